From an optimization exercise on the open Yosys and OpenROAD flow, aimed at small area; shortcuts taken in it are not production practice. RTL that was checked went through simulation tests only; none was proved equivalent to the original. The runs stand in the order in which they began. Some may have run side by side, so a run need not build on the results above it, and the first need not be the original design. Some runs may be left out. An edit can pass the tests and still lose a function that they never use. The RTL of runs 2 and 6 was laid out without a check of its function. The clock cells of runs 9 to 13 come from the design's own scripts or RTL, not from TritonCTS. No driver is modelled on the clock port, so clock power and skew are understated where the tree is cut down; a real chip needs a root buffer or a tree. Power figures rest on the tool's default switching activity, not on a simulated workload.

==> design/flow/design.v <==
`timescale 1ns / 1ps
module uart_tx 
  #(parameter CLKS_PER_BIT = 2000000)   
  (
   input       Clk,
   input       Reset,
   input       Tx_Start,
   input [7:0] Tx_Byte, 
   output      Tx_Active,
   output reg  Tx_Serial,
   output      Tx_Done
   );
  localparam IDLE  = 3'b000;
  localparam START = 3'b001;
  localparam DATA  = 3'b010;
  localparam STOP  = 3'b011;
  reg [2:0]    State;
  reg [31:0] r_Clk_Count;   
  reg [2:0]    r_Bit_Index;
  reg [7:0]    r_Tx_Data;
  reg          r_Tx_Done;
  reg [31:0]   r_Done_Count;   
  reg          r_Tx_Active;
  always @(posedge Clk)
    if (Reset)
    begin
      State        <= IDLE;
      r_Clk_Count  <= 0;
      r_Bit_Index  <= 0;
      r_Tx_Data    <= 0;
      r_Tx_Done    <= 0;
      r_Done_Count <= 0;
      r_Tx_Active  <= 0;
      Tx_Serial    <= 1'b1;
    end
    else
    begin
      case (State)
        IDLE :
          begin
            Tx_Serial   <= 1'b1;
            r_Clk_Count <= 0;
            r_Bit_Index <= 0;
            if (Tx_Start == 1'b1)
              begin
                r_Tx_Active <= 1'b1;
                r_Tx_Data   <= Tx_Byte;
                State       <= START;
              end
            else
              State <= IDLE;
          end
        START :
          begin
            Tx_Serial <= 1'b0;
            if (r_Clk_Count < CLKS_PER_BIT-1)
              begin
                r_Clk_Count <= r_Clk_Count + 1;
                State       <= START;
              end
            else
              begin
                r_Clk_Count <= 0;
                State       <= DATA;
              end
          end
        DATA :
          begin
            Tx_Serial <= r_Tx_Data[r_Bit_Index];
            if (r_Clk_Count < CLKS_PER_BIT-1)
              begin
                r_Clk_Count <= r_Clk_Count + 1;
                State       <= DATA;
              end
            else
              begin
                r_Clk_Count <= 0;
                if (r_Bit_Index < 7)
                  begin
                    r_Bit_Index <= r_Bit_Index + 1;
                    State     <= DATA;
                  end
                else
                  begin
                    r_Bit_Index <= 0;
                    State     <= STOP;
                  end
              end
          end
        STOP :
          begin
            Tx_Serial <= 1'b1;
            if (r_Clk_Count < CLKS_PER_BIT-1)
              begin
                r_Clk_Count <= r_Clk_Count + 1;
                State       <= STOP;
              end
            else
              begin
                r_Clk_Count <= 0;
                r_Bit_Index <= 0;
                r_Tx_Active <= 1'b0;
                State       <= IDLE;
                r_Tx_Done   <= 1'b1;   
                r_Done_Count <= 0;     
              end
          end
        default :
          State <= IDLE;
      endcase
      if (r_Tx_Done && r_Done_Count < CLKS_PER_BIT-1) begin
        r_Done_Count <= r_Done_Count + 1;   
      end
      else if (r_Tx_Done && r_Done_Count == CLKS_PER_BIT-1) begin
        r_Tx_Done <= 1'b0;   
      end
    end
  assign Tx_Active = r_Tx_Active;
  assign Tx_Done   = r_Tx_Done;
endmodule
`timescale 1ns / 1ps
module uart_rx 
  #(parameter CLKS_PER_BIT = 2000000)   
  (
   input        Clk,
   input        Reset,
   input        Rx_Serial,
   output       Data_Valid,
   output [7:0] Rx_Byte
   );
  localparam IDLE  = 3'b000;
  localparam START = 3'b001;
  localparam DATA  = 3'b010;
  localparam STOP  = 3'b011;
  reg           r_Rx_Data;
  reg [31:0] r_Clk_Count;   
  reg [2:0]     r_Bit_Index;
  reg [7:0]     r_Rx_Byte;
  reg           r_Data_Valid;
  reg [31:0]    r_DV_Count;   
  reg [2:0]     State;
  always @(posedge Clk)
    begin
      if (Reset)
        r_Rx_Data <= 1'b1;
      else
        r_Rx_Data <= Rx_Serial;
    end
  always @(posedge Clk)
    if (Reset)
    begin
      r_Clk_Count  <= 0;
      r_Bit_Index  <= 0;
      r_Rx_Byte    <= 0;
      r_Data_Valid <= 0;
      r_DV_Count   <= 0;
      State        <= IDLE;
    end
    else
    begin
      case (State)
        IDLE :
          begin
            r_Clk_Count <= 0;
            r_Bit_Index <= 0;
            if (r_Rx_Data == 1'b0)           
              State <= START;
            else
              State <= IDLE;
          end
        START :
          begin
            if (r_Clk_Count == (CLKS_PER_BIT-1)/2)   
              begin
                if (r_Rx_Data == 1'b0)
                  begin
                    State <= DATA;   
                    r_Clk_Count <= 0;   
                  end
                else
                  State <= IDLE;
              end
            else if (r_Clk_Count < CLKS_PER_BIT-1)   
              begin
                r_Clk_Count <= r_Clk_Count + 1;
                State     <= START;
              end
            else   
              begin
                r_Clk_Count <= 0;
                State     <= DATA;   
              end
          end
        DATA :
          begin
            if (r_Clk_Count < CLKS_PER_BIT-1)
              begin
                r_Clk_Count <= r_Clk_Count + 1;
                State     <= DATA;
              end
            else
              begin
                r_Clk_Count          <= 0;
                r_Rx_Byte[r_Bit_Index] <= r_Rx_Data;
                if (r_Bit_Index < 7)
                  begin
                    r_Bit_Index <= r_Bit_Index + 1;
                    State     <= DATA;
                  end
                else
                  begin
                    r_Bit_Index <= 0;
                    State     <= STOP;
                  end
              end
          end
        STOP :
          begin
            if (r_Clk_Count < CLKS_PER_BIT-1)
              begin
                r_Clk_Count <= r_Clk_Count + 1;
                State     <= STOP;
              end
            else
              begin
                r_Clk_Count   <= 0;
                r_Bit_Index   <= 0;
                r_Data_Valid  <= 1'b1;   
                r_DV_Count    <= 0;      
                State         <= IDLE;
              end
          end
        default :
          State <= IDLE;
      endcase
      if (r_Data_Valid && r_DV_Count < CLKS_PER_BIT-1) begin
        r_DV_Count <= r_DV_Count + 1;   
      end
      else if (r_Data_Valid && r_DV_Count == CLKS_PER_BIT-1) begin
        r_Data_Valid <= 1'b0;   
      end
    end   
  assign Data_Valid = r_Data_Valid;
  assign Rx_Byte    = r_Rx_Byte;
endmodule
`timescale 1ns / 1ps
module uart_top
  #(parameter CLKS_PER_BIT = 10417)   
  (
   input        Clk,
   input        Reset,
   input        Tx_Start,
   input [7:0]  Tx_Byte,
   input        Rx_Serial,
   output       Tx_Active,
   output       Tx_Done,
   output       Tx_Serial,
   output       Data_Valid,
   output [7:0] Rx_Byte
   );
   uart_tx
     #(.CLKS_PER_BIT(CLKS_PER_BIT))
     u_tx (
       .Clk(Clk),
       .Reset(Reset),
       .Tx_Start(Tx_Start),
       .Tx_Byte(Tx_Byte),
       .Tx_Active(Tx_Active),
       .Tx_Serial(Tx_Serial),
       .Tx_Done(Tx_Done)
     );
   uart_rx
     #(.CLKS_PER_BIT(CLKS_PER_BIT))
     u_rx (
       .Clk(Clk),
       .Reset(Reset),
       .Rx_Serial(Rx_Serial),
       .Data_Valid(Data_Valid),
       .Rx_Byte(Rx_Byte)
     );
endmodule
==> design/flow/run.sh <==
#!/bin/bash
# synth_recipe.tcl (not shown) runs the flow's synth.tcl, then flattens the netlist and writes it again
# the make line also repeats each setting of config.mk as NAME=value (left out here)
make -C /OpenROAD-flow-scripts/flow DESIGN_CONFIG=/design/flow/config.mk WORK_HOME=/design/flow/orfs CLKGATE_MAP_FILE= SYNTH_SCRIPT=/design/flow/synth_recipe.tcl finish
==> design/flow/config.mk <==
export PLATFORM = sky130hd
export DESIGN_NAME = uart_top
export DESIGN_NICKNAME = uart_top
export VERILOG_FILES = /design/flow/design.v
export SDC_FILE = /design/flow/constraint.sdc
export NUM_CORES = 4
export LEC_CHECK = 0
export CAP_MARGIN = 20
export CORE_MARGIN = 2
export CORE_UTILIZATION = 40
export SLEW_MARGIN = 20
==> design/flow/constraint.sdc <==
create_clock -name core_clock -period 10.0 [get_ports {Clk}]
set_input_delay 2.0000 -clock core_clock [delete_from_list [all_inputs] [get_ports {Clk}]]
set_output_delay 2.0000 -clock core_clock [all_outputs]
set_load 0.01 [all_outputs]
==> impl_metrics.json, run 1 <==
{
  "status": "no timing/DRC/antenna violations",
  "max_freq_mhz": 296.7,
  "yosysUniqueCellTypes": 67,
  "dp_hpwl_um": 8340,
  "avgRoutedWirePerCell_um": 12.90,
  "p_total_w": 0.001321,
  "synthTopCellsByCount": "dfxtp_1 (159), nor2_1 (69), nand2_1 (53)",
  "peakVddDrop_mv": 0.1929,
  "drtIter0Drc": 290,
  "grt_overflow_total": 0,
  "numCtsBuffers": 17,
  "worstSetupStartpointType": "register",
  "area_growth_pct": 16.04,
  "arrival_ns": 1.37,
  "fin_crit_ns": 3.370,
  "worst-path-buf-inv": 1,
  "rows": 46,
  "htreeDepth": 4,
  "antenna_found_initial": 0,
  "fin_nets": 776,
  "avgSynthCellArea_um2": 9.153,
  "required_ns": 8.00,
  "grt_max_degree": 70,
  "cp-end-kind": "output pin",
  "holdBufCountCts": 0,
  "clockRootBuffer": "clkbuf_16",
  "cts.reportedPaths.clkPinSlew_ns": 0.07,
  "slowest_stage": "clkdlybuf4s50_1",
  "drtAntennaViolNets": 0,
  "async_flop_share_pct": 0,
  "relSlewSlack_pct": 48.31,
  "syn_area_mm2": 0.006507,
  "p_leak_nw": 2.765,
  "cts_resized": 0,
  "yosys.area.top_type": "dfxtp_1",
  "ys_warn_count": 2,
  "path_class": "reg -> out",
  "die_height_um": 131.6,
  "hold_viol": 0,
  "syn_inst": 711,
  "place_ws_ns": 6.190,
  "synth_seq_area_share_pct": 48.91,
  "setup_viol": 0,
  "hold_class": "reg -> reg",
  "layout_setup_ws_ns": 6.630,
  "synthFlopType": "dfxtp_1",
  "vias": 5079,
  "clkLatencyLatePin_ns": 0.42,
  "synth_edf_count": 0,
  "cts_setup_buffers": 0,
  "netlist.area_leader.share_pct": 48.91,
  "cts.path.max_buffers": 2,
  "cts_tree": "done",
  "track_usage_pct": 15.02,
  "synth-seq-cells": 159,
  "fin_setup_tns_ns": 0,
  "clkSinkCount": 159,
  "gp_congestion": 0.8364,
  "core_mm2": 0.01589,
  "rsz0062_at_grt": "false",
  "dr.pass1.iters": 5,
  "viasPerCell": 5.204,
  "drive_above_1_share_pct": 6.974,
  "port_buffers": 23,
  "drcViolationCount": 0,
  "fillers": 1519,
  "tightest_slew_ns": 0.7739,
  "fin_util_pct": 47.53,
  "num_io_pins": 24,
  "worst_path_largest_cell_delay_ns": 0.56,
  "postRouteWirelength_um": 12590,
  "first_global_vias": 4843,
  "fin_crit_sh_pct": 33.70,
  "path_cells": "clkdlybuf4s50_1",
  "dieArea_mm2": 0.01731,
  "synth.most_common_cell": "dfxtp_1",
  "crit_family": "buffers and inverters",
  "synthTopCellsByArea": "dfxtp_1 (49%), and2_1 (4.2%), nor2_1 (4.0%)",
  "die_x_um": 131.6,
  "final_max_slew_viol_count": 0,
  "grt_pass1_wl_um": 21870,
  "p_per_area_mw_per_mm2": 175.0,
  "skew_ns": 0.008500,
  "critPathMaxFanout": 4,
  "antenna_cells": 0,
  "cap_viol_max_count": 0,
  "initial_core_util_pct": 40.97
}
==> cells in the final DEF (no fill, tap or decap), types with 19 or more instances in the layout <==
master             n
nand2_1           53
dfxtp_1          159
o21ai_0           19
nor4_1            21
and3_1            26
and2_1            44
clkdlybuf4s50_1   22
nand3_1           40
a21oi_1           46
nor2_1            69
==> registers in the layout (all words and copies together), names as in the netlist <==
signal and cells:
u_rx.State 2, u_tx.r_Done_Count 32, u_rx.r_Rx_Data 1, u_tx.r_Bit_Index 3, u_tx.r_Tx_Done 1, u_tx.r_Clk_Count 32, u_rx.r_DV_Count 32, u_tx.r_Tx_Data 8
u_rx.r_Data_Valid 1, u_rx.r_Bit_Index 3, u_tx.r_Tx_Active 1, u_rx.r_Rx_Byte 8, u_rx.r_Clk_Count 32, u_tx.State 2, u_tx.Tx_Serial 1
==> where the power goes <==
group	internal, W	leakage [nW]	switching [W]
combinational	0.0000179	1.20	0.0000319
sequential	0.000642	1.29	0.00000594
clock	0.000350	0.278	0.000274
==> logic make-up after synthesis <==
group | after synthesis | share of synthesized area (%)
compound gates | 129 | 13.56
xor+xnor | 21 | 2.826
fa+ha+maj | 17 | 3.269
buf+inv | 44 | 2.769
flops | 159 | 48.91
mux | 10 | 1.923
other cells | 1 | 0.05763
simple gates | 330 | 26.69
==> per-stage QoR <==
| stage | std cells | cell area (um^2) | hold WS [ns] |
|---|---|---|---|
| 5_1_grt | 976 | 7551 | 0.4833 |
| 6_report | 976 | 7551 | 0.4579 |
| 2_1_floorplan | 728 | 6571 | 0.4302 |
| 4_1_cts | 975 | 7543 | 0.4568 |
| 3_3_place_gp | 943 | 6969 | 0.4426 |
| 3_5_place_dp | 943 | 6969 | 0.4456 |
==> tightest hold or removal path: stages, from the launching register on <==
cell	delay, ns
dfxtp_1	0.31
nand2_1	0.05
a21oi_1	0.05
==> worst paths after layout <==
kind                             from             endpoint  slack (ns)  cells after the start
setup / recovery       u_tx.r_Tx_Done              Tx_Done        6.63                      1
hold / removal      u_tx.r_Tx_Data[3]    u_tx.r_Tx_Data[3]        0.46                      2
setup reg to reg  u_tx.r_Clk_Count[5]  u_tx.r_Clk_Count[6]        7.62                      5
hold reg to reg     u_tx.r_Tx_Data[3]    u_tx.r_Tx_Data[3]        0.46                      2
==> layout make-up <==
cell class              count  area (um^2)  area share (%)
clock inverters            15        148.9           1.972
flip-flops and latches    159         3183           42.15
well taps                 216        270.3           3.579
inverters                  18        67.56          0.8948
clock buffers              17        425.4           5.634
multi-input cells         525         3208           42.49
repair buffers             26        247.7           3.281
==> metal layers <==
| metal | part of all wire (%) | GRT usage (%) | vias up |
|---|---|---|---|
| met5 | 0 | 0 | - |
| li1 | - | - | 2610 |
| met2 | 47 | 25.16 | 84 |
| met4 | 1.2 | 5.133 | 0 |
| met1 | 48 | 19.09 | 2375 |
| met3 | 3.2 | 3.356 | 10 |
==> run 2, diff against run 1 <==
==> design/flow/design.v (replaced) <==
module uart_tx
  #(parameter CLKS_PER_BIT = 10417)
  (
   input       Clk,
   input       Reset,
   input       Tx_Start,
   input [7:0] Tx_Byte,
   output      Tx_Active,
   output reg  Tx_Serial,
   output      Tx_Done
   );
  localparam [13:0] TERM = 14'h0e53;
  localparam [13:0] MASK = 14'h3d7f;
  reg        r_Active;
  reg [9:0]  r_Shift;
  reg [13:0] r_Count;
  reg        r_Done;
  reg [13:0] r_Done_Count;
  wire w_Tick      = ((r_Count & MASK) == (TERM & MASK));
  wire w_Last      = (r_Shift[9:1] == 9'd0);
  wire w_Done_Tick = ((r_Done_Count & MASK) == (TERM & MASK));
  always @(posedge Clk)
    begin
      if (!r_Active || w_Tick)
        r_Count <= 14'd0;
      else
        r_Count <= {r_Count[12:0], ~(r_Count[13] ^ r_Count[12])};
      if (!r_Active)
        r_Shift <= {1'b1, Tx_Byte, 1'b0};
      else if (w_Tick)
        r_Shift <= {1'b0, r_Shift[9:1]};
      Tx_Serial <= Reset | ~r_Active | r_Shift[0];
      if (Reset)
        r_Active <= 1'b0;
      else if (!r_Active)
        r_Active <= Tx_Start;
      else if (w_Tick && w_Last)
        r_Active <= 1'b0;
      if (Reset)
        r_Done <= 1'b0;
      else if (r_Done)
        r_Done <= ~w_Done_Tick;
      else
        r_Done <= r_Active & w_Tick & w_Last;
      r_Done_Count <= {r_Done_Count[12:0],
                       r_Done & ~(r_Done_Count[13] ^ r_Done_Count[12])};
    end
  assign Tx_Active = r_Active;
  assign Tx_Done   = r_Done;
endmodule
module uart_rx
  #(parameter CLKS_PER_BIT = 10417)
  (
   input        Clk,
   input        Reset,
   input        Rx_Serial,
   output       Data_Valid,
   output [7:0] Rx_Byte
   );
  localparam [13:0] TERM = 14'h0e53;    
  localparam [13:0] MASK = 14'h3d7f;
  localparam [13:0] HALF = 14'h3a31;    
  localparam [3:0] IDLE  = 4'b0000;
  localparam [3:0] START = 4'b0001;
  localparam [3:0] STOP  = 4'b0010;
  reg        r_Rx_Data;
  reg [3:0]  r_State;
  reg [13:0] r_Count;
  reg [7:0]  r_Rx_Byte;
  reg        r_Data_Valid;
  reg [13:0] r_DV_Count;
  wire w_Tick    = ((r_Count & MASK) == (TERM & MASK));
  wire w_DV_Tick = ((r_DV_Count & MASK) == (TERM & MASK));
  wire [13:0] w_Next = {r_Count[12:0], ~(r_Count[13] ^ r_Count[12])};
  always @(posedge Clk)
    begin
      r_Rx_Data <= Reset | Rx_Serial;
      if (Reset)
        r_State <= IDLE;
      else if (r_State == IDLE)
        begin
          if (!r_Rx_Data)
            r_State <= START;
        end
      else if (w_Tick)
        begin
          if (r_State == START)
            r_State <= r_Rx_Data ? IDLE : 4'b1000;
          else if (r_State == STOP)
            r_State <= IDLE;
          else if (r_State == 4'b1111)
            r_State <= STOP;
          else
            r_State <= r_State + 4'd1;
        end
      if (r_State == IDLE)
        r_Count <= HALF;
      else if (w_Tick)
        r_Count <= 14'd0;
      else
        r_Count <= w_Next;
      if (r_State[3] && w_Tick)
        r_Rx_Byte <= {r_Rx_Data, r_Rx_Byte[7:1]};
      if (Reset)
        r_Data_Valid <= 1'b0;
      else if (r_Data_Valid)
        r_Data_Valid <= ~w_DV_Tick;
      else
        r_Data_Valid <= (r_State == STOP) & w_Tick;
      r_DV_Count <= {r_DV_Count[12:0],
                     r_Data_Valid & ~(r_DV_Count[13] ^ r_DV_Count[12])};
    end
  assign Data_Valid = r_Data_Valid;
  assign Rx_Byte    = r_Rx_Byte;
endmodule
`timescale 1ns / 1ps
module uart_top
  #(parameter CLKS_PER_BIT = 10417)   
  (
   input        Clk,
   input        Reset,
   input        Tx_Start,
   input [7:0]  Tx_Byte,
   input        Rx_Serial,
   output       Tx_Active,
   output       Tx_Done,
   output       Tx_Serial,
   output       Data_Valid,
   output [7:0] Rx_Byte
   );
   uart_tx
     #(.CLKS_PER_BIT(CLKS_PER_BIT))
     u_tx (
       .Clk(Clk),
       .Reset(Reset),
       .Tx_Start(Tx_Start),
       .Tx_Byte(Tx_Byte),
       .Tx_Active(Tx_Active),
       .Tx_Serial(Tx_Serial),
       .Tx_Done(Tx_Done)
     );
   uart_rx
     #(.CLKS_PER_BIT(CLKS_PER_BIT))
     u_rx (
       .Clk(Clk),
       .Reset(Reset),
       .Rx_Serial(Rx_Serial),
       .Data_Valid(Data_Valid),
       .Rx_Byte(Rx_Byte)
     );
endmodule
==> impl_metrics.json, run 2 <==
{
  "tightest_slew_ns": 0.7202,
  "drive_above_1_share_pct": 10.20,
  "avgRoutedWirePerCell_um": 13.11,
  "viasPerCell": 4.929,
  "required_ns": 8.00,
  "cts.path.max_buffers": 2,
  "max_freq_mhz": 295.9,
  "final_cell_mix": "dfxtp_1 (67), clkdlybuf4s50_1 (23), edfxtp_1 (16)",
  "die_height_um": 85.70,
  "fin_nets": 260,
  "critPathMaxFanout": 8,
  "dp_hpwl_um": 2843,
  "track_usage_pct": 12.56,
  "yosysUniqueCellTypes": 43,
  "clockRootBuffer": "clkbuf_8",
  "cts_resized": 0,
  "p_per_area_mw_per_mm2": 197.0,
  "grt_pass1_wl_um": 7127,
  "fillers": 595,
  "fin_setup_tns_ns": 0,
  "syn_area_mm2": 0.002670,
  "grt_overflow_total": 0,
  "fin_crit_ns": 3.380,
  "netlist.area_leader.share_pct": 50.23,
  "antenna_found_initial": 0,
  "setup_viol": 0,
  "switchingPower_w": 0.0001269,
  "avgSynthCellArea_um2": 12.54,
  "dieArea_mm2": 0.007344,
  "p_leak_nw": 1.205,
  "ys_warn_count": 2,
  "holdBufCountCts": 0,
  "rows": 29,
  "p_sw_share_pct": 20.26,
  "synth_edf_count": 16,
  "synthTopCellsByCount": "dfxtp_1 (67), edfxtp_1 (16), and2_1 (14), inv_1 (14), nor2_1 (10)",
  "cts.reportedPaths.clkPinSlew_ns": 0.07,
  "relSlewSlack_pct": 51.77,
  "drtAntennaViolNets": 0,
  "arrival_ns": 1.38,
  "numCtsBuffers": 9,
  "regArea_mm2": 0.001822,
  "initial_core_util_pct": 41.81,
  "rsz0062_at_grt": "false",
  "crit_family": "buffers and inverters",
  "hold_viol": 0,
  "die_x_um": 85.70,
  "path_class": "reg -> out",
  "slowest_stage": "clkdlybuf4s50_1",
  "core_mm2": 0.006386,
  "skew_ns": 0.01065,
  "postRouteWirelength_um": 4221,
  "mostFrequentLayoutCell": "dfxtp_1",
  "path_cells": "clkdlybuf4s50_1",
  "worst-path-buf-inv": 1,
  "hold_class": "reg -> reg",
  "gp_congestion": 0.7689,
  "synth_seq_area_share_pct": 68.23,
  "num_io_pins": 24,
  "p_int_w": 0.0004994,
  "antenna_cells": 0,
  "power_frac_clock_pct": 40.5,
  "worstSetupStartpointType": "register",
  "clkLatencyLatePin_ns": 0.35,
  "clkSinkCount": 83,
  "vias": 1587,
  "multi_input_area_um2": 768.2,
  "dr.pass1.iters": 4,
  "worst_path_largest_cell_delay_ns": 0.58,
  "synth.most_common_cell": "dfxtp_1",
  "area_growth_pct": 19.07,
  "synthFlopType": "dfxtp_1",
  "post-place-cells": 306,
  "port_buffers": 23,
  "cap_viol_max_count": 0,
  "first_global_vias": 1542,
  "cts_tree": "done",
  "synth-seq-cells": 83,
  "place_area_mm2": 0.002969,
  "yosys.area.top_type": "dfxtp_1",
  "htreeDepth": 3,
  "drcViolationCount": 0,
  "synthTopCellsByArea": "dfxtp_1 (50%), edfxtp_1 (18%), ha_1 (3.7%)",
  "peakVddDrop_mv": 0.1375,
  "drtIter0Drc": 152,
  "cts_setup_buffers": 0,
  "design_area_mm2": 0.003179,
  "syn_inst": 213,
  "async_flop_share_pct": 0,
  "fin_crit_sh_pct": 33.80,
  "power_frac_seq_pct": 56.2,
  "final_max_slew_viol_count": 0,
  "grt_max_degree": 19,
  "cp-end-kind": "output pin",
  "p_total_w": 0.0006263,
  "final_cells": 322,
  "power_frac_comb_pct": 3.3,
  "status": "no timing/DRC/antenna violations"
}
-- run 2: changes by cell type after synthesis, sizes merged, moves of 18 or more --
cell	change
nor4	-20
nand3	-36
nor2	-59
dfxtp	-92
and2	-30
a21oi	-45
and3	-20
o21ai	-18
nand2	-45
-- run 2: cell type report --
type	instances	share of cell area, %
multi-input cells	109	24.16
clock inverters	4	2.361
inverters	14	1.653
repair buffers	23	7.241
well taps	77	3.030
clock buffers	12	4.250
flip-flops and latches	83	57.30
-- run 2: path summary, 6_finish.rpt --
check                           to  slack [ns]                  from  depth (start not counted)
min reg2reg  u_tx.r_Done_Count[10]        0.33  u_tx.r_Done_Count[9]                          0
max reg2reg      u_rx.r_Rx_Byte[4]        7.68      u_rx.r_Count[12]                          5
min          u_tx.r_Done_Count[10]        0.33  u_tx.r_Done_Count[9]                          0
max                      Tx_Active        6.62         u_tx.r_Active                          1
-- run 2: through the flow --
stage	utilization, %	hold WS [ns]	setup WS, ns
after floorplan	-	0.3096	7.344
after global placement	46.49	0.3116	6.834
after detailed placement	46.49	0.3147	6.783
after CTS	49.78	0.3317	6.599
after global routing	49.78	0.3361	6.531
final	49.78	0.3287	6.620
-- run 2: cells by family after synthesis --
logic type	share of synthesized area, %
adders and majority gates	3.749
and+or+nand+nor	16.40
AOI/OAI and AO/OA	8.623
buffers and inverters	2.999
DFF	68.23
-- run 2: power groups by stage --
stage	logic [W]	clock network, W	registers, W
floorplan	0.0000127	0	0.000359
global placement	0.0000208	0	0.000360
detailed placement	0.0000211	0	0.000360
CTS	0.0000212	0.000261	0.000352
global route	0.0000232	0.000274	0.000353
finish	0.0000209	0.000253	0.000352
-- run 2: metal layers --
| metal | share of wire [%] | track usage [%] | wire length [um] |
|---|---|---|---|
| met4 | 0.76 | 6.061 | 32 |
| met5 | 0 | 0 | 0 |
| met1 | 51 | 16.66 | 2151 |
| met3 | 5.3 | 5.005 | 222 |
| met2 | 43 | 17.90 | 1815 |
==> run 3, diff against run 2 <==
--- a/design/flow/design.v
+++ b/design/flow/design.v
@@ -20,2 +20,3 @@
   wire w_Last      = (r_Shift[9:1] == 9'd0);
+  wire w_Run       = r_Active & ~w_Tick;
   wire w_Done_Tick = ((r_Done_Count & MASK) == (TERM & MASK));
@@ -23,6 +24,5 @@
     begin
-      if (!r_Active || w_Tick)
-        r_Count <= 14'd0;
-      else
-        r_Count <= {r_Count[12:0], ~(r_Count[13] ^ r_Count[12])};
+      r_Count[13:1] <= r_Count[12:0] & {13{w_Run}};
+      r_Count[0]    <= (w_Run & r_Count[13] & r_Count[12]) |
+                       (w_Run & ~r_Count[13] & ~r_Count[12]);
       if (!r_Active)
@@ -45,3 +45,4 @@
       r_Done_Count <= {r_Done_Count[12:0],
-                       r_Done & ~(r_Done_Count[13] ^ r_Done_Count[12])};
+                       (r_Done & r_Done_Count[13] & r_Done_Count[12]) |
+                       (r_Done & ~r_Done_Count[13] & ~r_Done_Count[12])};
     end
@@ -73,3 +74,2 @@
   wire w_DV_Tick = ((r_DV_Count & MASK) == (TERM & MASK));
-  wire [13:0] w_Next = {r_Count[12:0], ~(r_Count[13] ^ r_Count[12])};
   always @(posedge Clk)
@@ -93,10 +93,21 @@
           else
-            r_State <= r_State + 4'd1;
+            case (r_State[2:0])
+              3'd0: r_State <= 4'b1001;
+              3'd1: r_State <= 4'b1010;
+              3'd2: r_State <= 4'b1011;
+              3'd3: r_State <= 4'b1100;
+              3'd4: r_State <= 4'b1101;
+              3'd5: r_State <= 4'b1110;
+              default: r_State <= 4'b1111;
+            endcase
         end
       if (r_State == IDLE)
-        r_Count <= HALF;
+        r_Count[13:1] <= HALF[13:1];
       else if (w_Tick)
-        r_Count <= 14'd0;
+        r_Count[13:1] <= 13'd0;
       else
-        r_Count <= w_Next;
+        r_Count[13:1] <= r_Count[12:0];
+      r_Count[0] <= (r_State == IDLE) |
+                    (~w_Tick & r_Count[13] & r_Count[12]) |
+                    (~w_Tick & ~r_Count[13] & ~r_Count[12]);
       if (r_State[3] && w_Tick)
@@ -110,3 +121,4 @@
       r_DV_Count <= {r_DV_Count[12:0],
-                     r_Data_Valid & ~(r_DV_Count[13] ^ r_DV_Count[12])};
+                     (r_Data_Valid & r_DV_Count[13] & r_DV_Count[12]) |
+                     (r_Data_Valid & ~r_DV_Count[13] & ~r_DV_Count[12])};
     end
--- a/design/flow/config.mk
+++ b/design/flow/config.mk
@@ -10,2 +10,4 @@
 export CORE_UTILIZATION = 40
+export CTS_CLUSTER_DIAMETER = 500
+export CTS_CLUSTER_SIZE = 100
 export SLEW_MARGIN = 20
==> impl_metrics.json, run 3 <==
{
  "place_area_mm2": 0.002844,
  "regArea_mm2": 0.001822,
  "yosysUniqueCellTypes": 40,
  "clkLatencyLatePin_ns": 0.34,
  "dieArea_mm2": 0.006990,
  "dr_wl_met3_um": 218,
  "relSlewSlack_pct": 52.25,
  "synthFlopType": "dfxtp_1",
  "hold_viol": 0,
  "peakVddDrop_mv": 0.1418,
  "antenna_cells": 0,
  "clockRootBuffer": "clkbuf_8",
  "ys_warn_count": 2,
  "drcViolationCount": 0,
  "initial_core_util_pct": 40.62,
  "fin_crit_ns": 3.413,
  "cts_resized": 0,
  "postRouteWirelength_um": 3992,
  "gp_congestion": 0.7246,
  "avgSynthCellArea_um2": 13.07,
  "cts.path.max_buffers": 2,
  "port_buffers": 23,
  "mostFrequentLayoutCell": "dfxtp_1",
  "drtIter0Drc": 107,
  "min_path_cells": 0,
  "grt_max_degree": 15,
  "syn_area_mm2": 0.002535,
  "final_max_slew_viol_count": 0,
  "wl_met1_um": 1986,
  "cts.reportedPaths.clkPinSlew_ns": 0.08,
  "worst-path-buf-inv": 1,
  "slowest_stage": "clkdlybuf4s50_1",
  "skew_ns": 0.008513,
  "hold_class": "reg -> reg",
  "viasPerCell": 4.787,
  "htreeDepth": 3,
  "num_io_pins": 24,
  "synthTopCellsByArea": "dfxtp_1 (53%), edfxtp_1 (19%), and2_1 (5.2%)",
  "critPathMaxFanout": 9,
  "rsz0062_at_grt": "false",
  "fin_setup_tns_ns": 0,
  "vias": 1460,
  "cp-end-kind": "output pin",
  "async_flop_share_pct": 0,
  "numCtsBuffers": 9,
  "core_mm2": 0.006241,
  "cts_setup_buffers": 0,
  "multi_input_area_um2": 669.4,
  "tightest_slew_ns": 0.7129,
  "drive_above_1_share_pct": 10.09,
  "drtAntennaViolNets": 0,
  "dr_wl_met2_um": 1757,
  "syn_inst": 194,
  "worstSetupStartpointType": "register",
  "path_cells": "clkdlybuf4s50_1",
  "synth-seq-cells": 83,
  "grt_pass1_wl_um": 6713,
  "design_area_mm2": 0.003050,
  "yosys.area.top_type": "dfxtp_1",
  "path_depth": 1,
  "synth.most_common_cell": "dfxtp_1",
  "p_per_area_mw_per_mm2": 199.5,
  "die_height_um": 83.61,
  "required_ns": 8.00,
  "netlist.area_leader.share_pct": 52.91,
  "rr_worst_depth": 3,
  "p_leak_nw": 1.114,
  "synth_edf_count": 16,
  "arrival_ns": 1.41,
  "synthTopCellsByCount": "dfxtp_1 (67), and2_1 (21), edfxtp_1 (16)",
  "status": "no timing/DRC/antenna violations",
  "die_x_um": 83.61,
  "dr.max_layer_used": "met4",
  "clkSinkCount": 83,
  "dr.pass1.iters": 4,
  "post-place-cells": 289,
  "final_cells": 305,
  "holdBufCountCts": 0,
  "worst_path_largest_cell_delay_ns": 0.59,
  "cts_tree": "done",
  "rows": 29,
  "fin_crit_sh_pct": 34.13,
  "avgRoutedWirePerCell_um": 13.09,
  "crit_family": "buffers and inverters",
  "path_class": "reg -> out",
  "first_global_vias": 1467,
  "area_growth_pct": 20.34,
  "track_usage_pct": 12.43,
  "grt_overflow_total": 0,
  "max_freq_mhz": 293.0,
  "setup_viol": 0,
  "fin_util_pct": 48.88,
  "dp_hpwl_um": 2604,
  "synth_seq_area_share_pct": 71.87,
  "cap_viol_max_count": 0,
  "fin_nets": 235,
  "antenna_found_initial": 0,
  "fillers": 576,
  "final_cell_mix": "dfxtp_1 (67), clkdlybuf4s50_1 (23), and2_1 (21)"
}
## run 3: cells by family after synthesis
| logic type | Yosys count | synth area share (%) |
|---|---|---|
| compound gates | 29 | 8.736 |
| xor+xnor | 3 | 1.037 |
| buf+inv | 11 | 1.727 |
| flops | 83 | 71.87 |
| simple gates | 68 | 16.63 |
## run 3: layout make-up
type	instances	area share [%]
Inverter	5	0.6153
Multi-Input combinational cell	100	21.94
Sequential cell	83	59.72
Clock buffer	12	5.824
Timing Repair Buffer	24	7.793
Clock inverter	4	0.9434
Tap cell	77	3.158
## run 3: path summary, 6_finish.rpt
path                 startpoint                  to  slack [ns]
max               u_tx.r_Active           Tx_Active        6.59
min reg2reg  u_rx.r_DV_Count[7]  u_rx.r_DV_Count[8]        0.33
max reg2reg    u_rx.r_Count[12]   u_rx.r_Rx_Byte[0]        8.00
min          u_rx.r_DV_Count[7]  u_rx.r_DV_Count[8]        0.33
## run 3: where the power goes
group	total, W	switching [W]	internal (W)	leakage, nW
combinational	0.0000188	0.00000826	0.0000105	0.315
clock	0.000237	0.000116	0.000121	0.101
sequential	0.000353	0.00000490	0.000348	0.698
total	0.000609	0.000129	0.000480	1.11
## run 3: metal layers
metal	vias up	global-route usage [%]
met3	2	5.539
li1	743	-
met2	26	17.53
met1	689	16.20
met4	0	6.158
met5	-	0
## run 3: per-stage QoR
stage	hold slack (ns)	setup slack, ns	total power [W]
global placement	0.3119	6.877	0.0003793
CTS	0.3293	6.563	0.0006158
detailed placement	0.3121	6.853	0.0003795
finish	0.3285	6.587	0.0006086
global route	0.3256	6.488	0.0006315
floorplan	0.3096	7.335	0.0003701
==> run 4, diff against run 3 <==
--- a/design/flow/config.mk
+++ b/design/flow/config.mk
@@ -10,2 +10,3 @@
 export CORE_UTILIZATION = 40
+export CTS_BUF_LIST = sky130_fd_sc_hd__clkbuf_16
 export CTS_CLUSTER_DIAMETER = 500
==> impl_metrics.json, run 4 <==
{
  "synth.most_common_cell": "dfxtp_1",
  "worstSetupStartpointType": "register",
  "fin_crit_sh_pct": 33.99,
  "cts_setup_buffers": 0,
  "avgSynthCellArea_um2": 13.07,
  "min_path_cells": 0,
  "area_growth_pct": 24.33,
  "mostFrequentLayoutCell": "dfxtp_1",
  "drcViolationCount": 0,
  "drtAntennaViolNets": 0,
  "clkLatencyLatePin_ns": 0.33,
  "whs_ns": 0.3268,
  "ys_warn_count": 2,
  "die_x_um": 83.61,
  "syn_area_mm2": 0.002535,
  "grt_overflow_total": 0,
  "cp-end-kind": "output pin",
  "synth_top_family_by_area": "simple AND/OR/NAND/NOR gates",
  "rr_worst_depth": 3,
  "synth_xor_area_share_pct": 1.037,
  "r2r_start": "u_rx.r_Count[12]",
  "avgRoutedWirePerCell_um": 13.16,
  "synthTopCellsByArea": "dfxtp_1 (53%), edfxtp_1 (19%), and2_1 (5.2%)",
  "r2r_end": "u_rx.r_Rx_Byte[0]",
  "gp_congestion": 0.7246,
  "fin_util_pct": 50.50,
  "final_max_slew_viol_count": 0,
  "cts_tree": "done",
  "final_cell_mix": "dfxtp_1 (67), clkdlybuf4s50_1 (23), and2_1 (21)",
  "critPathMaxFanout": 9,
  "dr.pass1.iters": 4,
  "yosys.area.top_type": "dfxtp_1",
  "synth-seq-cells": 83,
  "syn_inst": 194,
  "initial_core_util_pct": 40.62,
  "synthTopCellsByCount": "dfxtp_1 (67), and2_1 (21), edfxtp_1 (16)",
  "clockRootBuffer": "clkbuf_16",
  "tightest_slew_ns": 0.6847,
  "cap_viol_max_count": 0,
  "setup_viol": 0,
  "port_buffers": 23,
  "synth_compound_area_share_pct": 8.736,
  "fin_nets": 235,
  "skew_ns": 0.005263,
  "vias": 1468,
  "grt_pass1_wl_um": 6817,
  "drive_above_1_share_pct": 10.09,
  "status": "no timing/DRC/antenna violations",
  "fin_setup_tns_ns": 0,
  "required_ns": 8.00,
  "cts.path.max_buffers": 2,
  "relSlewSlack_pct": 54.14,
  "viasPerCell": 4.813,
  "worst-path-buf-inv": 1,
  "hold_path_end": "u_tx.r_Done_Count[8]",
  "synth_seq_area_share_pct": 71.87,
  "yosysUniqueCellTypes": 40,
  "dp_hpwl_um": 2604,
  "first_global_vias": 1495,
  "synthMuxAreaShare_pct": 0,
  "track_usage_pct": 12.85,
  "p_leak_nw": 1.164,
  "async_flop_share_pct": 0,
  "num_io_pins": 24,
  "core_mm2": 0.006241,
  "synth_edf_count": 16,
  "yosys.area_share.simple_pct": 16.63,
  "reg2reg_setup_slack_ns": 8.01,
  "antenna_cells": 0,
  "hold_class": "reg -> reg",
  "die_height_um": 83.61,
  "path_cells": "clkdlybuf4s50_1",
  "synthFlopType": "dfxtp_1",
  "peakVddDrop_mv": 0.1773,
  "slowest_stage": "clkdlybuf4s50_1",
  "worst_path_largest_cell_delay_ns": 0.60,
  "dieArea_mm2": 0.006990,
  "crit_family": "buffers and inverters",
  "holdBufCountCts": 0,
  "rows": 29,
  "max_freq_mhz": 294.2,
  "fin_crit_ns": 3.399,
  "path_class": "reg -> out",
  "hold_viol": 0,
  "arrival_ns": 1.40,
  "netlist.area_leader.share_pct": 52.91,
  "rsz0062_at_grt": "false",
  "grt_max_degree": 15,
  "antenna_found_initial": 0,
  "postRouteWirelength_um": 4015,
  "numCtsBuffers": 9,
  "cts.reportedPaths.clkPinSlew_ns": 0.06,
  "p_per_area_mw_per_mm2": 220.6,
  "clkSinkCount": 83,
  "synthAdderAreaFrac_pct": 0,
  "cts_resized": 0,
  "drtIter0Drc": 104,
  "htreeDepth": 3,
  "hold_start": "u_tx.r_Done_Count[7]"
}
-- run 4: changes by cell type in the layout (fill, tap and decap cells not counted), sizes merged --
cell,before,now
inv,6,7
clkbuf,12,11
-- run 4: layout make-up --
| class | instances | area (um^2) |
|---|---|---|
| Fill cell | 564 | 3089 |
| Timing Repair Buffer | 24 | 237.7 |
| Multi-Input combinational cell | 100 | 669.4 |
| Clock inverter | 5 | 32.53 |
| Sequential cell | 83 | 1822 |
| Inverter | 5 | 18.77 |
| Clock buffer | 11 | 275.3 |
| Tap cell | 77 | 96.34 |
-- run 4: how the worst max path moves through the flow --
stage                              from               to  slack (ns)  cells past startpoint
after global placement            Reset  u_rx.r_State[0]        6.88                      3
final                     u_tx.r_Active        Tx_Active        6.60                      1
after floorplan                   Reset  u_rx.r_State[0]        7.33                      3
after global routing      u_tx.r_Active        Tx_Active        6.52                      1
after detailed placement          Reset  u_rx.r_State[0]        6.85                      3
after CTS                 u_tx.r_Active        Tx_Active        6.59                      1
-- run 4: where the power goes --
group	leakage (nW)	total, W	internal [W]	switching (W)
registers	0.698	0.000354	0.000349	0.00000491
logic	0.315	0.0000187	0.0000105	0.00000820
clock network	0.151	0.000323	0.000198	0.000125
total	1.16	0.000695	0.000557	0.000138
-- run 4: per-stage QoR --
step	worst slack [ns]	power (W)	instance area [um^2]	std cells
6_report	6.601	0.0006953	3152	305
5_1_grt	6.519	0.0007220	3152	305
4_1_cts	6.590	0.0007058	3152	305
3_5_place_dp	6.853	0.0003795	2844	289
3_3_place_gp	6.877	0.0003793	2844	289
2_1_floorplan	7.335	0.0003701	2535	194
-- run 4: metal layers --
| metal | share of wire, % | up-vias | GRT usage (%) |
|---|---|---|---|
| met1 | 50 | 696 | 16.27 |
| met5 | 0 | - | 0 |
| li1 | - | 742 | - |
| met3 | 4.7 | 7 | 6.133 |
| met4 | 2.0 | 0 | 7.038 |
| met2 | 43 | 23 | 18.04 |
-- run 4: logic make-up (layout without fill, tap and decap cells) --
kind of cell | count (synthesis) | in the layout
flip-flops | 83 | 83
AO/OA/AOI/OAI | 29 | 29
buffers and inverters | 11 | 45
XOR/XNOR | 3 | 3
AND/OR/NAND/NOR | 68 | 68
==> run 5, diff against run 4 <==
--- a/design/flow/config.mk
+++ b/design/flow/config.mk
@@ -10,3 +10,3 @@
 export CORE_UTILIZATION = 40
-export CTS_BUF_LIST = sky130_fd_sc_hd__clkbuf_16
+export CTS_BUF_LIST = sky130_fd_sc_hd__clkbuf_8
 export CTS_CLUSTER_DIAMETER = 500
==> impl_metrics.json, run 5 <==
{
  "avgSynthCellArea_um2": 13.07,
  "cts.reportedPaths.clkPinSlew_ns": 0.08,
  "gp_congestion": 0.7246,
  "r2r_end": "u_rx.r_Rx_Byte[0]",
  "synthTopCellsByArea": "dfxtp_1 (53%), edfxtp_1 (19%), and2_1 (5.2%)",
  "worst_path_largest_cell_delay_ns": 0.60,
  "first_global_vias": 1468,
  "cts.path.max_buffers": 2,
  "final_cell_mix": "dfxtp_1 (67), clkdlybuf4s50_1 (23), and2_1 (21)",
  "antenna_found_initial": 0,
  "htreeDepth": 3,
  "setup_viol": 0,
  "drtAntennaViolNets": 0,
  "port_buffers": 23,
  "grt_pass1_wl_um": 6686,
  "setup.worst_path.start": "u_tx.r_Active",
  "antenna_cells": 0,
  "dr_wl_met3_um": 211,
  "status": "no timing/DRC/antenna violations",
  "power_frac_clock_pct": 40.7,
  "synthFlopType": "dfxtp_1",
  "netlist.area_leader.share_pct": 52.91,
  "dp_hpwl_um": 2604,
  "drive_above_1_share_pct": 10.09,
  "p_sw_share_pct": 20.36,
  "rows": 29,
  "hold_viol": 0,
  "core_mm2": 0.006241,
  "worst-path-buf-inv": 1,
  "reg2reg_setup_slack_ns": 8.00,
  "r2r_start": "u_rx.r_Count[12]",
  "initial_core_util_pct": 40.62,
  "mostFrequentLayoutCell": "dfxtp_1",
  "relSlewSlack_pct": 52.61,
  "dr.pass1.iters": 4,
  "worstSetupStartpointType": "register",
  "drtIter0Drc": 86,
  "skew_ns": 0.008478,
  "whs_ns": 0.3295,
  "synth.most_common_cell": "dfxtp_1",
  "crit_end": "Tx_Active",
  "clkLatencyLatePin_ns": 0.34,
  "arrival_ns": 1.42,
  "die_height_um": 83.61,
  "dieArea_mm2": 0.006990,
  "synthTopCellsByCount": "dfxtp_1 (67), and2_1 (21), edfxtp_1 (16)",
  "die_x_um": 83.61,
  "cts_tree": "done",
  "fin_crit_ns": 3.417,
  "crit_family": "buffers and inverters",
  "cp-end-kind": "output pin",
  "switchingPower_w": 0.0001276,
  "num_io_pins": 24,
  "path_class": "reg -> out",
  "max_freq_mhz": 292.7,
  "p_int_w": 0.0004989,
  "clockRootBuffer": "clkbuf_8",
  "path_depth": 1,
  "power_frac_comb_pct": 3.0,
  "fin_crit_sh_pct": 34.17,
  "p_leak_nw": 1.122,
  "syn_inst": 194,
  "yosys.area.top_type": "dfxtp_1",
  "fin_nets": 235,
  "cap_viol_max_count": 0,
  "viasPerCell": 4.754,
  "area_growth_pct": 20.73,
  "postRouteWirelength_um": 3972,
  "fin_setup_tns_ns": 0,
  "tightest_slew_ns": 0.7076,
  "peakVddDrop_mv": 0.1260,
  "clkSinkCount": 83,
  "avgRoutedWirePerCell_um": 13.02,
  "required_ns": 8.00,
  "slowest_stage": "clkdlybuf4s50_1",
  "numCtsBuffers": 9,
  "drcViolationCount": 0,
  "synth-seq-cells": 83,
  "cts_setup_buffers": 0,
  "dr_wl_met2_um": 1776,
  "async_flop_share_pct": 0,
  "cts_resized": 0,
  "power_frac_seq_pct": 56.4,
  "grt_overflow_total": 0,
  "synth_edf_count": 16,
  "rsz0062_at_grt": "false",
  "grt_max_degree": 15,
  "path_cells": "clkdlybuf4s50_1",
  "final_max_slew_viol_count": 0,
  "rr_worst_depth": 3,
  "p_per_area_mw_per_mm2": 204.7,
  "wl_met1_um": 1954,
  "syn_area_mm2": 0.002535,
  "yosysUniqueCellTypes": 40,
  "track_usage_pct": 12.39,
  "hold_class": "reg -> reg",
  "ys_warn_count": 2,
  "critPathMaxFanout": 9,
  "dr.max_layer_used": "met4",
  "holdBufCountCts": 0,
  "vias": 1450,
  "synth_seq_area_share_pct": 71.87
}
## run 5: cell counts after synthesis
No cell type changed its count.
## run 5: power by group through the flow
stage          registers (W)  logic (W)  clock network [W]
2_1_floorplan       0.000359  0.0000113                  0
3_5_place_dp        0.000361  0.0000187                  0
4_1_cts             0.000353  0.0000189           0.000263
6_report            0.000353  0.0000187           0.000255
3_3_place_gp        0.000361  0.0000186                  0
5_1_grt             0.000354  0.0000208           0.000275
## run 5: metrics by stage
| stage | total power (W) | cells | utilization (%) | cell area (um^2) | setup WS, ns |
|---|---|---|---|---|---|
| 2_1_floorplan | 0.0003701 | 194 | - | 2535 | 7.335 |
| 3_3_place_gp | 0.0003793 | 289 | 45.57 | 2844 | 6.877 |
| 3_5_place_dp | 0.0003795 | 289 | 45.57 | 2844 | 6.853 |
| 4_1_cts | 0.0006347 | 305 | 49.04 | 3060 | 6.565 |
| 5_1_grt | 0.0006499 | 305 | 49.04 | 3060 | 6.490 |
| 6_report | 0.0006265 | 305 | 49.04 | 3060 | 6.583 |
## run 5: cell type report
class	count	area [um^2]
Clock buffer	9	123.9
Clock inverter	7	92.59
Fill cell	574	3181
Inverter	5	18.77
Multi-Input combinational cell	100	669.4
Sequential cell	83	1822
Tap cell	77	96.34
Timing Repair Buffer	24	237.7
## run 5: routing by layer
layer / up-vias / GRT usage (%)
met3: 2 / 5.539
met1: 679 / 16.19
met5: - / 0
met4: 0 / 6.158
li1: 743 / -
met2: 26 / 17.38
## run 5: worst min-delay path by stage
stage          slack (ns)  depth (start not counted)                   to          startpoint
2_1_floorplan        0.31                          0  u_rx.r_DV_Count[10]  u_rx.r_DV_Count[9]
3_3_place_gp         0.31                          0  u_rx.r_DV_Count[10]  u_rx.r_DV_Count[9]
3_5_place_dp         0.31                          0   u_rx.r_DV_Count[8]  u_rx.r_DV_Count[7]
4_1_cts              0.33                          0   u_rx.r_DV_Count[8]  u_rx.r_DV_Count[7]
5_1_grt              0.33                          0   u_rx.r_DV_Count[8]  u_rx.r_DV_Count[7]
6_report             0.33                          0   u_rx.r_DV_Count[8]  u_rx.r_DV_Count[7]
## run 5: kinds of logic after synthesis
logic type / after synthesis / share of synthesized area (%)
XOR/XNOR: 3 / 1.037
flip-flops: 83 / 71.87
buffers and inverters: 11 / 1.727
AO/OA/AOI/OAI: 29 / 8.736
AND/OR/NAND/NOR: 68 / 16.63
==> run 6, diff against run 5 <==
--- a/design/flow/design.v
+++ b/design/flow/design.v
@@ -13,8 +13,10 @@
   localparam [13:0] MASK = 14'h3d7f;
+  localparam [13:0] POL  = 14'h2aaa;
   reg        r_Active;
   reg [9:0]  r_Shift;
-  reg [13:0] r_Count;
+  reg [13:0] r_Count;       
   reg        r_Done;
-  reg [13:0] r_Done_Count;
-  wire w_Tick      = ((r_Count & MASK) == (TERM & MASK));
+  reg [13:0] r_Done_Count;  
+  wire [13:0] w_Count = r_Count ^ POL;
+  wire w_Tick      = ((w_Count & MASK) == (TERM & MASK));
   wire w_Last      = (r_Shift[9:1] == 9'd0);
@@ -22,7 +24,9 @@
   wire w_Done_Tick = ((r_Done_Count & MASK) == (TERM & MASK));
+  wire [13:0] w_Count_Next;
+  assign w_Count_Next[13:1] = w_Count[12:0] & {13{w_Run}};
+  assign w_Count_Next[0]    = (w_Run & w_Count[13] & w_Count[12]) |
+                              (w_Run & ~w_Count[13] & ~w_Count[12]);
   always @(posedge Clk)
     begin
-      r_Count[13:1] <= r_Count[12:0] & {13{w_Run}};
-      r_Count[0]    <= (w_Run & r_Count[13] & r_Count[12]) |
-                       (w_Run & ~r_Count[13] & ~r_Count[12]);
+      r_Count <= w_Count_Next ^ POL;
       if (!r_Active)
@@ -63,2 +67,3 @@
   localparam [13:0] HALF = 14'h3a31;    
+  localparam [13:0] POL  = 14'h2aaa;
   localparam [3:0] IDLE  = 4'b0000;
@@ -68,8 +73,16 @@
   reg [3:0]  r_State;
-  reg [13:0] r_Count;
+  reg [13:0] r_Count;       
   reg [7:0]  r_Rx_Byte;
   reg        r_Data_Valid;
-  reg [13:0] r_DV_Count;
-  wire w_Tick    = ((r_Count & MASK) == (TERM & MASK));
+  reg [13:0] r_DV_Count;    
+  wire [13:0] w_Count = r_Count ^ POL;
+  wire w_Idle    = (r_State == IDLE);
+  wire w_Tick    = ((w_Count & MASK) == (TERM & MASK));
   wire w_DV_Tick = ((r_DV_Count & MASK) == (TERM & MASK));
+  wire [13:0] w_Count_Next;
+  assign w_Count_Next[13:1] = w_Idle ? HALF[13:1] :
+                              (w_Count[12:0] & {13{~w_Tick}});
+  assign w_Count_Next[0] = w_Idle |
+                           (~w_Tick & w_Count[13] & w_Count[12]) |
+                           (~w_Tick & ~w_Count[13] & ~w_Count[12]);
   always @(posedge Clk)
@@ -79,3 +92,3 @@
         r_State <= IDLE;
-      else if (r_State == IDLE)
+      else if (w_Idle)
         begin
@@ -103,11 +116,3 @@
         end
-      if (r_State == IDLE)
-        r_Count[13:1] <= HALF[13:1];
-      else if (w_Tick)
-        r_Count[13:1] <= 13'd0;
-      else
-        r_Count[13:1] <= r_Count[12:0];
-      r_Count[0] <= (r_State == IDLE) |
-                    (~w_Tick & r_Count[13] & r_Count[12]) |
-                    (~w_Tick & ~r_Count[13] & ~r_Count[12]);
+      r_Count <= w_Count_Next ^ POL;
       if (r_State[3] && w_Tick)
--- a/design/flow/config.mk
+++ b/design/flow/config.mk
@@ -10,5 +10,2 @@
 export CORE_UTILIZATION = 40
-export CTS_BUF_LIST = sky130_fd_sc_hd__clkbuf_8
-export CTS_CLUSTER_DIAMETER = 500
-export CTS_CLUSTER_SIZE = 100
 export SLEW_MARGIN = 20
==> impl_metrics.json, run 6 <==
{
  "syn_inst": 203,
  "status": "no timing/DRC/antenna violations",
  "synth_edf_count": 16,
  "port_buffers": 23,
  "multi_input_area_um2": 689.4,
  "skew_ns": 0.01301,
  "rsz0062_at_grt": "false",
  "arrival_ns": 1.39,
  "slowest_stage": "clkdlybuf4s50_1",
  "avgRoutedWirePerCell_um": 12.55,
  "path_cells": "clkdlybuf4s50_1",
  "p_per_area_mw_per_mm2": 211.4,
  "die_height_um": 84.22,
  "path_class": "reg -> out",
  "clockRootBuffer": "clkbuf_8",
  "synth.most_common_cell": "dfxtp_1",
  "fillers": 564,
  "yosys.area.top_type": "dfxtp_1",
  "fin_nets": 241,
  "dieArea_mm2": 0.007092,
  "cts_tree": "done",
  "htreeDepth": 3,
  "postRouteWirelength_um": 3903,
  "drtAntennaViolNets": 0,
  "antenna_cells": 0,
  "drtIter0Drc": 93,
  "worst-path-buf-inv": 1,
  "crit_family": "buffers and inverters",
  "worst_path_largest_cell_delay_ns": 0.59,
  "numCtsBuffers": 9,
  "die_x_um": 84.22,
  "avgSynthCellArea_um2": 12.68,
  "async_flop_share_pct": 0,
  "setup_viol": 0,
  "hold_class": "reg -> reg",
  "synthTopCellsByArea": "dfxtp_1 (52%), edfxtp_1 (19%), nor2_1 (3.4%)",
  "fin_setup_tns_ns": 0,
  "cp-end-kind": "output pin",
  "clkLatencyLatePin_ns": 0.35,
  "synth_seq_area_share_pct": 70.78,
  "num_io_pins": 24,
  "place_ws_ns": 6.840,
  "dr.pass1.iters": 4,
  "gp_congestion": 0.7451,
  "tightest_slew_ns": 0.6939,
  "core_mm2": 0.006277,
  "ys_warn_count": 2,
  "netlist.area_leader.share_pct": 52.11,
  "vias": 1523,
  "grt_pass1_wl_um": 6713,
  "critPathMaxFanout": 7,
  "cts_resized": 0,
  "hold_viol": 0,
  "place_area_mm2": 0.002843,
  "final_cell_mix": "dfxtp_1 (67), nor2_1 (23), clkdlybuf4s50_1 (23)",
  "clkSinkCount": 83,
  "wl_met1_um": 1947,
  "synth-seq-cells": 83,
  "drcViolationCount": 0,
  "cap_viol_max_count": 0,
  "cts.reportedPaths.clkPinSlew_ns": 0.07,
  "dr_wl_met2_um": 1686,
  "track_usage_pct": 12.25,
  "relSlewSlack_pct": 53.35,
  "grt_overflow_total": 0,
  "holdBufCountCts": 0,
  "max_freq_mhz": 295.2,
  "cts.path.max_buffers": 2,
  "antenna_found_initial": 0,
  "grt_max_degree": 17,
  "p_total_w": 0.0006533,
  "area_growth_pct": 20.08,
  "final_max_slew_viol_count": 0,
  "p_leak_nw": 1.138,
  "required_ns": 8.00,
  "synthTopCellsByCount": "dfxtp_1 (67), nor2_1 (23), nand2_1 (18)",
  "regArea_mm2": 0.001822,
  "mostFrequentLayoutCell": "dfxtp_1",
  "design_area_mm2": 0.003090,
  "dr_wl_met3_um": 174,
  "dp_hpwl_um": 2494,
  "dr.max_layer_used": "met4",
  "drive_above_1_share_pct": 9.829,
  "viasPerCell": 4.897,
  "synthFlopType": "dfxtp_1",
  "cts_setup_buffers": 0,
  "initial_core_util_pct": 41.00,
  "worstSetupStartpointType": "register",
  "syn_area_mm2": 0.002574,
  "fin_crit_sh_pct": 33.88,
  "first_global_vias": 1423,
  "rows": 29,
  "peakVddDrop_mv": 0.1019,
  "layout_setup_ws_ns": 6.612,
  "fin_crit_ns": 3.388,
  "yosysUniqueCellTypes": 44
}
[run 6: cell types whose count changed in the layout (fill, tap and decap cells not counted), moves of 3 or more]
cell,change
and2_1,-18
inv_1,-3
nand2_1,+10
nor2_1,+17
nand4b_1,-5
[run 6: report_power, final]
part	switching, W	internal [W]
Combinational	0.00000898	0.0000101
Sequential	0.00000472	0.000348
Clock	0.000110	0.000172
[run 6: final cells by class]
cell class | count | share of cell area, %
sequential | 83 | 58.95
timing repair buffer | 23 | 7.449
clock inverter | 5 | 3.239
multi-input combinational | 109 | 22.31
tap | 77 | 3.117
inverter | 3 | 0.3644
clock buffer | 11 | 4.575
[run 6: cells by family (layout without fill, tap and decap cells)]
kind of cell | Yosys count | after routing | share of synthesized area (%)
DFF | 83 | 83 | 70.78
and+or+nand+nor | 79 | 79 | 16.72
AOI/OAI and AO/OA | 28 | 28 | 9.140
buffers and inverters | 11 | 42 | 2.674
xor gates and xnor gates | 2 | 2 | 0.6807
[run 6: per-stage QoR]
stage / utilization [%] / cells / hold slack, ns
floorplan: - / 203 / 0.3096
global placement: 45.29 / 295 / 0.3109
detailed placement: 45.29 / 295 / 0.3121
CTS: 49.13 / 311 / 0.3305
global route: 49.23 / 311 / 0.3339
finish: 49.23 / 311 / 0.3303
[run 6: final timing paths]
path | cells past startpoint | startpoint | to | slack, ns
setup / recovery | 1 | u_tx.r_Active | Tx_Active | 6.61
hold / removal | 0 | u_tx.r_Done_Count[7] | u_tx.r_Done_Count[8] | 0.33
setup reg to reg | 3 | u_rx.r_Count[12] | u_rx.r_Rx_Byte[4] | 7.90
hold reg to reg | 0 | u_tx.r_Done_Count[7] | u_tx.r_Done_Count[8] | 0.33
[run 6: worst reg2reg max path, delay by kind of cell (launching register included)]
family	cells	cell delay, ns
flops	1	0.34
simple gates	3	1.44
[run 6: metal layers]
layer / track usage (%) / vias up
li1: - / 768
met1: 17.46 / 713
met2: 16.38 / 34
met3: 3.835 / 8
met4: 7.038 / 0
met5: 0 / -
==> run 7, diff against run 6 <==
==> design/flow/design.v: back to that of run 3 <==
==> impl_metrics.json, run 7 <==
{
  "first_global_vias": 1467,
  "r2r_start": "u_rx.r_Count[12]",
  "netlist.area_leader.share_pct": 52.91,
  "cap_viol_max_count": 0,
  "crit_family": "buffers and inverters",
  "worstSetupStartpointType": "register",
  "hold_viol": 0,
  "holdBufCountCts": 0,
  "crit_end": "Tx_Active",
  "place_area_mm2": 0.002844,
  "die_height_um": 83.61,
  "synthTopCellsByArea": "dfxtp_1 (53%), edfxtp_1 (19%), and2_1 (5.2%)",
  "gp_congestion": 0.7246,
  "worst-path-buf-inv": 1,
  "path_depth": 1,
  "postRouteWirelength_um": 3992,
  "antenna_cells": 0,
  "synthFlopType": "dfxtp_1",
  "slowest_stage": "clkdlybuf4s50_1",
  "peakVddDrop_mv": 0.1418,
  "fillers": 576,
  "fin_crit_sh_pct": 34.13,
  "post-place-cells": 289,
  "status": "no timing/DRC/antenna violations",
  "drtIter0Drc": 107,
  "yosys.area.top_type": "dfxtp_1",
  "layout_setup_ws_ns": 6.587,
  "htreeDepth": 3,
  "fin_setup_tns_ns": 0,
  "final_cell_mix": "dfxtp_1 (67), clkdlybuf4s50_1 (23), and2_1 (21)",
  "syn_area_mm2": 0.002535,
  "synth_seq_area_share_pct": 71.87,
  "synthTopCellsByCount": "dfxtp_1 (67), and2_1 (21), edfxtp_1 (16)",
  "port_buffers": 23,
  "dp_hpwl_um": 2604,
  "place_ws_ns": 6.853,
  "avgRoutedWirePerCell_um": 13.09,
  "rr_worst_depth": 3,
  "clkLatencyLatePin_ns": 0.34,
  "core_mm2": 0.006241,
  "synth.most_common_cell": "dfxtp_1",
  "setup_viol": 0,
  "drtAntennaViolNets": 0,
  "arrival_ns": 1.41,
  "synth-seq-cells": 83,
  "path_cells": "clkdlybuf4s50_1",
  "cp-end-kind": "output pin",
  "avgSynthCellArea_um2": 13.07,
  "mostFrequentLayoutCell": "dfxtp_1",
  "reg2reg_setup_slack_ns": 8.00,
  "track_usage_pct": 12.43,
  "clkSinkCount": 83,
  "async_flop_share_pct": 0,
  "dr.pass1.iters": 4,
  "viasPerCell": 4.787,
  "final_cells": 305,
  "max_freq_mhz": 293.0,
  "cts_tree": "done",
  "final_max_slew_viol_count": 0,
  "tightest_slew_ns": 0.7129,
  "ys_warn_count": 2,
  "r2r_end": "u_rx.r_Rx_Byte[0]",
  "grt_pass1_wl_um": 6713,
  "cts.path.max_buffers": 2,
  "vias": 1460,
  "cts_resized": 0,
  "yosysUniqueCellTypes": 40,
  "critPathMaxFanout": 9,
  "required_ns": 8.00,
  "num_io_pins": 24,
  "fin_nets": 235,
  "rsz0062_at_grt": "false",
  "design_area_mm2": 0.003050,
  "cts_setup_buffers": 0,
  "worst_path_largest_cell_delay_ns": 0.59,
  "grt_overflow_total": 0,
  "die_x_um": 83.61,
  "p_per_area_mw_per_mm2": 199.5,
  "dieArea_mm2": 0.006990,
  "path_class": "reg -> out",
  "area_growth_pct": 20.34,
  "initial_core_util_pct": 40.62,
  "skew_ns": 0.008513,
  "clockRootBuffer": "clkbuf_8",
  "hold_class": "reg -> reg",
  "syn_inst": 194,
  "fin_crit_ns": 3.413,
  "cts.reportedPaths.clkPinSlew_ns": 0.08,
  "grt_max_degree": 15,
  "antenna_found_initial": 0,
  "relSlewSlack_pct": 52.25,
  "drcViolationCount": 0,
  "numCtsBuffers": 9,
  "setup.worst_path.start": "u_tx.r_Active",
  "p_leak_nw": 1.114,
  "synth_edf_count": 16,
  "rows": 29,
  "drive_above_1_share_pct": 10.09
}
## run 7: cell types whose count changed in the layout (fill, tap and decap cells not counted), moves of 3 or more
cell	change
bufinv_16	-3
and2_1	+18
nor2_1	-17
nand4b_1	+5
nand2_1	-10
## run 7: routing by layer
layer  track usage (%)  part of all wire (%)  up-vias
li1                  -                     -      743
met1             16.20                    50      689
met2             17.53                    44       26
met3             5.539                   5.5        2
met4             6.158                  0.73        0
met5                 0                     0        -
## run 7: report_power, final
| part | internal (W) | switching (W) | leakage (nW) |
|---|---|---|---|
| clock | 0.000121 | 0.000116 | 0.101 |
| combinational | 0.0000105 | 0.00000826 | 0.315 |
| sequential | 0.000348 | 0.00000490 | 0.698 |
| total | 0.000480 | 0.000129 | 1.11 |
## run 7: cell families (layout without fill, tap and decap cells)
group | after synthesis | count (layout) | share of synthesized area (%)
DFF | 83 | 83 | 71.87
AOI/OAI and AO/OA | 29 | 29 | 8.736
and+or+nand+nor | 68 | 68 | 16.63
buffers and inverters | 11 | 45 | 1.727
xor gates and xnor gates | 3 | 3 | 1.037
## run 7: worst min path at each step
stage,from,endpoint,slack (ns),depth (start not counted)
floorplan,u_rx.r_DV_Count[9],u_rx.r_DV_Count[10],0.31,0
global placement,u_rx.r_DV_Count[9],u_rx.r_DV_Count[10],0.31,0
detailed placement,u_rx.r_DV_Count[7],u_rx.r_DV_Count[8],0.31,0
CTS,u_rx.r_DV_Count[7],u_rx.r_DV_Count[8],0.33,0
global route,u_rx.r_DV_Count[7],u_rx.r_DV_Count[8],0.33,0
finish,u_rx.r_DV_Count[7],u_rx.r_DV_Count[8],0.33,0
## run 7: final cells by class
| cell class | count | area [um^2] | area share, % |
|---|---|---|---|
| Sequential cell | 83 | 1822 | 59.72 |
| Multi-Input combinational cell | 100 | 669.4 | 21.94 |
| Timing Repair Buffer | 24 | 237.7 | 7.793 |
| Clock buffer | 12 | 177.7 | 5.824 |
| Tap cell | 77 | 96.34 | 3.158 |
| Clock inverter | 4 | 28.78 | 0.9434 |
| Inverter | 5 | 18.77 | 0.6153 |
## run 7: metrics by stage
step	hold slack (ns)	util (%)	power (W)
floorplan	0.3096	-	0.0003701
global placement	0.3119	45.57	0.0003793
detailed placement	0.3121	45.57	0.0003795
CTS	0.3293	48.88	0.0006158
global route	0.3256	48.88	0.0006315
finish	0.3285	48.88	0.0006086
==> run 8, diff against run 7 <==
==> design/flow/flow/run.sh (new file) <==
#!/bin/bash
# Standard ORFS flow with two changes:
#  - port buffers use the smallest buffer (buf_1) instead of ORFS's default
#  - CTS clusters all sinks under few buffers and inserts no dummy loads
set -e
export BUFFER_PORTS_ARGS="-buffer_cell sky130_fd_sc_hd__buf_1"
export CTS_ARGS="-sink_clustering_enable -repair_clock_nets -dont_use_dummy_load -sink_clustering_size 100 -sink_clustering_max_diameter 500"
bash standard.sh finish > standard.log 2>&1
==> design/flow/standard.sh (new file) <==
#!/bin/bash
# synth_recipe.tcl (not shown) runs the flow's synth.tcl, then flattens the netlist and writes it again
# the make line also repeats each setting of config.mk as NAME=value (left out here)
make -C /OpenROAD-flow-scripts/flow DESIGN_CONFIG=/design/flow/config.mk WORK_HOME=/design/flow/orfs CLKGATE_MAP_FILE= SYNTH_SCRIPT=/design/flow/synth_recipe.tcl "${@:-finish}"
removed: design/flow/run.sh
==> impl_metrics.json, run 8 <==
{
  "port_buffers": 23,
  "drtAntennaViolNets": 0,
  "p_per_area_mw_per_mm2": 193.1,
  "avgRoutedWirePerCell_um": 13.32,
  "fin_nets": 235,
  "cts.path.max_buffers": 2,
  "dieArea_mm2": 0.006990,
  "post-place-cells": 289,
  "worst_path_largest_cell_delay_ns": 0.45,
  "multi_input_area_um2": 669.4,
  "fin_setup_tns_ns": 0,
  "vias": 1440,
  "htreeDepth": 3,
  "ys_warn_count": 2,
  "netlist.area_leader.share_pct": 52.91,
  "antenna_cells": 0,
  "clkLatencyLatePin_ns": 0.34,
  "dr_wl_met2_um": 1668,
  "clockRootBuffer": "clkbuf_8",
  "hold_start": "u_rx.r_DV_Count[7]",
  "path_class": "reg -> out",
  "syn_inst": 194,
  "place_ws_ns": 7.227,
  "numCtsBuffers": 9,
  "viasPerCell": 4.832,
  "syn_area_mm2": 0.002535,
  "final_cell_mix": "dfxtp_1 (67), buf_1 (23), and2_1 (21)",
  "hold_path_end": "u_rx.r_DV_Count[8]",
  "crit_family": "flip-flops",
  "synth_seq_area_share_pct": 71.87,
  "final_cells": 298,
  "r2r_end": "u_rx.r_Rx_Byte[0]",
  "drcViolationCount": 0,
  "cts_setup_buffers": 0,
  "slowest_stage": "dfxtp_1",
  "max_freq_mhz": 337.2,
  "skew_ns": 0.01592,
  "rows": 29,
  "required_ns": 8.00,
  "tightest_slew_ns": 0.7139,
  "worstSetupStartpointType": "register",
  "final_max_slew_viol_count": 0,
  "fillers": 585,
  "synthTopCellsByArea": "dfxtp_1 (53%), edfxtp_1 (19%), and2_1 (5.2%)",
  "initial_core_util_pct": 40.62,
  "worst-path-buf-inv": 1,
  "synth.most_common_cell": "dfxtp_1",
  "antenna_found_initial": 0,
  "num_io_pins": 24,
  "postRouteWirelength_um": 3970,
  "reg2reg_setup_slack_ns": 7.99,
  "yosys.area.top_type": "dfxtp_1",
  "synth_edf_count": 16,
  "p_total_w": 0.0005454,
  "drive_above_1_share_pct": 8.145,
  "hold_class": "reg -> reg",
  "dr_wl_met3_um": 201,
  "layout_setup_ws_ns": 7.034,
  "dr.max_layer_used": "met4",
  "rr_worst_depth": 3,
  "holdBufCountCts": 0,
  "gp_congestion": 0.7121,
  "cts_resized": 0,
  "path_depth": 1,
  "peakVddDrop_mv": 0.1192,
  "grt_pass1_wl_um": 6803,
  "synth-seq-cells": 83,
  "status": "no timing/DRC/antenna violations",
  "cp-end-kind": "output pin",
  "fin_crit_sh_pct": 29.66,
  "synthFlopType": "dfxtp_1",
  "grt_overflow_total": 0,
  "r2r_start": "u_rx.r_Count[12]",
  "yosysUniqueCellTypes": 40,
  "area_growth_pct": 11.40,
  "track_usage_pct": 12.43,
  "regArea_mm2": 0.001822,
  "cts.reportedPaths.clkPinSlew_ns": 0.06,
  "die_height_um": 83.61,
  "wl_met1_um": 2041,
  "setup_viol": 0,
  "p_leak_nw": 1.016,
  "path_cells": "buf_1",
  "hold_viol": 0,
  "critPathMaxFanout": 9,
  "core_mm2": 0.006241,
  "drtIter0Drc": 36,
  "dp_hpwl_um": 2592,
  "avgSynthCellArea_um2": 13.07,
  "first_global_vias": 1466,
  "async_flop_share_pct": 0,
  "grt_max_degree": 14,
  "die_x_um": 83.61,
  "fin_crit_ns": 2.966,
  "dr.pass1.iters": 4,
  "mostFrequentLayoutCell": "dfxtp_1",
  "cts_tree": "done",
  "relSlewSlack_pct": 52.18,
  "synthTopCellsByCount": "dfxtp_1 (67), and2_1 (21), edfxtp_1 (16)",
  "clkSinkCount": 83,
  "cap_viol_max_count": 0,
  "rsz0062_at_grt": "false",
  "min_path_cells": 0,
  "arrival_ns": 0.97
}
## run 8: cell types whose count changed in the layout (fill, tap and decap cells not counted), sizes merged
cell / previous run / this run
clkinv: 2 / 0
buf: 1 / 24
inv: 6 / 5
clkbuf: 12 / 9
clkinvlp: 1 / 0
clkdlybuf4s50: 23 / 0
## run 8: how the worst max path moves through the flow
stage                              from         endpoint  slack, ns
after floorplan                   Reset  u_rx.r_State[0]       7.33
final                     u_tx.r_Active        Tx_Active       7.03
after global placement            Reset  u_rx.r_State[0]       7.24
after CTS                 u_tx.r_Active        Tx_Active       7.01
after global routing      u_tx.r_Active        Tx_Active       6.96
after detailed placement          Reset  u_rx.r_State[0]       7.23
## run 8: kinds of logic (layout without fill, tap and decap cells)
family	after synthesis	count (layout)	synth area share (%)
xor+xnor	3	3	1.037
flops	83	83	71.87
simple gates	68	68	16.63
compound gates	29	29	8.736
buf+inv	11	38	1.727
## run 8: per-layer routing
metal	track usage (%)	up-vias
met1	16.19	679
met3	6.726	6
met2	17.53	20
met5	0	-
li1	-	735
met4	4.399	0
## run 8: per-stage QoR
stage / hold slack, ns / cell area [um^2] / util (%)
after floorplan: 0.3096 / 2535 / -
after global placement: 0.3118 / 2700 / 43.26
after detailed placement: 0.3161 / 2700 / 43.26
after CTS: 0.3305 / 2824 / 45.25
after global routing: 0.3449 / 2824 / 45.25
final: 0.3269 / 2824 / 45.25
## run 8: layout make-up
class | instances | share of cell area, %
Tap cell | 77 | 3.412
Sequential cell | 83 | 64.51
Inverter | 5 | 0.6646
Clock buffer | 9 | 4.386
Timing Repair Buffer | 24 | 3.323
Multi-Input combinational cell | 100 | 23.70
## run 8: report_power, final
group          total (W)  switching, W  internal [W]
sequential      0.000353    0.00000467      0.000348
combinational  0.0000154    0.00000822    0.00000717
clock           0.000177     0.0000964     0.0000804
total           0.000545      0.000109      0.000436
==> run 9, diff against run 8 <==
==> design/flow/flow/run.sh (replaced) <==
#!/bin/bash
# The standard ORFS flow (standard.sh) with two changes:
#  - port buffers use the smallest buffer, buf_1, instead of ORFS's default
#  - the clock is distributed by flow/clkbuf.tcl (run as ORFS's PRE_CTS_TCL
#    hook) in place of ORFS's clock tree: CLK_GROUPS buffers, each driving a
#    group of neighbouring flip-flops, fed directly by the clock port
set -euo pipefail
HERE=$(pwd)
export BUFFER_PORTS_ARGS="-buffer_cell sky130_fd_sc_hd__buf_1"
export PRE_CTS_TCL=$HERE/flow/clkbuf.tcl
export CLK_GROUPS=3
export CLK_LEAF_BUF=sky130_fd_sc_hd__clkbuf_16
export CLK_ROOT_BUF=
bash standard.sh finish > $HERE/standard.log 2>&1
==> design/flow/flow/clkbuf.tcl (new file) <==
# Clock distribution in place of ORFS's clock tree: the clock sinks are split
# into CLK_GROUPS groups of neighbouring sinks (k-means on their locations),
# each driven by one CLK_LEAF_BUF placed at the group's centroid; one
# CLK_ROOT_BUF at the centre of the group buffers drives them, so the clock
# port drives a single cell.
set block [ord::get_db_block]
set clk [$block findNet Clk]
set k $::env(CLK_GROUPS)
set master [[ord::get_db] findMaster $::env(CLK_LEAF_BUF)]
set pts {}
foreach it [$clk getITerms] {
  set inst [$it getInst]
  set bb [$inst getBBox]
  lappend pts [list $it [expr {([$bb xMin] + [$bb xMax]) / 2.0}] [expr {([$bb yMin] + [$bb yMax]) / 2.0}]]
}
set pts [lsort -real -index 1 $pts]
set n [llength $pts]
# initial centres: evenly spaced along x
set cs {}
for {set g 0} {$g < $k} {incr g} {
  set p [lindex $pts [expr {int(($g + 0.5) * $n / $k)}]]
  lappend cs [list [lindex $p 1] [lindex $p 2]]
}
for {set iter 0} {$iter < 50} {incr iter} {
  set asg {}
  foreach p $pts {
    set best 0; set bd 1e30
    for {set g 0} {$g < $k} {incr g} {
      set c [lindex $cs $g]
      set d [expr {abs([lindex $p 1] - [lindex $c 0]) + abs([lindex $p 2] - [lindex $c 1])}]
      if {$d < $bd} { set bd $d; set best $g }
    }
    lappend asg $best
  }
  set ncs {}
  for {set g 0} {$g < $k} {incr g} {
    set sx 0; set sy 0; set m 0
    foreach p $pts a $asg { if {$a == $g} { set sx [expr {$sx + [lindex $p 1]}]; set sy [expr {$sy + [lindex $p 2]}]; incr m } }
    if {$m > 0} { lappend ncs [list [expr {$sx / $m}] [expr {$sy / $m}]] } else { lappend ncs [lindex $cs $g] }
  }
  set cs $ncs
}
if {[info exists ::env(CLK_ROOT_BUF)] && $::env(CLK_ROOT_BUF) ne ""} {
  set rmaster [[ord::get_db] findMaster $::env(CLK_ROOT_BUF)]
  set root [odb::dbInst_create $block $rmaster clkbuf_root]
  set rnet [odb::dbNet_create $block clknet_root]
  $rnet setSigType CLOCK
  [$root findITerm A] connect $clk
  [$root findITerm X] connect $rnet
  set rx 0; set ry 0
  foreach c $cs { set rx [expr {$rx + [lindex $c 0] / $k}]; set ry [expr {$ry + [lindex $c 1] / $k}] }
  $root setLocation [expr {int($rx)}] [expr {int($ry)}]
  $root setPlacementStatus PLACED
} else {
  set rnet $clk
}
for {set g 0} {$g < $k} {incr g} {
  set buf [odb::dbInst_create $block $master clkbuf_leaf_$g]
  set net [odb::dbNet_create $block clknet_leaf_$g]
  $net setSigType CLOCK
  set m 0
  foreach p $pts a $asg { if {$a == $g} { set it [lindex $p 0]; $it disconnect; $it connect $net; incr m } }
  [$buf findITerm A] connect $rnet
  [$buf findITerm X] connect $net
  set c [lindex $cs $g]
  $buf setLocation [expr {int([lindex $c 0])}] [expr {int([lindex $c 1])}]
  $buf setPlacementStatus PLACED
  puts "clkbuf.tcl: group $g: $m sinks"
}

# the clock is distributed: ORFS's clock tree synthesis has nothing to do
rename clock_tree_synthesis orfs_clock_tree_synthesis
proc clock_tree_synthesis {args} { puts "clkbuf.tcl: clock tree already built" }
==> impl_metrics.json, run 9 <==
{
  "status": "no timing/DRC/antenna violations",
  "hold_viol": 0,
  "cap_viol_max_count": 0,
  "reg2reg_setup_slack_ns": 7.95,
  "drtAntennaViolNets": 0,
  "avgSynthCellArea_um2": 13.07,
  "synth_edf_count": 16,
  "synthFlopType": "dfxtp_1",
  "p_total_w": 0.0004997,
  "core_mm2": 0.006241,
  "r2r_end": "u_rx.r_Rx_Byte[0]",
  "cts_resized": 0,
  "rr_worst_depth": 3,
  "r2r_start": "u_rx.r_Count[12]",
  "synth_seq_area_share_pct": 71.87,
  "async_flop_share_pct": 0,
  "fin_util_pct": 44.47,
  "cts.reportedPaths.clkPinSlew_ns": 0.10,
  "critPathMaxFanout": 9,
  "final_max_slew_viol_count": 0,
  "first_global_vias": 1374,
  "worst_path_largest_cell_delay_ns": 0.47,
  "drcViolationCount": 0,
  "crit_family": "flip-flops",
  "synth.most_common_cell": "dfxtp_1",
  "holdBufCountCts": 0,
  "area_growth_pct": 9.477,
  "viasPerCell": 4.784,
  "vias": 1397,
  "rsz0062_at_grt": "false",
  "max_freq_mhz": 354.7,
  "path_class": "reg -> out",
  "postRouteWirelength_um": 3769,
  "synthTopCellsByArea": "dfxtp_1 (53%), edfxtp_1 (19%), and2_1 (5.2%)",
  "path_cells": "buf_1",
  "die_height_um": 83.61,
  "antenna_found_initial": 0,
  "drive_above_1_share_pct": 5.581,
  "antenna_cells": 0,
  "worst-path-buf-inv": 1,
  "fin_nets": 229,
  "tightest_slew_ns": 0.7076,
  "mostFrequentLayoutCell": "dfxtp_1",
  "yosysUniqueCellTypes": 40,
  "final_cell_mix": "dfxtp_1 (67), buf_1 (23), and2_1 (21)",
  "fin_crit_ns": 2.819,
  "synth-seq-cells": 83,
  "dr.pass1.iters": 4,
  "fin_setup_tns_ns": 0,
  "hold_class": "reg -> reg",
  "crit_end": "Tx_Active",
  "p_per_area_mw_per_mm2": 180.1,
  "p_leak_nw": 0.9882,
  "initial_core_util_pct": 40.62,
  "synthTopCellsByCount": "dfxtp_1 (67), and2_1 (21), edfxtp_1 (16)",
  "avgRoutedWirePerCell_um": 12.91,
  "use_met1_pct": 16.70,
  "fin_crit_sh_pct": 28.19,
  "netlist.area_leader.share_pct": 52.91,
  "slowest_stage": "dfxtp_1",
  "die_x_um": 83.61,
  "relSlewSlack_pct": 52.61,
  "required_ns": 8.00,
  "setup.worst_path.start": "u_tx.r_Active",
  "syn_inst": 194,
  "gp_congestion": 0.7121,
  "place_ws_ns": 7.227,
  "arrival_ns": 0.82,
  "grt_max_degree": 31,
  "dieArea_mm2": 0.006990,
  "peakVddDrop_mv": 0.1262,
  "grt_pass1_wl_um": 6541,
  "skew_ns": 0.008975,
  "num_io_pins": 24,
  "cts_setup_buffers": 0,
  "whs_ns": 0.3358,
  "grt_overflow_total": 0,
  "ys_warn_count": 2,
  "drtIter0Drc": 63,
  "gr-usage-met3_pct": 1.286,
  "track_usage_pct": 10.67,
  "setup_viol": 0,
  "syn_area_mm2": 0.002535,
  "path_depth": 1,
  "dp_hpwl_um": 2592,
  "layout_setup_ws_ns": 7.181,
  "grtUsageMet2_pct": 16.29,
  "rows": 29,
  "cp-end-kind": "output pin",
  "clkLatencyLatePin_ns": 0.16,
  "yosys.area.top_type": "dfxtp_1",
  "grt.busiest_layer": "met1",
  "worstSetupStartpointType": "register",
  "port_buffers": 23
}
## run 9: final cells by class
type,instances,area [um^2]
buffer,3,75.07
fill,581,3466
inverter,5,18.77
multi-input combinational,100,669.4
sequential,83,1822
tap,77,96.34
timing repair buffer,24,93.84
## run 9: worst min path at each step
stage	startpoint	slack, ns	cells after the start	end
after CTS	u_rx.r_DV_Count[7]	0.32	0	u_rx.r_DV_Count[8]
after global routing	u_tx.r_Done_Count[9]	0.35	0	u_tx.r_Done_Count[10]
after detailed placement	u_tx.r_Done_Count[9]	0.32	0	u_tx.r_Done_Count[10]
after floorplan	u_rx.r_DV_Count[9]	0.31	0	u_rx.r_DV_Count[10]
after global placement	u_rx.r_DV_Count[9]	0.31	0	u_rx.r_DV_Count[10]
final	u_rx.r_DV_Count[7]	0.34	0	u_rx.r_DV_Count[8]
## run 9: report_power, final
group	switching [W]	internal [W]
combinational	0.00000823	0.00000717
clock	0.0000762	0.0000553
sequential	0.00000457	0.000348
## run 9: cell families (layout without fill, tap and decap cells)
kind of cell	after synthesis	after routing	share of synthesized area [%]
xor gates and xnor gates	3	3	1.037
DFF	83	83	71.87
and+or+nand+nor	68	68	16.63
buffers and inverters	11	32	1.727
AOI/OAI and AO/OA	29	29	8.736
## run 9: metal layers
| metal | share of wire, % | up-vias |
|---|---|---|
| met5 | 0 | - |
| met4 | 1.6 | 0 |
| met3 | 3.6 | 7 |
| met2 | 41 | 16 |
| met1 | 54 | 652 |
| li1 | - | 722 |
## run 9: stage by stage
| stage | area [um^2] | std cells |
|---|---|---|
| after CTS | 2775 | 292 |
| after detailed placement | 2700 | 289 |
| final | 2775 | 292 |
| after floorplan | 2535 | 194 |
| after global routing | 2775 | 292 |
| after global placement | 2700 | 289 |
==> run 10, diff against run 9 <==
--- a/design/flow/flow/run.sh
+++ b/design/flow/flow/run.sh
@@ -13,2 +13,4 @@
 export CLK_ROOT_BUF=
+export REMOVE_ABC_BUFFERS=1
+export RECOVER_POWER=100
 bash standard.sh finish > $HERE/standard.log 2>&1
==> impl_metrics.json, run 10 <==
{
  "gp_congestion": 0.7073,
  "grt_overflow_total": 0,
  "fin_crit_ns": 2.843,
  "port_buffers": 23,
  "dp_hpwl_um": 2536,
  "max_freq_mhz": 351.7,
  "yosysUniqueCellTypes": 40,
  "cts.reportedPaths.clkPinSlew_ns": 0.12,
  "peakVddDrop_mv": 0.1244,
  "hold_class": "reg -> reg",
  "yosys.area.top_type": "dfxtp_1",
  "syn_area_mm2": 0.002535,
  "required_ns": 8.00,
  "worst_path_largest_cell_delay_ns": 0.48,
  "synthFlopType": "dfxtp_1",
  "dieArea_mm2": 0.006990,
  "fin_util_pct": 44.27,
  "first_global_vias": 1310,
  "async_flop_share_pct": 0,
  "synth-seq-cells": 83,
  "setup_viol": 0,
  "final_max_slew_viol_count": 0,
  "place_ws_ns": 7.161,
  "rows": 29,
  "synth_edf_count": 16,
  "antenna_found_initial": 0,
  "layout_setup_ws_ns": 7.157,
  "path_class": "reg -> out",
  "final_cell_mix": "dfxtp_1 (67), buf_1 (22), edfxtp_1 (16)",
  "viasPerCell": 4.771,
  "drtAntennaViolNets": 0,
  "vias": 1393,
  "cp-end-kind": "output pin",
  "mostFrequentLayoutCell": "dfxtp_1",
  "p_total_w": 0.0004994,
  "initial_core_util_pct": 40.62,
  "synthTopCellsByCount": "dfxtp_1 (67), and2_1 (21), edfxtp_1 (16)",
  "tightest_slew_ns": 0.7406,
  "netlist.area_leader.share_pct": 52.91,
  "track_usage_pct": 10.12,
  "core_mm2": 0.006241,
  "hold_viol": 0,
  "drive_above_1_share_pct": 4.186,
  "status": "no timing/DRC/antenna violations",
  "worstSetupStartpointType": "register",
  "p_leak_nw": 0.9683,
  "synthTopCellsByArea": "dfxtp_1 (53%), edfxtp_1 (19%), and2_1 (5.2%)",
  "fin_crit_sh_pct": 28.43,
  "dr.pass1.iters": 4,
  "num_io_pins": 24,
  "cts_setup_buffers": 0,
  "crit_family": "flip-flops",
  "reg2reg_setup_slack_ns": 7.55,
  "avgSynthCellArea_um2": 13.07,
  "area_growth_pct": 8.983,
  "ys_warn_count": 2,
  "drcViolationCount": 0,
  "die_height_um": 83.61,
  "avgRoutedWirePerCell_um": 12.50,
  "grt_pass1_wl_um": 6127,
  "critPathMaxFanout": 9,
  "rsz0062_at_grt": "false",
  "die_x_um": 83.61,
  "antenna_cells": 0,
  "cts_resized": 0,
  "p_per_area_mw_per_mm2": 180.8,
  "slowest_stage": "dfxtp_1",
  "skew_ns": 0.02583,
  "fin_nets": 229,
  "clkLatencyLatePin_ns": 0.17,
  "path_cells": "buf_1",
  "cap_viol_max_count": 0,
  "synth.most_common_cell": "dfxtp_1",
  "relSlewSlack_pct": 50.25,
  "postRouteWirelength_um": 3649,
  "worst-path-buf-inv": 1,
  "synth_seq_area_share_pct": 71.87,
  "fin_setup_tns_ns": 0,
  "drtIter0Drc": 59,
  "grt_max_degree": 35,
  "holdBufCountCts": 0,
  "syn_inst": 194,
  "arrival_ns": 0.84,
  "whs_ns": 0.3340
}
## run 10: cell counts after synthesis
No cell type changed its count.
## run 10: per-layer routing
| metal | part of all wire [%] | global-route usage, % |
|---|---|---|
| met5 | 0 | 0 |
| met2 | 42 | 16.44 |
| met1 | 54 | 15.25 |
| met3 | 3.2 | 0.9891 |
| met4 | 1.3 | 1.173 |
## run 10: cell type report
class	instances	area, um^2
fill	604	3478
sequential	83	1822
multi-input combinational	100	660.6
tap	77	96.34
timing repair buffer	24	90.09
buffer	3	75.07
inverter	5	18.77
## run 10: final timing paths
check	startpoint	end	depth (start not counted)
worst max register to register	u_rx.r_Count[12]	u_rx.r_Rx_Byte[2]	3
worst max-delay path	u_tx.r_Active	Tx_Active	1
worst min register to register	u_tx.r_Done_Count[9]	u_tx.r_Done_Count[10]	0
worst min-delay path	u_tx.r_Done_Count[9]	u_tx.r_Done_Count[10]	0
## run 10: cells by family (layout without fill, tap and decap cells)
kind of cell              after synthesis  in the layout  synth area share [%]
AOI/OAI and AO/OA                      29             29                 8.736
xor gates and xnor gates                3              3                 1.037
buffers and inverters                  11             32                 1.727
DFF                                    83             83                 71.87
and+or+nand+nor                        68             68                 16.63
## run 10: through the flow
step,instance area [um^2],instances
after detailed placement,2700,289
after CTS,2775,292
after global routing,2763,292
after floorplan,2510,188
after global placement,2700,289
final,2763,292
## run 10: report_power, final
part | internal [W] | switching (W) | total, W
combinational | 0.00000666 | 0.00000810 | 0.0000148
clock | 0.0000553 | 0.0000764 | 0.000132
sequential | 0.000348 | 0.00000466 | 0.000353
## run 10: worst reg2reg max path, stage by stage, from the launching register on
cell	delay [ns]
dfxtp_1	0.35
or4_1	0.55
nor3_1	0.63
and2_0	0.53
==> run 11, diff against run 10 <==
--- a/design/flow/design.v
+++ b/design/flow/design.v
@@ -63,11 +63,16 @@
   localparam [13:0] HALF = 14'h3a31;    
-  localparam [3:0] IDLE  = 4'b0000;
-  localparam [3:0] START = 4'b0001;
-  localparam [3:0] STOP  = 4'b0010;
+  localparam [1:0] IDLE  = 2'b00;
+  localparam [1:0] START = 2'b01;
+  localparam [1:0] FIRST = 2'b10;   
+  localparam [1:0] DATA  = 2'b11;   
   reg        r_Rx_Data;
-  reg [3:0]  r_State;
+  reg [1:0]  r_State;
   reg [13:0] r_Count;
-  reg [7:0]  r_Rx_Byte;
+  reg [8:0]  r_Shift;
   reg        r_Data_Valid;
   reg [13:0] r_DV_Count;
+  wire w_Data    = r_State[1];
+  wire w_Sub     = r_State[0];
+  wire w_Idle    = ~w_Data & ~w_Sub;
+  wire w_Stop    = w_Data & w_Sub & r_Shift[0];
   wire w_Tick    = ((r_Count & MASK) == (TERM & MASK));
@@ -79,27 +84,10 @@
         r_State <= IDLE;
-      else if (r_State == IDLE)
-        begin
-          if (!r_Rx_Data)
-            r_State <= START;
-        end
+      else if (w_Idle)
+        r_State <= {1'b0, ~r_Rx_Data};
       else if (w_Tick)
         begin
-          if (r_State == START)
-            r_State <= r_Rx_Data ? IDLE : 4'b1000;
-          else if (r_State == STOP)
-            r_State <= IDLE;
-          else if (r_State == 4'b1111)
-            r_State <= STOP;
-          else
-            case (r_State[2:0])
-              3'd0: r_State <= 4'b1001;
-              3'd1: r_State <= 4'b1010;
-              3'd2: r_State <= 4'b1011;
-              3'd3: r_State <= 4'b1100;
-              3'd4: r_State <= 4'b1101;
-              3'd5: r_State <= 4'b1110;
-              default: r_State <= 4'b1111;
-            endcase
+          r_State[1] <= (~w_Data & ~r_Rx_Data) | (w_Data & ~w_Stop);
+          r_State[0] <= w_Data & ~w_Stop;
         end
-      if (r_State == IDLE)
+      if (w_Idle)
         r_Count[13:1] <= HALF[13:1];
@@ -109,7 +97,7 @@
         r_Count[13:1] <= r_Count[12:0];
-      r_Count[0] <= (r_State == IDLE) |
+      r_Count[0] <= w_Idle |
                     (~w_Tick & r_Count[13] & r_Count[12]) |
                     (~w_Tick & ~r_Count[13] & ~r_Count[12]);
-      if (r_State[3] && w_Tick)
-        r_Rx_Byte <= {r_Rx_Data, r_Rx_Byte[7:1]};
+      if (w_Tick & w_Data & ~(w_Sub & r_Shift[0]))
+        r_Shift <= {r_Rx_Data, ~w_Sub | r_Shift[8], r_Shift[7:1] & {7{w_Sub}}};
       if (Reset)
@@ -119,3 +107,3 @@
       else
-        r_Data_Valid <= (r_State == STOP) & w_Tick;
+        r_Data_Valid <= w_Stop & w_Tick;
       r_DV_Count <= {r_DV_Count[12:0],
@@ -125,3 +113,3 @@
   assign Data_Valid = r_Data_Valid;
-  assign Rx_Byte    = r_Rx_Byte;
+  assign Rx_Byte    = r_Shift[8:1];
 endmodule
==> impl_metrics.json, run 11 <==
{
  "status": "no timing/DRC/antenna violations",
  "area_growth_pct": 5.843,
  "worst-path-buf-inv": 1,
  "gp_congestion": 0.6702,
  "place_ws_ns": 7.225,
  "synth_seq_area_share_pct": 69.92,
  "arrival_ns": 0.98,
  "multi_input_area_um2": 665.6,
  "holdBufCountCts": 0,
  "port_buffers": 23,
  "critPathMaxFanout": 18,
  "fin_util_pct": 43.44,
  "synthTopCellsByArea": "dfxtp_1 (50%), edfxtp_1 (20%), and3_1 (3.9%)",
  "netlist.area_leader.share_pct": 50.22,
  "cts_setup_buffers": 0,
  "tightest_slew_ns": 0.6781,
  "antenna_cells": 0,
  "hold_class": "reg -> reg",
  "path_class": "reg -> out",
  "grt_pass1_wl_um": 6341,
  "num_io_pins": 24,
  "relSlewSlack_pct": 54.80,
  "drive_above_1_share_pct": 7.042,
  "grt_overflow_total": 0,
  "grt_max_degree": 31,
  "cap_viol_max_count": 0,
  "final_max_slew_viol_count": 0,
  "slowest_stage": "dfxtp_1",
  "yosys.area.top_type": "dfxtp_1",
  "syn_inst": 200,
  "postRouteWirelength_um": 3755,
  "min_path_cells": 0,
  "ys_warn_count": 2,
  "die_height_um": 84.49,
  "synthFlopType": "dfxtp_1",
  "synth.most_common_cell": "dfxtp_1",
  "fin_crit_sh_pct": 29.76,
  "rsz0062_at_grt": "false",
  "rows": 29,
  "avgSynthCellArea_um2": 12.96,
  "p_per_area_mw_per_mm2": 180.3,
  "fin_crit_ns": 2.976,
  "skew_ns": 0.01189,
  "synth-seq-cells": 82,
  "worst_path_largest_cell_delay_ns": 0.62,
  "fin_nets": 227,
  "worstSetupStartpointType": "register",
  "clkLatencyLatePin_ns": 0.16,
  "mostFrequentLayoutCell": "dfxtp_1",
  "avgRoutedWirePerCell_um": 12.95,
  "hold_viol": 0,
  "fin_setup_tns_ns": 0,
  "dr.pass1.iters": 4,
  "track_usage_pct": 10.24,
  "drcViolationCount": 0,
  "async_flop_share_pct": 0,
  "max_freq_mhz": 336.0,
  "regArea_mm2": 0.001812,
  "peakVddDrop_mv": 0.09211,
  "antenna_found_initial": 0,
  "syn_area_mm2": 0.002591,
  "dp_hpwl_um": 2516,
  "synth_edf_count": 17,
  "viasPerCell": 4.855,
  "dieArea_mm2": 0.007138,
  "vias": 1408,
  "required_ns": 8.00,
  "path_depth": 1,
  "synthTopCellsByCount": "dfxtp_1 (65), edfxtp_1 (17), and3_1 (16)",
  "drtAntennaViolNets": 0,
  "final_cell_mix": "dfxtp_1 (65), buf_1 (22), edfxtp_1 (17)",
  "yosysUniqueCellTypes": 39,
  "layout_setup_ws_ns": 7.024,
  "drtIter0Drc": 53,
  "cts_resized": 0,
  "core_mm2": 0.006314,
  "crit_family": "flip-flops",
  "first_global_vias": 1320,
  "setup_viol": 0,
  "die_x_um": 84.49,
  "initial_core_util_pct": 41.04,
  "rr_worst_depth": 3,
  "whs_ns": 0.3383,
  "fillers": 606,
  "p_leak_nw": 1.046,
  "path_cells": "buf_1",
  "cp-end-kind": "output pin",
  "cts.reportedPaths.clkPinSlew_ns": 0.10
}
## run 11: layout make-up
class	count	area share, %
multi-input combinational	103	24.27
buffer	3	2.737
timing repair buffer	23	3.148
inverter	2	0.2737
tap	77	3.513
sequential	82	66.06
## run 11: path summary, 6_finish.rpt
| check | startpoint | to | slack [ns] |
|---|---|---|---|
| setup reg to reg | u_rx.r_Count[3] | u_rx.r_Shift[1] | 8.20 |
| hold reg to reg | u_tx.r_Done_Count[9] | u_tx.r_Done_Count[10] | 0.34 |
| hold / removal | u_tx.r_Done_Count[9] | u_tx.r_Done_Count[10] | 0.34 |
| setup / recovery | u_tx.r_Active | Tx_Active | 7.02 |
## run 11: kinds of logic (layout without fill, tap and decap cells)
logic type	after synthesis	count (layout)	share of synthesized area (%)
AO/OA/AOI/OAI	20	20	6.808
XOR/XNOR	2	2	0.6761
buffers and inverters	15	28	3.911
flip-flops	82	82	69.92
AND/OR/NAND/NOR	81	81	18.69
## run 11: power by group
group          internal, W  switching [W]  total [W]
Sequential        0.000344     0.00000519   0.000350
Clock            0.0000553      0.0000759   0.000131
Combinational   0.00000681     0.00000684  0.0000136
## run 11: metal layers
layer / track usage, % / wire [um]
met5: 0 / 0
met4: 1.154 / 52
met3: 0.8850 / 134
met2: 15.39 / 1472
met1: 16.58 / 2095
## run 11: per-stage QoR
stage	cell area [um^2]	std cells	total power, W
CTS	2755	290	0.0004750
global placement	2680	287	0.0003708
global route	2743	290	0.0005105
detailed placement	2680	287	0.0003709
floorplan	2497	187	0.0003648
finish	2743	290	0.0004944
==> run 12, diff against run 11 <==
--- a/design/flow/design.v
+++ b/design/flow/design.v
@@ -13,8 +13,10 @@
   localparam [13:0] MASK = 14'h3d7f;
+  localparam [13:0] POL  = 14'h2aaa;
   reg        r_Active;
   reg [9:0]  r_Shift;
-  reg [13:0] r_Count;
+  reg [13:0] r_Count;       
   reg        r_Done;
-  reg [13:0] r_Done_Count;
-  wire w_Tick      = ((r_Count & MASK) == (TERM & MASK));
+  reg [13:0] r_Done_Count;  
+  wire [13:0] w_Count = r_Count ^ POL;
+  wire w_Tick      = ((w_Count & MASK) == (TERM & MASK));
   wire w_Last      = (r_Shift[9:1] == 9'd0);
@@ -22,7 +24,9 @@
   wire w_Done_Tick = ((r_Done_Count & MASK) == (TERM & MASK));
+  wire [13:0] w_Count_Next;
+  assign w_Count_Next[13:1] = w_Count[12:0] & {13{w_Run}};
+  assign w_Count_Next[0]    = (w_Run & w_Count[13] & w_Count[12]) |
+                              (w_Run & ~w_Count[13] & ~w_Count[12]);
   always @(posedge Clk)
     begin
-      r_Count[13:1] <= r_Count[12:0] & {13{w_Run}};
-      r_Count[0]    <= (w_Run & r_Count[13] & r_Count[12]) |
-                       (w_Run & ~r_Count[13] & ~r_Count[12]);
+      r_Count <= w_Count_Next ^ POL;
       if (!r_Active)
@@ -63,2 +67,3 @@
   localparam [13:0] HALF = 14'h3a31;    
+  localparam [13:0] POL  = 14'h2aaa;
   localparam [1:0] IDLE  = 2'b00;
@@ -69,3 +74,3 @@
   reg [1:0]  r_State;
-  reg [13:0] r_Count;
+  reg [13:0] r_Count;       
   reg [8:0]  r_Shift;
@@ -77,4 +82,11 @@
   wire w_Stop    = w_Data & w_Sub & r_Shift[0];
-  wire w_Tick    = ((r_Count & MASK) == (TERM & MASK));
+  wire [13:0] w_Count = r_Count ^ POL;
+  wire w_Tick    = ((w_Count & MASK) == (TERM & MASK));
   wire w_DV_Tick = ((r_DV_Count & MASK) == (TERM & MASK));
+  wire [13:0] w_Count_Next;
+  assign w_Count_Next[13:1] = w_Idle ? HALF[13:1] :
+                              (w_Count[12:0] & {13{~w_Tick}});
+  assign w_Count_Next[0] = w_Idle |
+                           (~w_Tick & w_Count[13] & w_Count[12]) |
+                           (~w_Tick & ~w_Count[13] & ~w_Count[12]);
   always @(posedge Clk)
@@ -91,11 +103,3 @@
         end
-      if (w_Idle)
-        r_Count[13:1] <= HALF[13:1];
-      else if (w_Tick)
-        r_Count[13:1] <= 13'd0;
-      else
-        r_Count[13:1] <= r_Count[12:0];
-      r_Count[0] <= w_Idle |
-                    (~w_Tick & r_Count[13] & r_Count[12]) |
-                    (~w_Tick & ~r_Count[13] & ~r_Count[12]);
+      r_Count <= w_Count_Next ^ POL;
       if (w_Tick & w_Data & ~(w_Sub & r_Shift[0]))
==> design/flow/flow/run.sh (replaced) <==
#!/bin/bash
# The standard flow (standard.sh) with these changes:
#  - synthesis maps logic with an area-oriented ABC script (flow/synth.tcl)
#  - ORFS removes the buffers ABC inserted (REMOVE_ABC_BUFFERS)
#  - port buffers use the smallest buffer, buf_1, instead of ORFS's default
#  - the clock is distributed by flow/clkbuf.tcl (run as ORFS's PRE_CTS_TCL
#    hook) in place of ORFS's clock tree: CLK_GROUPS buffers, each driving a
#    group of neighbouring flip-flops, fed directly by the clock port
# Each tool's output is in the ORFS logs under orfs/logs; make's own output
# is in standard.log.
set -euo pipefail
HERE=$(pwd)
export FLOW_SYNTH_TCL=$HERE/synth_recipe.tcl
export FLOW_ABC_SCRIPT=$HERE/flow/abc_area.script
export REMOVE_ABC_BUFFERS=1
export BUFFER_PORTS_ARGS="-buffer_cell sky130_fd_sc_hd__buf_1"
export PRE_CTS_TCL=$HERE/flow/clkbuf.tcl
export CLK_GROUPS=3
export CLK_LEAF_BUF=sky130_fd_sc_hd__clkbuf_16
export CLK_ROOT_BUF=
# standard.sh with flow/synth.tcl as the synthesis script
sed "s#SYNTH_SCRIPT=[^ ]*synth_recipe.tcl#SYNTH_SCRIPT=$HERE/flow/synth.tcl#" standard.sh > flow_standard.sh
grep -q "SYNTH_SCRIPT=$HERE/flow/synth.tcl" flow_standard.sh
bash flow_standard.sh finish > $HERE/standard.log 2>&1
==> design/flow/flow/abc_area.script (new file) <==
strash
&get -n
&st
&dch
&nf -a
&put
topo
dnsize
==> design/flow/flow/synth.tcl (new file) <==
# The standard flow's synthesis script (synth_recipe.tcl, unchanged) with one change: ABC
# maps the logic with flow/abc_area.script, an area-oriented script, in place
# of ORFS's speed script. Flip-flops are mapped before ABC runs and are not
# affected.
proc abc {args} {
  set i [lsearch -exact $args -script]
  if {$i >= 0} {
    set args [lreplace $args [expr {$i + 1}] [expr {$i + 1}] $::env(FLOW_ABC_SCRIPT)]
  }
  yosys abc {*}$args
}
source $::env(FLOW_SYNTH_TCL)
==> impl_metrics.json, run 12 <==
{
  "clkLatencyLatePin_ns": 0.17,
  "synth_edf_count": 17,
  "antenna_found_initial": 0,
  "p_per_area_mw_per_mm2": 183.3,
  "relSlewSlack_pct": 44.01,
  "worstSetupStartpointType": "register",
  "critPathMaxFanout": 8,
  "dr.pass1.iters": 4,
  "dieArea_mm2": 0.006888,
  "drtIter0Drc": 72,
  "p_leak_nw": 0.9396,
  "fin_crit_sh_pct": 28.42,
  "layout_setup_ws_ns": 7.158,
  "ys_warn_count": 2,
  "rows": 28,
  "yosys.area.top_type": "dfxtp_1",
  "final_max_slew_viol_count": 0,
  "viasPerCell": 4.874,
  "synth_seq_area_share_pct": 72.58,
  "crit_family": "flip-flops",
  "gp_congestion": 0.7278,
  "synth.most_common_cell": "dfxtp_1",
  "cap_viol_max_count": 0,
  "final_cells": 285,
  "rsz0062_at_grt": "false",
  "path_cells": "buf_1",
  "status": "no timing/DRC/antenna violations",
  "yosysUniqueCellTypes": 30,
  "fin_setup_tns_ns": 0,
  "vias": 1389,
  "drcViolationCount": 0,
  "final_cell_mix": "dfxtp_1 (65), buf_1 (23), nor2_1 (18)",
  "antenna_cells": 0,
  "skew_ns": 0.02447,
  "syn_area_mm2": 0.002496,
  "async_flop_share_pct": 0,
  "peakVddDrop_mv": 0.1178,
  "die_x_um": 83.00,
  "tightest_slew_ns": 0.8399,
  "cp-end-kind": "output pin",
  "hold_class": "reg -> reg",
  "grt_overflow_total": 0,
  "hold_path_end": "u_rx.r_DV_Count[10]",
  "syn_inst": 192,
  "max_freq_mhz": 351.9,
  "first_global_vias": 1291,
  "post-place-cells": 282,
  "cts.reportedPaths.clkPinSlew_ns": 0.11,
  "synthTopCellsByCount": "dfxtp_1 (65), nor2_1 (18), edfxtp_1 (17)",
  "synthFlopType": "dfxtp_1",
  "fin_nets": 224,
  "cts_setup_buffers": 0,
  "grt_max_degree": 35,
  "area_growth_pct": 7.820,
  "synthTopCellsByArea": "dfxtp_1 (52%), edfxtp_1 (20%), a22o_1 (3.2%)",
  "dp_hpwl_um": 2627,
  "synth-seq-cells": 82,
  "mostFrequentLayoutCell": "dfxtp_1",
  "whs_ns": 0.3393,
  "holdBufCountCts": 0,
  "path_class": "reg -> out",
  "worst_path_largest_cell_delay_ns": 0.49,
  "fillers": 553,
  "avgSynthCellArea_um2": 13.00,
  "worst-path-buf-inv": 1,
  "hold_viol": 0,
  "fin_crit_ns": 2.842,
  "postRouteWirelength_um": 3751,
  "track_usage_pct": 10.41,
  "r2r_start": "u_rx.r_Count[12]",
  "drtAntennaViolNets": 0,
  "slowest_stage": "dfxtp_1",
  "place_ws_ns": 7.345,
  "grt_pass1_wl_um": 6299,
  "num_io_pins": 24,
  "required_ns": 8.00,
  "drive_above_1_share_pct": 1.429,
  "die_height_um": 83.00,
  "avgRoutedWirePerCell_um": 13.16,
  "port_buffers": 23,
  "reg2reg_setup_slack_ns": 7.84,
  "fin_util_pct": 44.92,
  "initial_core_util_pct": 41.67,
  "r2r_end": "u_rx.r_Shift[1]",
  "netlist.area_leader.share_pct": 52.13,
  "arrival_ns": 0.84,
  "setup_viol": 0,
  "core_mm2": 0.005991,
  "cts_resized": 0,
  "hold_start": "u_rx.r_DV_Count[9]",
  "min_path_cells": 0,
  "rr_worst_depth": 4
}
-- run 12: worst register-to-register path, cell delays in order, from the launching register on --
cell and delay [ns]:
dfxtp_1 0.34, nand4bb_1 0.24, nor3_1 0.45, nand2_1 0.10, a21oi_1 0.66
-- run 12: power by group --
part / switching (W) / internal [W] / leakage, nW / total, W
Clock: 0.0000780 / 0.0000553 / 0.0370 / 0.000133
Combinational: 0.00000703 / 0.00000541 / 0.210 / 0.0000124
Sequential: 0.00000418 / 0.000343 / 0.693 / 0.000347
-- run 12: worst max path at each step --
stage	start	end	slack, ns	depth (start not counted)
2_1_floorplan	Tx_Byte[0]	u_tx.r_Shift[1]	7.55	1
3_3_place_gp	Reset	u_tx.Tx_Serial	7.35	2
3_5_place_dp	u_tx.r_Active	Tx_Active	7.34	1
4_1_cts	Reset	u_tx.Tx_Serial	7.35	2
5_1_grt	u_tx.r_Active	Tx_Active	7.08	1
6_report	u_tx.r_Active	Tx_Active	7.16	1
-- run 12: kinds of logic after synthesis --
kind of cell    Yosys count  share of synthesized area, %
compound gates           22                         6.365
xor+xnor                  3                         1.053
buf+inv                  12                         3.007
flops                    82                         72.58
mux                       2                        0.8020
simple gates             71                         16.19
-- run 12: per-layer routing --
metal  vias up  GRT usage, %  share of wire [%]
met5         -             0                  0
met4         0         1.192                1.4
met3         5         1.093                4.4
met2        32         15.10                 40
met1       642         17.11                 54
li1        710             -                  -
-- run 12: metrics by stage --
| stage | total power, W | area, um^2 |
|---|---|---|
| finish | 0.0004933 | 2691 |
| global route | 0.0005117 | 2691 |
| CTS | 0.0004715 | 2691 |
| detailed placement | 0.0003677 | 2616 |
| global placement | 0.0003675 | 2616 |
| floorplan | 0.0003617 | 2436 |
-- run 12: cell type report --
cell class	instances	area [um^2]	area share, %
sequential	82	1812	67.32
multi-input combinational	98	609.3	22.64
tap	75	93.84	3.487
timing repair buffer	23	86.33	3.208
buffer	3	75.07	2.789
inverter	4	15.01	0.5579
==> run 13, diff against run 12 <==
--- a/design/flow/flow/run.sh
+++ b/design/flow/flow/run.sh
@@ -17,4 +17,4 @@
 export PRE_CTS_TCL=$HERE/flow/clkbuf.tcl
-export CLK_GROUPS=3
-export CLK_LEAF_BUF=sky130_fd_sc_hd__clkbuf_16
+export CLK_GROUPS=4
+export CLK_LEAF_BUF=sky130_fd_sc_hd__clkbuf_8
 export CLK_ROOT_BUF=
--- a/design/flow/config.mk
+++ b/design/flow/config.mk
@@ -9,3 +9,3 @@
 export CORE_MARGIN = 2
-export CORE_UTILIZATION = 40
+export CORE_UTILIZATION = 65
 export SLEW_MARGIN = 20
==> impl_metrics.json, run 13 <==
{
  "core_mm2": 0.003689,
  "port_buffers": 23,
  "yosysUniqueCellTypes": 30,
  "fin_setup_tns_ns": 0,
  "dp_hpwl_um": 2724,
  "initial_core_util_pct": 67.67,
  "worst_path_largest_cell_delay_ns": 0.44,
  "syn_area_mm2": 0.002496,
  "r2r_end": "u_rx.r_Shift[1]",
  "final_max_slew_viol_count": 0,
  "slowest_stage": "dfxtp_1",
  "gp_congestion": 0.7351,
  "drcViolationCount": 0,
  "path_cells": "buf_1",
  "holdBufCountCts": 0,
  "num_io_pins": 24,
  "grt_overflow_total": 0,
  "grt_pass1_wl_um": 6672,
  "arrival_ns": 0.78,
  "synthTopCellsByCount": "dfxtp_1 (65), nor2_1 (18), edfxtp_1 (17)",
  "worstSetupStartpointType": "register",
  "synth.most_common_cell": "dfxtp_1",
  "ys_warn_count": 2,
  "p_per_area_mw_per_mm2": 179.3,
  "drtIter0Drc": 154,
  "fin_crit_sh_pct": 27.83,
  "p_total_w": 0.0004728,
  "cts.reportedPaths.clkPinSlew_ns": 0.12,
  "die_x_um": 65.97,
  "synthFlopType": "dfxtp_1",
  "die_height_um": 65.97,
  "vias": 1452,
  "grt_max_degree": 24,
  "cap_viol_max_count": 0,
  "yosys.area.top_type": "dfxtp_1",
  "hold_class": "reg -> reg",
  "rsz0062_at_grt": "false",
  "final_cell_mix": "dfxtp_1 (65), buf_1 (23), nor2_1 (18)",
  "path_class": "reg -> out",
  "reg2reg_setup_slack_ns": 7.80,
  "clkLatencyLatePin_ns": 0.17,
  "synthTopCellsByArea": "dfxtp_1 (52%), edfxtp_1 (20%), a22o_1 (3.2%)",
  "fillers": 272,
  "fin_nets": 225,
  "syn_inst": 192,
  "rows": 22,
  "area_growth_pct": 5.664,
  "drive_above_1_share_pct": 1.896,
  "rr_worst_depth": 4,
  "max_freq_mhz": 359.3,
  "min_path_cells": 0,
  "fin_crit_ns": 2.783,
  "synth_seq_area_share_pct": 72.58,
  "viasPerCell": 5.606,
  "status": "no timing/DRC/antenna violations",
  "cts_resized": 0,
  "postRouteWirelength_um": 3989,
  "async_flop_share_pct": 0,
  "hold_viol": 0,
  "p_leak_nw": 0.9314,
  "crit_family": "flip-flops",
  "critPathMaxFanout": 8,
  "synth_edf_count": 17,
  "dieArea_mm2": 0.004352,
  "hold_start": "u_rx.r_DV_Count[9]",
  "peakVddDrop_mv": 0.1472,
  "worst-path-buf-inv": 1,
  "required_ns": 8.00,
  "synth-seq-cells": 82,
  "tightest_slew_ns": 0.7967,
  "skew_ns": 0.01313,
  "setup_viol": 0,
  "first_global_vias": 1419,
  "mostFrequentLayoutCell": "dfxtp_1",
  "cts_setup_buffers": 0,
  "whs_ns": 0.3412,
  "antenna_found_initial": 0,
  "netlist.area_leader.share_pct": 52.13,
  "hold_path_end": "u_rx.r_DV_Count[10]",
  "relSlewSlack_pct": 46.89,
  "antenna_cells": 0,
  "dr.pass1.iters": 4,
  "avgRoutedWirePerCell_um": 15.40,
  "drtAntennaViolNets": 0,
  "avgSynthCellArea_um2": 13.00,
  "r2r_start": "u_rx.r_Count[12]",
  "track_usage_pct": 19.20,
  "cp-end-kind": "output pin"
}
==> run 13: cell counts after synthesis <==
No cell type changed its count.
==> run 13: cell families after synthesis <==
logic type,synth area share [%]
flip-flops,72.58
AND/OR/NAND/NOR,16.19
AO/OA/AOI/OAI,6.365
buffers and inverters,3.007
XOR/XNOR,1.053
multiplexers,0.8020
==> run 13: power breakdown <==
part / internal [W] / leakage [nW] / switching [W]
Sequential: 0.000343 / 0.693 / 0.00000422
Combinational: 0.00000542 / 0.210 / 0.00000716
Clock: 0.0000374 / 0.0288 / 0.0000752
Total: 0.000386 / 0.931 / 0.0000866
==> run 13: how the worst max path moves through the flow <==
| stage | start | endpoint | slack [ns] | cells past startpoint |
|---|---|---|---|---|
| after floorplan | Tx_Byte[0] | u_tx.r_Shift[1] | 7.55 | 1 |
| after global placement | Reset | u_tx.Tx_Serial | 7.40 | 2 |
| after detailed placement | Reset | u_tx.Tx_Serial | 7.39 | 2 |
| after CTS | Reset | u_tx.Tx_Serial | 7.39 | 2 |
| after global routing | u_tx.r_Active | Tx_Active | 7.15 | 1 |
| final | u_tx.r_Active | Tx_Active | 7.22 | 1 |
==> run 13: worst reg2reg max path, delay by kind of cell (launching register included) <==
kind            cells  cell delay (ns)
flops               1             0.35
simple gates        3             0.86
compound gates      1             0.64
==> run 13: layout make-up <==
| cell class | count | area [um^2] | share of cell area [%] |
|---|---|---|---|
| flip-flops and latches | 82 | 1812 | 68.69 |
| repair buffers | 23 | 86.33 | 3.273 |
| multi-input cells | 98 | 609.3 | 23.10 |
| well taps | 48 | 60.06 | 2.277 |
| inverters | 4 | 15.01 | 0.5693 |
| plain buffers | 4 | 55.05 | 2.087 |
==> run 13: layer usage <==
layer	share of wire, %	wire [um]	vias to the layer above	GRT usage (%)
met2	47	1875	47	32.45
met1	46	1819	682	27.47
met5	0	0	-	0
met4	1.8	71	0	2.806
li1	-	-	715	-
met3	5.6	223	8	2.385
==> run 13: metrics by stage <==
step                setup WS, ns  utilization (%)  area [um^2]  instances
finish                     7.217            71.51         2638        259
global route               7.150            71.51         2638        259
CTS                        7.389            71.51         2638        259
detailed placement         7.385            70.01         2582        255
global placement           7.401            70.01         2582        255
floorplan                  7.548                -         2436        184

[port drivers added, routing unchanged]
In the flow no input, the clock included, has a driving cell. The finished layouts below were timed again as built, in two steps.
Step 1, drivers: a clkbuf_16 drives Clk and a buf_2 each remaining input, both assumed.
Step 2 also shifts input and output timing later by t, the mid clock arrival at the registers, as if the neighbouring blocks saw the same clock.
Three values: ideal ports, drivers, drivers and shift; two values: the first two.
run	t (ns)	slack for setup (ns)	worst slew at a driven data input, ns
run 1	0.455	6.630 / 6.591 / 6.248	0.03
run 2	0.367	6.620 / 6.594 / 6.796	0.03
run 3	0.367	6.587 / 6.558 / 6.843	0.04
run 4	0.359	6.601 / 6.567 / 6.841	0.04
run 5	0.366	6.583 / 6.554 / 6.839	0.04
run 6	0.369	6.612 / 6.587 / 6.848	0.03
run 7	0.367	6.587 / 6.558 / 6.843	0.04
run 8	0.361	7.034 / 7.007 / 7.196	0.04
run 9	0.216	7.181 / 7.120 / 7.208	0.04
run 10	0.218	7.157 / 7.099 / 7.170	0.04
run 11	0.215	7.024 / 6.964 / 7.179	0.03
run 12	0.217	7.158 / 7.099 / 7.316	0.03
run 13	0.220	7.217 / 7.162 / 7.381	0.04
After both steps setup and hold are still met in every run listed. For run 1, which loses most, drivers alone change the setup slack by -0.039 ns; drivers and shift together by -0.382 ns.
